From an optimization exercise on the open Yosys and OpenROAD flow, aimed at small area and a short achievable clock period; shortcuts taken in it are not production practice. The RTL was checked by simulation tests, not by an equivalence proof against the original design. Order is by start time. A run may have started before the one above it ended, and the first run may already hold edits. The series may have gaps, and a smaller design here may also do less where the tests do not look. Power is estimated from default activity; no workload was simulated.

<file path="flow/run.sh">
#!/bin/bash
# synth_recipe.tcl (not shown) runs the flow's synth.tcl, then flattens the netlist and writes it again
# the make line also repeats each setting of config.mk as NAME=value (left out here)
make -C /OpenROAD-flow-scripts/flow DESIGN_CONFIG=/design/flow/config.mk WORK_HOME=/design/flow/orfs CLKGATE_MAP_FILE= SYNTH_SCRIPT=/design/flow/synth_recipe.tcl finish
</file>
<file path="flow/config.mk">
export PLATFORM = sky130hd
export DESIGN_NAME = SCP
export DESIGN_NICKNAME = SCP
export VERILOG_FILES = /design/flow/design.v
export SDC_FILE = /design/flow/constraint.sdc
export NUM_CORES = 4
export LEC_CHECK = 0
export CAP_MARGIN = 20
export CORE_MARGIN = 2
export CORE_UTILIZATION = 30
export SLEW_MARGIN = 20
</file>
<file path="flow/constraint.sdc">
create_clock -name core_clock -period 22.0 [get_ports {Clock}]
set_input_delay 4.4000 -clock core_clock [delete_from_list [all_inputs] [get_ports {Clock}]]
set_output_delay 4.4000 -clock core_clock [all_outputs]
set_load 0.01 [all_outputs]
</file>
<file path="flow/design.v">
module Adder(A, B, Result);
	parameter W = 32;
	input  [W-1:0] A, B;
	output [W-1:0] Result;
	assign Result = A + B;
endmodule
module Mux2x1(In0, In1, Select, Out);
	parameter W = 32;
	output reg[W-1:0] Out;
	input [W-1:0] In0, In1;
	input Select;
	always @(In0 or In1 or Select)
		Out = (Select) ? In1 : In0;
endmodule
module PC(clock, reset, PC_in, PC_out);
	parameter Addr_W = 32;
	input clock, reset;
	input [Addr_W-1:0] PC_in;
	output reg [Addr_W-1:0] PC_out;
	always @ (posedge clock) begin
		if(reset==1'b1)
			PC_out<=0;
		else
			PC_out<=PC_in;
	end
endmodule
module RF(clock, reset, write_enable, write_data, read_addr1, 
		   read_addr2, pc, write_addr, read_data1, read_data2);
	parameter Addr_W = 16; 
	parameter Data_W = 32;
	input  clock, reset ,write_enable;
	input  [3:0]write_addr;
	input  [3:0]read_addr1;
	input  [3:0]read_addr2;
	input  [Data_W-1:0]write_data;
	input  [Data_W-1:0]pc;
	output reg [Data_W-1:0]read_data1;
	output reg [Data_W-1:0]read_data2;
	integer k;
	reg [Data_W-1:0] register_file [Addr_W-1:0];
	always@(*) begin 
		if (read_addr1 == 4'hf) begin 
			read_data1 = pc;
		end else begin 
			read_data1 = register_file[read_addr1];
		end 
		if (read_addr2 == 4'hf) begin 
			read_data2 = pc;
		end else begin 
			read_data2 = register_file[read_addr2];
		end 	
	end 
	always@(posedge clock) begin 
		if (reset==1'b1) begin 
			for (k=0; k<16; k=k+1) begin
				register_file[k] <= 32'b0;
			end
		end else if (write_enable==1'b1) begin
			register_file[write_addr] <= write_data;
		end
	end
endmodule
module SignExtender (In, Out, ExtType);
	input [11:0] In;
	input ExtType;
	output [31:0] Out;
	wire [31:0] Ext12;
	wire [31:0] Ext8;
	assign Ext12 = {{20{1'b0}},In[11:0]};
	assign Ext8 =  {{24{1'b0}},In[7:0]};
	assign Out = (ExtType==1'b1) ? Ext12 : Ext8;  
endmodule 
module Shifter(In, ShiftType, ShiftAmount, Out);
	input  [31:0] In;
	input  ShiftType;
	input  [4:0]ShiftAmount;
	output [31:0] Out;
	assign Out = (ShiftType == 1'b1) ? (In >> ShiftAmount) : (In << ShiftAmount);
endmodule   
module ALU(A, B, ALU_Control, ALU_Out, CO, OVF, N, Z);
    parameter W = 16;
    input [W-1:0] A,B;   
    input [2:0] ALU_Control; 
    output [W-1:0] ALU_Out;  
    output CO;   
    output OVF;  
    output N;    
    output Z;    
	reg [W-1:0] ALU_Result;
	assign ALU_Out = ALU_Result;  
	reg [W:0]Carry_Out;  
	reg Overflow;  
	assign CO = Carry_Out[W];  
	assign OVF = Overflow;
	assign N = ALU_Result[W-1];
	assign Z = ~(|ALU_Result);
    always @(*)
    begin
        case(ALU_Control)
        3'b000: begin 
			ALU_Result = A + B ; 
			Overflow  = ((~A[W-1])&(~B[W-1])&ALU_Result[W-1])|(A[W-1]&B[W-1]&(~ALU_Result[W-1]));
			Carry_Out = {1'b0, A} + {1'b0, B};
			end 
        3'b001: begin 
			ALU_Result = A - B ;
			Overflow  = ((~A[W-1])&B[W-1]&ALU_Result[W-1])|((A[W-1])&(~B[W-1])&(~ALU_Result[W-1]));
			Carry_Out = ~({1'b0, A} + {1'b0, (-B)});
			end
        3'b010: begin  
			ALU_Result = B - A;
			Overflow  = ((~A[W-1])&B[W-1]&(~ALU_Result[W-1]))|((A[W-1])&(~B[W-1])&ALU_Result[W-1]);
			Carry_Out = ~({1'b0, (-A)} + {1'b0, B});
			end 
        3'b011: begin  
			ALU_Result = A & (~B); 
			Overflow = 1'b0;
			Carry_Out = {W{1'b0}};
			end 
        3'b100: begin  
			ALU_Result = A & B;
			Overflow = 1'b0;
			Carry_Out = {W{1'b0}};
			end
        3'b101: begin  
			ALU_Result = A | B;
			Overflow = 1'b0;
			Carry_Out = {W{1'b0}};
			end
        3'b110: begin  
            ALU_Result = A ^ B;
			Overflow = 1'b0;
			Carry_Out = {W{1'b0}};
			end
        3'b111: begin  
            ALU_Result = ~(A ^ B);
			Overflow = 1'b0;
			Carry_Out = {W{1'b0}};
			end
        default: begin ALU_Result = A + B ; 
		   	Overflow = 1'b0;
			Carry_Out = {W{1'b0}};
			end
        endcase
    end
endmodule
module DM(clock, reset, write_enable, write_data, addr, read_data);
	parameter Addr_W = 64; 
	parameter Data_W = 32;
	input  clock;
	input  reset;
	input  write_enable;
	input  [31:0]addr;
	input  [Data_W-1:0]write_data;
	output [Data_W-1:0]read_data;
	integer k;
	reg [Data_W-1:0] memory [Addr_W-1:0];
	assign read_data=memory[addr[7:2]];
	always@(posedge clock) begin 
		if (reset== 1'b1) begin 
			for (k=0; k<64; k=k+1) begin
				memory[k] <= 32'b0;
			end
		end else if (write_enable==1'b1) begin
			memory[addr[7:2]] <= write_data;
		end
	end 
endmodule
module Datapath(Clock, Reset, PCSrc, MemtoReg, MemWrite, ALUSrc,
				ALUControl, ImmSrc, RegWrite, Shift, RegSrc,
				Cond, Op, Funct, Rd, Flags, Result_Out,
				Inst, InstAddr);
	parameter Data_W = 32;
	parameter Addr_W = 6;
	input  Clock,Reset,MemtoReg,PCSrc, ALUSrc;  
	input  MemWrite, ImmSrc, RegWrite, Shift,RegSrc;
	input  [2:0] ALUControl;
	output [3:0] Cond;
	output [1:0] Op;
	output [5:0] Funct;
	output [3:0] Rd;
	output [3:0] Flags;
	output [31:0] Result_Out;
	input  [31:0] Inst;
	output [31:0] InstAddr;
	wire [31:0] PC_in;
	wire [31:0] PCPlus4;
	wire [31:0] PCPlus8;
	wire [31:0] Result;
	wire [31:0] PC;
	wire [3:0] RA2;
	wire [31:0] RD1;
	wire [31:0] RD2;
	wire [31:0] SRD2;
	wire [31:0] ExtImm;
	wire [31:0] ALUResult;
	wire [31:0] ALUResultS;
	wire [31:0] ReadData;
	wire [31:0] SrcB;
	assign Cond  = Inst[31:28];
	assign Op	 = Inst[27:26];
	assign Funct = Inst[25:20];
	assign Rd 	 = Inst[15:12];
	assign Result_Out = Result;
	assign InstAddr = PC;
	Mux2x1 #(.W(Data_W)) PCMux (.In0(PCPlus4), .In1(Result), .Select(PCSrc), .Out(PC_in));
	PC #(.Addr_W(32)) ProgramCounter (.clock(Clock), .reset(Reset), .PC_in(PC_in), .PC_out(PC));
	Adder #(.W(Data_W)) PC4 (.A(PC), .B(32'h4), .Result(PCPlus4));
	Adder #(.W(Data_W)) PC8 (.A(PCPlus4), .B(32'h4), .Result(PCPlus8));
	Mux2x1 #(.W(4)) RA2Mux (.In0(Inst[3:0]), .In1(Inst[15:12]), .Select(RegSrc), .Out(RA2));
	RF #(.Addr_W(16), .Data_W(Data_W)) RegisterFile ( .clock(Clock), .reset(Reset), 
								  .write_enable(RegWrite), .write_data(Result), 
								  .read_addr1(Inst[19:16]), .read_addr2(RA2), .pc(PCPlus8), 
								  .write_addr(Inst[15:12]), .read_data1(RD1), .read_data2(RD2));
	SignExtender SE1 (.In(Inst[11:0]), .Out(ExtImm), .ExtType(ImmSrc));
	Shifter SH1 (.In(RD2),.ShiftType(Inst[5]),.ShiftAmount(Inst[11:7]),.Out(SRD2));
	Mux2x1 #(.W(Data_W)) SrcBMux (.In0(SRD2), .In1(ExtImm), .Select(ALUSrc), .Out(SrcB));
	ALU #(.W(Data_W)) ALU1 (.A(RD1), .B(SrcB), .ALU_Control(ALUControl), 
							.ALU_Out(ALUResult), .CO(Flags[1]), .OVF(Flags[0]), 
							.N(Flags[3]), .Z(Flags[2]));
	Mux2x1 #(.W(Data_W)) SHMux (.In0(ALUResult), .In1(SrcB), .Select(Shift), .Out(ALUResultS));
	DM #(.Addr_W(64), .Data_W(Data_W)) DataMemory (.clock(Clock), .reset(Reset), .write_enable(MemWrite), 
													.write_data(RD2), .addr(ALUResultS), .read_data(ReadData));
	Mux2x1 #(.W(Data_W)) ResultMux (.In0(ALUResultS), .In1(ReadData), .Select(MemtoReg), .Out(Result));												
endmodule 
module Controller(Clock, Reset, Cond, Op, Funct, Rd, Flags,
				  PCSrc, MemtoReg, MemWrite, ALUSrc,
				  ImmSrc, RegWrite, Shift, RegSrc,
				  ALUControl, FlagReg);
	input  Clock;
	input  Reset;
	input [3:0] Cond;
	input [1:0] Op;
	input [5:0] Funct;
	input [3:0] Rd;
	input [3:0] Flags;
	output reg PCSrc, MemtoReg,ALUSrc;  
	output reg MemWrite, ImmSrc, RegWrite, Shift,RegSrc;
	output reg [2:0] ALUControl;
	output reg[3:0] FlagReg;
	reg ALUOp;
	reg [1:0]FlagW;
	reg NoWrite;
	always@(Op, Funct, NoWrite,Rd) begin 
		PCSrc	 = (Rd == 4'hF); 
		MemtoReg = 0; 
		ALUSrc   = 0;  
		MemWrite = 0; 
		ImmSrc 	 = 0;
		RegWrite = 0;
		RegSrc	 = 0;
		ALUOp 	 = 0;
		if (Op == 2'b00) begin 
			MemtoReg = 0;
			MemWrite = 0;
			RegWrite = ~NoWrite;
			ALUOp 	 = 1;
			if (Funct[5] == 1) begin 
				ALUSrc = 1;
				ImmSrc = 0;
			end else begin 
				RegSrc = 0;
				ALUSrc = 0;
			end 
		end else if (Op == 2'b01) begin 
			MemtoReg = 1;
			RegSrc   = 1;
			ALUOp 	 = 0;
			ALUSrc   = 1;  
			ImmSrc 	 = 1;
			if (Funct[0]==1) begin 
				MemWrite = 0;
				RegWrite = 1;
			end else begin 
				MemWrite = 1;
				RegWrite = 0;
			end
		end 
	end 
	always@(Funct, ALUOp) begin 
		ALUControl = 3'b000;
		FlagW = 2'b00;
		if (ALUOp == 0) begin 
			ALUControl = 3'b000;
			FlagW = 2'b00;
			NoWrite = 0;
			Shift = 0;
		end else begin 
			case(Funct[4:1])
				4'h0: begin  
					ALUControl = 3'b100;
					FlagW = Funct[0] ? 2'b10 : 2'b00;
					NoWrite = 0;
					Shift = 0;
				end 
				4'h2: begin  
					ALUControl = 3'b001;
					FlagW = Funct[0] ? 2'b11 : 2'b00;
					NoWrite = 0;
					Shift = 0;
				end 
				4'h4: begin  
					ALUControl = 3'b000;
					FlagW = Funct[0] ? 2'b11 : 2'b00;
					NoWrite = 0;
					Shift = 0;
				end 
				4'hA: begin  
					ALUControl = 3'b001;
					FlagW = 2'b11;
					NoWrite = 1;
					Shift = 0;
				end 
				4'hC: begin  
					ALUControl = 3'b101;
					FlagW = Funct[0] ? 2'b10 : 2'b00;
					NoWrite = 0;
					Shift = 0;
				end
				4'hD: begin 
					Shift = 1;
					NoWrite = 0;
				end
				default: begin
					ALUControl = 3'b000;
					FlagW = 2'b00;
					Shift = 0;
					NoWrite = 0;
				end 
			endcase 
		end 
	end 
	always@(posedge Clock) begin 
		if (Reset == 1'b1) begin 
			FlagReg <= 4'b0000;
		end else begin 
			if (FlagW[0] == 1'b1) begin 
				FlagReg[1:0] <= Flags[1:0];
			end 
			if (FlagW[1] == 1'b1) begin 
				FlagReg[3:2] <= Flags[3:2];
			end 
		end 
	end 
endmodule 
module SCP(Clock,Reset,Inst,InstAddr,FlagReg,Result_Out);
	input Clock,Reset;
	input [31:0] Inst;
	output [31:0] InstAddr;
	output [3:0] FlagReg;
	output [31:0] Result_Out;
	wire  Clock;
	wire  [3:0] Cond;
	wire  [1:0] Op;
	wire  [5:0] Funct;
	wire  [3:0] Rd;
	wire  [3:0] Flags;
	wire  MemtoReg,PCSrc, ALUSrc, MemWrite;  
	wire  ImmSrc, RegWrite, Shift,RegSrc;
	wire [2:0] ALUControl;
	Datapath m_Datapath(.Clock(Clock), .Reset(Reset), .PCSrc(PCSrc), .MemtoReg(MemtoReg), .MemWrite(MemWrite), 
				.ALUSrc(ALUSrc), .ALUControl(ALUControl), .ImmSrc(ImmSrc), .RegWrite(RegWrite), .Shift(Shift), 
				.RegSrc(RegSrc), .Cond(Cond), .Op(Op), .Funct(Funct), .Rd(Rd), .Flags(Flags), .Result_Out(Result_Out),
				.Inst(Inst), .InstAddr(InstAddr));
	Controller m_Controller (.Clock(Clock), .Reset(Reset), .Cond(Cond), .Op(Op), .Funct(Funct), .Rd(Rd), .Flags(Flags),
				  .PCSrc(PCSrc), .MemtoReg(MemtoReg), .MemWrite(MemWrite), .ALUSrc(ALUSrc), .Shift(Shift), 
				  .RegSrc(RegSrc), .ImmSrc(ImmSrc), .RegWrite(RegWrite),.ALUControl(ALUControl), .FlagReg(FlagReg));
endmodule	  
</file>
==> results.cfg, run 1 <==
[outcome]
outcome = timing/DRC/antenna clean

[power_and_ir_drop]
pwr-share-comb_pct = 34.6
seqPwrFrac_pct = 35.8
power.internal_mw = 9.52
p_leak_nw = 53.8
pwr-share-clk_pct = 29.6
p_per_area_nw_per_um2 = 105
switching_share_pct = 39.4
vdd_drop_max_mv = 0.0955
p_sw_mw = 6.20

[floorplan]
core_um2 = 434000
initial_core_util_pct = 30.1
die_h_um = 664
die_area_um2 = 441000
io-pin-count = 102
die_w_um = 664
num_rows = 242

[sta]
rsz0062_at_grt = false
fin_worst_skew_ns = 0.104
worst_pin_slew_ns = 1.34
hold_slack_ns = 0.521
fin_crit_ns = 21.90
setup_violations = 0
slew_violations = 0
max_freq_mhz = 45.7
maxSlewHeadroom_pct = 10.1
fin_crit_sh_pct = 99.5
fin_tns_setup_ns = 0
hold_violations = 0

[cts]
holdBufCountCts = 0
cts_tree = built
cts_made_buffers = 289
cts_repair_resize_count = 0
post-cts-setup-buffer-count = 0
clock-root-buffer = clkbuf_16
cts.reportedPaths.clkPinSlew_ns = 0.06
cts.sinks = 2574
clk_latency_ns = 0.97
clk_path_buf_depth = 4
htree_levels = 5

[yosys]
ys_top_cells_by_count = nor2_1 (2695), edfxtp_1 (2538), nand2_1 (1197), clkbuf_1 (760), a21oi_1 (372)
synth-edff-count = 2538
synth_cells = 11800
synth.distinct_cells = 124
synthTopCellsByArea = edfxtp_1 (58%), nor2_1 (7.7%), mux4_2 (3.7%)
yosysTopAreaCellShare_pct = 58.3
seq_area_frac_synth_pct = 58.8
async_flop_share_pct = 0
synth_warnings = 7
syn_area_per_cell_um2 = 11.1
syn-num-nets = 12000
ys.flop_type = edfxtp_1
netlist_area_um2 = 131000
yosysTopAreaCell = edfxtp_1
yosys.cell_count.top_type = nor2_1
synth-seq-cells = 2574

[critical_path]
worstPathMaxFanout = 25
startpoint = Inst[27]
cp-end-kind = primary output
crit_slowest_cell = nor4bb_1
arrival_ns = 17.50
required_ns = 17.60
critical-path-max-stage-delay_ns = 1.08
crit_type = in -> out
critPathLaunchType = input port
timing.rr.start = m_Datapath.ProgramCounter.PC_out[2]$_SDFF_PP0_

[hold_path]
hold_path.class = reg -> reg
worstHoldStart = m_Controller.FlagReg[0]$_SDFFE_PP0P_

[route]
antenna_left = 0
wl_met3_mm = 90.2
drc = 0
drt-met1-wl_mm = 215
first_pass_iters = 9
wl_mm = 600
highest_layer = met5
drtIter0Drc = 19000
route.met2.wl_mm = 245
vias = 108000
wl_per_cell_um = 33.9
viasPerCell = 6.09

[cells_and_area]
fillers = 43000
utilization_pct = 34.5
area_delta_synth_final_pct = 14.4
final_net_count = 11900
drive_gt1_share_pct = 14.6

[placement]
place_hpwl_mm = 385
gp_congestion = 1.04
portBuffers = 97

[grt]
grt_max_degree = 86
grtUsageTotal_pct = 26.2
grt_pass1_wl_mm = 819
grt_pass1_vias = 98400
antenna_found_initial = 44
grt-ovfl-total = 0

[job]
cap_violations = 0
## worst paths after layout
kind,endpoint,slack [ns],cells past startpoint
setup / recovery,Result_Out[0],0.10,31
setup reg to reg,m_Datapath.DataMemory.memory[52][0]$_SDFFCE_PN0P_,8.70,27
hold reg to reg,m_Controller.FlagReg[0]$_SDFFE_PP0P_,0.52,2
hold / removal,m_Controller.FlagReg[0]$_SDFFE_PP0P_,0.52,2
## logic make-up (layout without fill, tap and decap cells)
| group | count (synthesis) | in the layout | synth area share, % |
|---|---|---|---|
| XOR/XNOR | 88 | 88 | 0.595 |
| multiplexers | 697 | 697 | 7.62 |
| AO/OA/AOI/OAI | 2104 | 2104 | 11.8 |
| buffers and inverters | 1273 | 1414 | 4.06 |
| other | 0 | 22 | 0 |
| adder cells (fa/ha/maj) | 133 | 133 | 1.28 |
| flip-flops | 2574 | 2574 | 58.8 |
| AND/OR/NAND/NOR | 4918 | 4918 | 15.8 |
## power by group through the flow
stage | clock [mW] | sequential (mW) | combinational (mW)
floorplan | 0 | 5.71 | 2.40
finish | 4.66 | 5.63 | 5.43
CTS | 4.64 | 5.63 | 5.11
detailed placement | 0 | 5.73 | 5.09
global placement | 0 | 5.72 | 5.09
global route | 4.82 | 5.64 | 5.38
## flip-flops by register name, indices dropped and copies added, names as in the netlist
| register | flops |
|---|---|
| m_Datapath.DataMemory.memory | 2048 |
| m_Datapath.ProgramCounter.PC_out | 32 |
| m_Controller.FlagReg | 4 |
| m_Datapath.RegisterFile.register_file | 490 |
## cell usage in the layout (no fill, tap or decap), types with 216 or more instances in the layout
master,instances
a21oi_1,367
edfxtp_1,2538
clkbuf_16,293
mux2i_1,269
o21ai_0,245
nor2_1,2682
mux4_2,216
nand2_1,1116
nand3_1,336
buf_4,610
## through the flow
stage                     instances  instance area (µm²)  setup WS, ns  total power [mW]
after floorplan               11800               131000          4.70              8.11
after global placement        17100               141000          1.05              10.8
after detailed placement      17100               141000          1.02              10.8
after CTS                     17700               149000         0.983              15.4
after global routing          17700               150000         0.147              15.8
final                         17700               150000         0.105              15.7
## worst max-delay path, delay by kind of cell
family	cells	cell delay (ns)
adder cells (fa/ha/maj)	2	0.84
multiplexers	5	1.96
buffers and inverters	6	2.58
AND/OR/NAND/NOR	9	5.11
AO/OA/AOI/OAI	9	2.40
## routing by layer
| layer | global-route usage (%) | vias to the layer above |
|---|---|---|
| li1 | - | 43300 |
| met1 | 33.5 | 53700 |
| met2 | 36.9 | 8840 |
| met3 | 9.30 | 1833 |
| met4 | 17.4 | 40 |
| met5 | 0.499 | - |
## cell type report
type	instances	area, µm²	share of cell area (%)
Antenna cell	22	55.1	0.0368
Clock buffer	371	7640	5.11
Clock inverter	141	1090	0.726
Inverter	138	523	0.350
Multi-Input combinational cell	7940	49500	33.1
Sequential cell	2574	76900	51.4
Tap cell	5734	7170	4.80
Timing Repair Buffer	764	6660	4.45
==> inputs of run 2 (changes only) <==
==> flow/design.v (replaced) <==
module SCP(Clock,Reset,Inst,InstAddr,FlagReg,Result_Out);
	input Clock,Reset;
	input [31:0] Inst;
	output [31:0] InstAddr;
	output reg [3:0] FlagReg;
	output [31:0] Result_Out;
	wire [1:0] Op  = Inst[27:26];
	wire       I   = Inst[25];
	wire [3:0] cmd = Inst[24:21];
	wire       S   = Inst[20];
	wire [3:0] Rn  = Inst[19:16];
	wire [3:0] Rd  = Inst[15:12];
	wire [3:0] Rm  = Inst[3:0];
	reg  [31:0] PC;
	reg  [32*15-1:0] rf;    
	reg  [32*64-1:0] dm;    
	assign InstAddr = PC;
	wire [29:0] pc_hi4 = PC[31:2] + 30'd1;
	wire [29:0] pc_hi8 = PC[31:2] + 30'd2;
	wire [31:0] PCPlus4 = {pc_hi4, PC[1:0]};
	wire [31:0] PCPlus8 = {pc_hi8, PC[1:0]};
	wire        is_mem = (Op == 2'b01);
	wire [3:0]  ra2    = is_mem ? Rd : Rm;
	wire [15:0] oh1    = 16'd1 << Rn;
	wire [15:0] oh2    = 16'd1 << ra2;
	reg [31:0] RD1, RD2;
	integer k;
	always @(*) begin
		RD1 = PCPlus8 & {32{oh1[15]}};
		RD2 = PCPlus8 & {32{oh2[15]}};
		for (k = 0; k < 15; k = k + 1) begin
			RD1 = RD1 | (rf[32*k +: 32] & {32{oh1[k]}});
			RD2 = RD2 | (rf[32*k +: 32] & {32{oh2[k]}});
		end
	end
	wire [7:0]  addr8 = RD1[7:0] + Inst[7:0];
	wire [5:0]  widx  = addr8[7:2];
	wire [63:0] ohm   = 64'd1 << widx;
	reg  [31:0] ReadData;
	always @(*) begin
		ReadData = 32'd0;
		for (k = 0; k < 64; k = k + 1)
			ReadData = ReadData | (dm[32*k +: 32] & {32{ohm[k]}});
	end
	wire [31:0] SRD2 = Inst[5] ? (RD2 >> Inst[11:7]) : (RD2 << Inst[11:7]);
	wire        dp   = (Op == 2'b00);
	wire [31:0] B    = (dp & I) ? {24'd0, Inst[7:0]} : SRD2;
	wire        sub  = dp & ((cmd == 4'h2) | (cmd == 4'hA));
	wire [31:0] Bx   = B ^ {32{sub}};
	wire [32:0] sum  = {1'b0, RD1} + {1'b0, Bx} + {32'd0, sub};
	reg [31:0] alu;
	always @(*) begin
		if (dp && cmd == 4'h0)      alu = RD1 & B;
		else if (dp && cmd == 4'hC) alu = RD1 | B;
		else if (dp && cmd == 4'hD) alu = B;
		else                        alu = sum[31:0];
	end
	wire [31:0] Result = is_mem ? ReadData : alu;
	assign Result_Out = Result;
	wire logic_op = (cmd == 4'h0) | (cmd == 4'hC);
	wire arith_op = (cmd == 4'h2) | (cmd == 4'h4);
	wire we_nz = dp & ((S & (logic_op | arith_op)) | (cmd == 4'hA));
	wire we_cv = dp & ((S & arith_op) | (cmd == 4'hA));
	wire fN = alu[31];
	wire fZ = ~(|alu);
	wire fC = sub ? (~sum[32] | ~(|B)) : sum[32];
	wire fV = (RD1[31] == Bx[31]) & (sum[31] != RD1[31]);
	always @(posedge Clock) begin
		if (Reset) FlagReg <= 4'd0;
		else begin
			if (we_nz) FlagReg[3:2] <= {fN, fZ};
			if (we_cv) FlagReg[1:0] <= {fC, fV};
		end
	end
	wire pc_wr  = (Rd == 4'hF);
	always @(posedge Clock) begin
		if (Reset) PC <= 32'd0;
		else       PC <= pc_wr ? Result : PCPlus4;
	end
	wire reg_we = (dp & (cmd != 4'hA)) | (is_mem & S);
	wire mem_we = is_mem & ~S;
	wire [15:0] ohd = 16'd1 << Rd;
	wire [31:0] rf_wd = Reset ? 32'd0 : Result;
	wire [31:0] dm_wd = Reset ? 32'd0 : RD2;
	genvar g;
	generate
		for (g = 0; g < 15; g = g + 1) begin : regs
			always @(posedge Clock)
				if (Reset | (reg_we & ohd[g])) rf[32*g +: 32] <= rf_wd;
		end
		for (g = 0; g < 64; g = g + 1) begin : mem
			always @(posedge Clock)
				if (Reset | (mem_we & ohm[g])) dm[32*g +: 32] <= dm_wd;
		end
	endgenerate
endmodule
==> run 2 against run 1 <==
  * Still clean
  * Clock-buffer cell count down 69
  * Non-clock buffer count is 297 lower
  * Die area fell by 18%
  * Critical path depth increased by 1
  * Cell count fell by 31%
  * Largest cell class unchanged
  * Highest routed layer unchanged
==> results.cfg, run 2 <==
[grt]
antenna_found_initial = 30
grt_pass1_vias = 73200
grt_pass1_wl_mm = 643
grtUsageTotal_pct = 25.6
grt-ovfl-total = 0
grt_max_degree = 66

[critical_path]
cp-end-kind = primary output
critical-path-max-stage-delay_ns = 1.01
startpoint = Inst[27]
arrival_ns = 15.99
crit_slowest_cell = clkdlybuf4s50_1
required_ns = 17.60
critPathLaunchType = input port
crit_type = in -> out
worstPathMaxFanout = 29
timing.rr.start = PC[4]$_SDFF_PP0_
ff2ff_setup_slack_ns = 10.44

[cts]
holdBufCountCts = 0
clk_latency_ns = 0.94
cts_repair_resize_count = 0
clock-root-buffer = clkbuf_16
cts_tree = built
cts.sinks = 2564
cts.reportedPaths.clkPinSlew_ns = 0.05
cts_made_buffers = 236
clk_path_buf_depth = 4
htree_levels = 4
post-cts-setup-buffer-count = 0

[yosys]
synth_cells = 7075
yosysTopAreaCell = edfxtp_1
synth-edff-count = 2528
synth-seq-cells = 2564
seq_area_frac_synth_pct = 71.8
netlist_area_um2 = 107000
yosys.cell_count.top_type = edfxtp_1
ys_top_cells_by_count = edfxtp_1 (2528), a22oi_1 (683), clkbuf_1 (354), nor2_1 (295), a221oi_1 (281)
syn-num-nets = 7149
synth.distinct_cells = 112
synth_warnings = 1
ys.flop_type = edfxtp_1
synthTopCellsByArea = edfxtp_1 (71%), a22oi_1 (4.8%), a221oi_1 (2.3%)
syn_area_per_cell_um2 = 15.1
yosysTopAreaCellShare_pct = 71.1
async_flop_share_pct = 0

[floorplan]
initial_core_util_pct = 30.1
num_rows = 219
die_w_um = 601
die_h_um = 601
core_um2 = 355000
die_area_um2 = 361000
io-pin-count = 102

[sta]
fin_worst_skew_ns = 0.104
fin_crit_ns = 20.39
fin_tns_setup_ns = 0
setup_violations = 0
max_freq_mhz = 49.0
slew_violations = 0
rsz0062_at_grt = false
hold_violations = 0
hold_slack_ns = 0.477
fin_crit_sh_pct = 92.7
worst_pin_slew_ns = 1.31
maxSlewHeadroom_pct = 12.1
finalWorstSetupSlack_ns = 1.61

[power_and_ir_drop]
p_leak_nw = 40.9
vdd_drop_max_mv = 0.0833
p_per_area_nw_per_um2 = 113

[outcome]
outcome = timing/DRC/antenna clean

[placement]
gp_congestion = 0.983
place_hpwl_mm = 293
portBuffers = 97
dp.cells = 11800
pre_cts_slack_ns = 2.24

[cells_and_area]
fin_cells = 12200
drive_gt1_share_pct = 14.1
final_common_cell = edfxtp_1
most-common-layout-cells = edfxtp_1 (2528), a22oi_1 (683), buf_4 (367)
area_delta_synth_final_pct = 15.5
top_register = dm
fillers = 33800
largest_reg_flops = 2048
utilization_pct = 34.7
reg.largest.list = dm: 2048 flops, rf: 480 flops, PC: 32 flops
final_net_count = 7368

[route]
drc = 0
viasPerCell = 6.47
wl_mm = 484
wl_per_cell_um = 39.6
first_pass_iters = 9
drtIter0Drc = 17300
antenna_left = 0
vias = 79200

[job]
cap_violations = 0

[hold_path]
worstHoldStart = FlagReg[1]$_SDFFE_PP0P_
hold_path.class = reg -> reg
run 2: changes by cell type in the layout (fill, tap and decap cells not counted), sizes merged, moves of 157 or more:
cell | previous run | this run
a21oi | 372 | 215
buf | 674 | 374
a22o | 45 | 262
nor2 | 2697 | 295
mux2 | 209 | 17
nand2 | 1198 | 271
a22oi | 176 | 683
mux2i | 272 | 69
mux4 | 216 | 24
run 2: stage by stage:
step | total power [mW] | area, µm²
3_5_place_dp | 9.81 | 116000
4_1_cts | 13.7 | 123000
6_report | 14.0 | 123000
5_1_grt | 14.2 | 123000
2_1_floorplan | 7.93 | 107000
3_3_place_gp | 9.75 | 116000
run 2: critical path, delay by kind of cell:
family	cells	cell delay, ns
compound gates	17	4.74
simple gates	7	2.95
buf+inv	4	2.35
mux	1	0.60
fa+ha+maj	1	0.47
xor+xnor	2	0.37
run 2: power by group:
group	switching [mW]	leakage [nW]	internal, mW
clock	1.83	3.53	2.21
combinational	2.54	11.2	0.787
sequential	0.258	26.2	6.33
run 2: logic make-up (layout without fill, tap and decap cells):
kind of cell | Yosys count | in the layout | share of synthesized area, %
flip-flops | 2564 | 2564 | 71.8
AO/OA/AOI/OAI | 2270 | 2270 | 16.4
AND/OR/NAND/NOR | 1446 | 1446 | 7.09
buffers and inverters | 543 | 939 | 2.09
multiplexers | 110 | 110 | 1.34
XOR/XNOR | 102 | 102 | 0.850
adder cells (fa/ha/maj) | 40 | 40 | 0.476
other | 0 | 10 | 0
run 2: worst paths after layout:
kind,to,cells after the start
setup / recovery,Result_Out[24],32
hold / removal,FlagReg[1]$_SDFFE_PP0P_,2
setup reg to reg,rf[370]$_DFFE_PP_,29
hold reg to reg,FlagReg[1]$_SDFFE_PP0P_,2
run 2: cell type report:
type | count | area (µm²) | area share [%]
Clock buffer | 302 | 6230 | 5.05
Clock inverter | 113 | 1040 | 0.847
Sequential cell | 2564 | 76600 | 62.1
Inverter | 57 | 214 | 0.173
Tap cell | 4751 | 5940 | 4.82
Timing Repair Buffer | 467 | 3750 | 3.04
Antenna cell | 10 | 25.0 | 0.0203
Multi-Input combinational cell | 3968 | 29500 | 23.9
run 2: metal layers:
layer	wire length, µm	part of all wire [%]	vias to the layer above	track usage, %
li1	-	-	30100	-
met1	169000	35	40300	32.9
met2	206000	43	7350	37.9
met3	74300	15	1489	8.21
met4	34300	7.1	12	14.9
met5	80	0.017	-	0
==> inputs of run 3 (changes only) <==
--- a/flow/config.mk
+++ b/flow/config.mk
@@ -6,6 +6,8 @@
 export NUM_CORES = 4
 export LEC_CHECK = 0
+export ABC_AREA = 1
 export CAP_MARGIN = 20
 export CORE_MARGIN = 2
-export CORE_UTILIZATION = 30
+export CORE_UTILIZATION = 55
+export SETUP_SLACK_MARGIN = 5
 export SLEW_MARGIN = 20
==> run 3 against run 2 <==
  * Combinational power is essentially flat
  * First-iteration DRC count grew 4.2%
  * Sequential cell count is the same
  * Sequential share of layout area fell by 1.8 points
  * Largest cell class unchanged
  * Cell area grew 3.0%
  * Maximum frequency is 18% higher
  * Register-to-register slack gained 2.8 ns
  * Still clean
  * Non-clock buffer count increased by 19
==> results.cfg, run 3 <==
[outcome]
outcome = timing/DRC/antenna clean

[grt]
grtUsageTotal_pct = 50.6
grt-ovfl-total = 0
antenna_found_initial = 42
grt_max_degree = 69
grt_pass1_vias = 81100
grt_pass1_wl_mm = 694

[critical_path]
ff2ff_setup_slack_ns = 13.23
cpMostUsedCell = nand2_1
cp-end-kind = primary output
worstPathMaxFanout = 27
critPathLaunchType = input port
crit_type = in -> out
crit_slowest_cell = clkdlybuf4s50_1
critical-path-max-stage-delay_ns = 0.73
arrival_ns = 12.82
required_ns = 17.60

[power_and_ir_drop]
switching_share_pct = 33.3
p_per_area_nw_per_um2 = 114
vdd_drop_max_mv = 0.0996
pwr-share-clk_pct = 31.3
p_leak_nw = 48.4
p_sw_mw = 4.81
pwr-share-comb_pct = 23.0
power.internal_mw = 9.64
seqPwrFrac_pct = 45.7

[cts]
clk_latency_ns = 0.96
cts_tree = built
clk_path_buf_depth = 4
cts_made_buffers = 283
cts.reportedPaths.clkPinSlew_ns = 0.06
htree_levels = 5
cts.sinks = 2564
clock-root-buffer = clkbuf_16

[cells_and_area]
fillers = 15700
ff_latch_area_um2 = 76600
largest_reg_flops = 2048
final_net_count = 10000
area_delta_synth_final_pct = 14.6
utilization_pct = 63.5
reg.largest.list = dm: 2048 flops, rf: 480 flops, PC: 32 flops
final_common_cell = edfxtp_1
multi_input_area_um2 = 30900
top_register = dm
fin_cells = 12800
drive_gt1_share_pct = 11.5
most-common-layout-cells = edfxtp_1 (2528), nand2_1 (2371), nor2_1 (729)

[floorplan]
num_rows = 164
io-pin-count = 102
die_area_um2 = 205000
initial_core_util_pct = 55.4
die_h_um = 453
core_um2 = 200000
die_w_um = 453

[sta]
fin_crit_ns = 17.22
fin_worst_skew_ns = 0.0747
finalWorstSetupSlack_ns = 4.78
fin_crit_sh_pct = 78.3
slew_violations = 0
max_freq_mhz = 58.1
hold_violations = 0
rsz0062_at_grt = true
worst_pin_slew_ns = 1.27
fin_tns_setup_ns = 0
maxSlewHeadroom_pct = 15.1
setup_violations = 0

[yosys]
syn-num-nets = 9675
ys.flop_type = edfxtp_1
synth_cells = 9601
yosys.cell_count.top_type = edfxtp_1
netlist_area_um2 = 111000
ys_top_cells_by_count = edfxtp_1 (2528), nand2_1 (2391), nor2_1 (780), inv_1 (690), nand3_1 (499)
synth-edff-count = 2528
synth.distinct_cells = 74
synth_warnings = 1
yosysTopAreaCell = edfxtp_1
async_flop_share_pct = 0
seq_area_frac_synth_pct = 69.1
yosysTopAreaCellShare_pct = 68.5
syn_area_per_cell_um2 = 11.5
synthTopCellsByArea = edfxtp_1 (68%), nand2_1 (8.1%), nand4_1 (2.8%)
synth-seq-cells = 2564

[route]
drtIter0Drc = 18000
antenna_left = 0
wl_mm = 527
viasPerCell = 6.97
vias = 89300
drc = 0
wl_per_cell_um = 41.1
first_pass_iters = 9

[placement]
place_hpwl_mm = 322
portBuffers = 97
pre_cts_slack_ns = 3.05
gp_congestion = 1.06
dp.cells = 12300

[job]
cap_violations = 0

[hold_path]
hold_path.class = reg -> reg
run 3: cell count changes after synthesis, moves of 83 or more:
cell and delta:
clkbuf_1 -229, o21ai_0 +245, nand4_1 +296, buf_2 +93
a21o_1 -100, nor2_1 +485, inv_1 +635, a221oi_1 -192
nor3_1 -83, a22o_1 -210, a22oi_1 -403, nand2_1 +2122
nand3_1 +284, a222oi_1 -142
run 3: what timing repair did:
action | in CTS | in global routing
resized for setup | 175 | 102
hold buffers | 0 | 0
buffers inserted | 14 | 35
cloned | 5 | 4
pin swaps | 6 | 19
setup endpoints to repair | 32 | 31
run 3: critical path, delay by kind of cell:
family | cells | cell delay [ns]
and+or+nand+nor | 18 | 3.80
xor gates and xnor gates | 1 | 0.46
adders and majority gates | 1 | 0.57
AOI/OAI and AO/OA | 1 | 0.34
buffers and inverters | 9 | 3.15
run 3: area by class of cell:
type                    count  area share, %
diodes                     18         0.0354
clock buffers             341           5.87
clock inverters           127          0.801
inverters                 784           2.53
multi-input cells        5838           24.3
flip-flops and latches   2564           60.3
well taps                2656           2.61
repair buffers            486           3.57
run 3: power groups by stage:
| stage | clock (mW) | sequential [mW] | combinational, mW |
|---|---|---|---|
| floorplan | 0 | 6.64 | 1.40 |
| global placement | 0 | 6.66 | 2.99 |
| detailed placement | 0 | 6.69 | 3.01 |
| CTS | 4.48 | 6.59 | 3.08 |
| global route | 4.66 | 6.66 | 3.33 |
| finish | 4.52 | 6.60 | 3.33 |
run 3: metrics by stage:
stage | power [mW] | instance area, µm² | hold slack, ns
final | 14.4 | 127000 | 0.471
after global routing | 14.6 | 127000 | 0.507
after CTS | 14.1 | 126000 | 0.476
after detailed placement | 9.70 | 117000 | 0.467
after global placement | 9.65 | 117000 | 0.472
after floorplan | 8.04 | 111000 | 0.488
run 3: metal layers:
metal | track usage (%) | share of wire [%] | vias to the layer above
li1 | - | - | 35200
met1 | 60.7 | 31 | 43000
met2 | 73.3 | 42 | 8566
met3 | 16.6 | 15 | 2457
met4 | 44.3 | 11 | 32
met5 | 0 | 0.046 | -
run 3: kinds of logic after synthesis:
kind of cell | share of synthesized area [%]
fa+ha+maj | 0.458
compound gates | 7.77
flops | 69.1
mux | 0.0372
xor+xnor | 0.674
buf+inv | 4.65
simple gates | 17.3
run 3: path summary, 6_finish.rpt:
path,start,end,depth (start not counted)
max,Inst[18],Result_Out[2],30
min,FlagReg[1]$_SDFFE_PP0P_,FlagReg[1]$_SDFFE_PP0P_,2
max reg2reg,PC[4]$_SDFF_PP0_,FlagReg[2]$_SDFFE_PP0P_,49
min reg2reg,FlagReg[1]$_SDFFE_PP0P_,FlagReg[1]$_SDFFE_PP0P_,2
==> inputs of run 4 (changes only) <==
--- a/flow/design.v
+++ b/flow/design.v
@@ -24,23 +24,30 @@
 	wire [15:0] oh1    = 16'd1 << Rn;
 	wire [15:0] oh2    = 16'd1 << ra2;
-	reg [31:0] RD1, RD2;
-	integer k;
-	always @(*) begin
-		RD1 = PCPlus8 & {32{oh1[15]}};
-		RD2 = PCPlus8 & {32{oh2[15]}};
-		for (k = 0; k < 15; k = k + 1) begin
-			RD1 = RD1 | (rf[32*k +: 32] & {32{oh1[k]}});
-			RD2 = RD2 | (rf[32*k +: 32] & {32{oh2[k]}});
+	wire [31:0] RD1, RD2;
+	genvar b, w;
+	generate
+		for (b = 0; b < 32; b = b + 1) begin : rdp
+			wire [15:0] col;
+			for (w = 0; w < 15; w = w + 1) begin : c
+				assign col[w] = rf[32*w + b];
+			end
+			assign col[15] = PCPlus8[b];
+			assign RD1[b] = |(col & oh1);
+			assign RD2[b] = |(col & oh2);
 		end
-	end
+	endgenerate
 	wire [7:0]  addr8 = RD1[7:0] + Inst[7:0];
 	wire [5:0]  widx  = addr8[7:2];
 	wire [63:0] ohm   = 64'd1 << widx;
-	reg  [31:0] ReadData;
-	always @(*) begin
-		ReadData = 32'd0;
-		for (k = 0; k < 64; k = k + 1)
-			ReadData = ReadData | (dm[32*k +: 32] & {32{ohm[k]}});
-	end
+	wire [31:0] ReadData;
+	generate
+		for (b = 0; b < 32; b = b + 1) begin : rdm
+			wire [63:0] col;
+			for (w = 0; w < 64; w = w + 1) begin : c
+				assign col[w] = dm[32*w + b];
+			end
+			assign ReadData[b] = |(col & ohm);
+		end
+	endgenerate
 	wire [31:0] SRD2 = Inst[5] ? (RD2 >> Inst[11:7]) : (RD2 << Inst[11:7]);
 	wire        dp   = (Op == 2'b00);
==> flow/flow/run.sh (new file) <==
#!/bin/bash
# Standard ORFS layout, with timing repair aimed well below the clock period.
set -euo pipefail
bash standard.sh SETUP_SLACK_MARGIN=7 finish > standard_flow.log 2>&1
==> flow/standard.sh (new file) <==
#!/bin/bash
# synth_recipe.tcl (not shown) runs the flow's synth.tcl, then flattens the netlist and writes it again
# the make line also repeats each setting of config.mk as NAME=value (left out here)
make -C /OpenROAD-flow-scripts/flow DESIGN_CONFIG=/design/flow/config.mk WORK_HOME=/design/flow/orfs CLKGATE_MAP_FILE= SYNTH_SCRIPT=/design/flow/synth_recipe.tcl "${@:-finish}"
--- a/flow/config.mk
+++ b/flow/config.mk
@@ -9,5 +9,5 @@
 export CAP_MARGIN = 20
 export CORE_MARGIN = 2
-export CORE_UTILIZATION = 55
-export SETUP_SLACK_MARGIN = 5
+export CORE_UTILIZATION = 45
+export CTS_BUF_LIST = sky130_fd_sc_hd__clkbuf_4 sky130_fd_sc_hd__clkbuf_8
 export SLEW_MARGIN = 20
removed: flow/run.sh
==> run 4 against run 3 <==
  * Still clean on timing, DRC and antenna
  * Maximum frequency rose by 14%
  * Die area grew 20%
  * Cell area increased by 2.9%
  * Via count shrank 3.2%
  * Critical path type unchanged
  * Highest routed layer unchanged
==> results.cfg, run 4 <==
[cells_and_area]
fillers = 20100
multi_input_area_um2 = 32400
top_register = dm
largest_reg_flops = 2048
final_net_count = 9976
drive_gt1_share_pct = 20.3
reg.largest.list = dm: 2048 flops, rf: 480 flops, PC: 32 flops
ff_latch_area_um2 = 76600
final_common_cell = edfxtp_1
area_delta_synth_final_pct = 20.3
fin_cells = 13400
most-common-layout-cells = edfxtp_1 (2528), nand2_1 (2234), buf_4 (489)

[yosys]
yosysTopAreaCellShare_pct = 69.8
syn_area_per_cell_um2 = 11.9
seq_area_frac_synth_pct = 70.5
synthTopCellsByArea = edfxtp_1 (70%), nand2_1 (8.3%), a22oi_1 (3.1%)
synth.distinct_cells = 71
ys_top_cells_by_count = edfxtp_1 (2528), nand2_1 (2397), nor2_1 (677), nand3_1 (497), inv_1 (486)
ys.flop_type = edfxtp_1
yosys.cell_count.top_type = edfxtp_1
synth_cells = 9159
netlist_area_um2 = 109000
async_flop_share_pct = 0
synth_warnings = 1
synth-seq-cells = 2564
synth-edff-count = 2528
syn-num-nets = 9233
yosysTopAreaCell = edfxtp_1

[route]
vias = 86400
viasPerCell = 6.45
drtIter0Drc = 14800
first_pass_iters = 12
wl_per_cell_um = 37.1
drc = 0
antenna_left = 0
wl_mm = 496

[sta]
hold_violations = 0
fin_tns_setup_ns = 0
slew_violations = 0
fin_crit_ns = 15.06
setup_violations = 0
worst_pin_slew_ns = 1.23
fin_crit_sh_pct = 68.5
rsz0062_at_grt = true
max_freq_mhz = 66.4
maxSlewHeadroom_pct = 17.5
fin_worst_skew_ns = 0.129

[hold_path]
worstHoldStart = FlagReg[0]$_SDFFE_PP0P_
hold_path.class = reg -> reg

[floorplan]
die_w_um = 495
io-pin-count = 102
die_area_um2 = 245000
die_h_um = 495
initial_core_util_pct = 45.2
num_rows = 180
core_um2 = 240000

[critical_path]
worstPathMaxFanout = 21
critPathLaunchType = input port
crit_type = in -> out
arrival_ns = 10.66
timing.rr.start = PC[3]$_SDFF_PP0_
startpoint = Inst[16]
required_ns = 17.60
cp-end-kind = primary output

[power_and_ir_drop]
finalPower_mw = 14.7
p_per_area_nw_per_um2 = 112
vdd_drop_max_mv = 0.0751
p_leak_nw = 49.1

[cts]
holdBufCountCts = 0
clock-root-buffer = clkbuf_8
htree_levels = 5
cts_made_buffers = 422
clk_latency_ns = 1.17
cts_tree = built
cts.reportedPaths.clkPinSlew_ns = 0.09
clk_path_buf_depth = 4
cts.sinks = 2564

[outcome]
outcome = timing/DRC/antenna clean

[grt]
grt-ovfl-total = 0
antenna_found_initial = 27
grtUsageTotal_pct = 39.6
grt_max_degree = 71
grt_pass1_wl_mm = 660
grt_pass1_vias = 79300

[placement]
gp_congestion = 0.986
dp.cells = 12300
place_hpwl_mm = 299
portBuffers = 97

[job]
cap_violations = 0
-- run 4: timing repair --
action | in CTS | in global routing
buffers inserted | 230 | 84
pin swaps | 164 | 124
setup endpoints to repair | 32 | 32
gates cloned | 27 | 3
gates resized for setup | 776 | 285
-- run 4: logic make-up after synthesis --
logic type / count (synthesis) / share of synthesized area [%]
xor gates and xnor gates: 79 / 0.650
adders and majority gates: 40 / 0.467
AOI/OAI and AO/OA: 1321 / 8.16
DFF: 2564 / 70.5
buffers and inverters: 960 / 3.65
and+or+nand+nor: 4193 / 16.5
muxes: 2 / 0.0184
-- run 4: per-stage QoR --
stage,utilization (%),hold WS [ns],worst slack (ns),instance area [µm²]
3_3_place_gp,48.2,0.458,2.81,116000
5_1_grt,54.4,0.496,6.80,131000
2_1_floorplan,-,0.488,8.37,109000
4_1_cts,53.7,0.471,6.84,129000
3_5_place_dp,48.2,0.458,2.78,116000
6_report,54.4,0.472,6.94,131000
-- run 4: worst max-delay path, stage by stage --
cell             delay [ns]
buf_2                  0.17
inv_2                  0.09
nor2_2                 0.06
nand3_1                0.21
inv_1                  0.09
buf_4                  0.25
a221oi_1               0.45
nand4_1                0.17
nor2_2                 0.48
inv_1                  0.44
ha_1                   0.43
or2_1                  0.27
nand2_4                0.20
inv_4                  0.16
nand2_2                0.19
nor2_4                 0.06
buf_6                  0.23
nand2_1                0.10
nand2_1                0.05
a21oi_1                0.14
nand4_1                0.24
nor3_4                 0.70
nand3_4                0.32
nand2_8                0.18
inv_1                  0.05
clkdlybuf4s50_1        0.47
-- run 4: layout make-up --
type | instances | share of cell area (%)
Antenna cell | 28 | 0.0536
Clock buffer | 586 | 5.42
Clock inverter | 118 | 0.480
Inverter | 508 | 1.55
Multi-Input combinational cell | 5641 | 24.8
Sequential cell | 2564 | 58.6
Tap cell | 3185 | 3.05
Timing Repair Buffer | 762 | 6.03
Timing Repair inverter | 3 | 0.0277
-- run 4: layer usage --
metal	GRT usage, %	share of wire, %	vias up
li1	-	-	34900
met1	50.1	34	42100
met2	57.5	42	7492
met3	12.1	14	1833
met4	29.1	9.1	16
met5	0	0.040	-
-- run 4: final timing paths --
kind                             endpoint  slack (ns)  depth (start not counted)
setup reg to reg        rf[382]$_DFFE_PP_       13.55                         42
setup / recovery           Result_Out[10]        6.94                         26
hold / removal    FlagReg[0]$_SDFFE_PP0P_        0.47                          2
hold reg to reg   FlagReg[0]$_SDFFE_PP0P_        0.47                          2
-- run 4: where the power goes --
group	total [mW]	switching, mW	leakage (nW)	internal, mW
sequential	6.66	0.244	26.2	6.42
clock	4.02	1.92	4.10	2.10
combinational	4.01	3.00	18.8	1.01
total	14.7	5.16	49.1	9.53
==> inputs of run 5 (changes only) <==
==> flow/flow/run.sh (replaced) <==
#!/bin/bash
# Standard ORFS layout, with timing repair aimed well below the clock period.
set -euo pipefail
bash standard.sh SETUP_SLACK_MARGIN=9 finish > standard_flow.log 2>&1
==> run 5 against run 4 <==
  * Clock skew grew 0.0072 ns
  * Largest power group unchanged
  * Highest routed layer unchanged
  * Combinational power grew about 10%
  * Sequential share of layout area shrank 1.8 points
  * Sequential power is essentially flat
  * Cell area grew 3.2%
  * Worst setup slack gained 0.18 ns
  * Power grew 2.8%
  * Largest cell class unchanged
  * Die area is the same
==> results.cfg, run 5 <==
[hold_path]
worstHoldStart = FlagReg[0]$_SDFFE_PP0P_
hold_path.class = reg -> reg
hold_depth = 2
hold_end = FlagReg[0]$_SDFFE_PP0P_

[power_and_ir_drop]
pwr-share-comb_pct = 29.2
p_leak_nw = 50.9
pwr-share-clk_pct = 26.6
seqPwrFrac_pct = 44.1
p_sw_mw = 5.35
power.internal_mw = 9.76
switching_share_pct = 35.4
vdd_drop_max_mv = 0.0710
p_per_area_nw_per_um2 = 112

[yosys]
synth-seq-cells = 2564
yosysTopAreaCellShare_pct = 69.8
synth-edff-count = 2528
async_flop_share_pct = 0
syn_area_per_cell_um2 = 11.9
ys.flop_type = edfxtp_1
seq_area_frac_synth_pct = 70.5
yosysTopAreaCell = edfxtp_1
syn-num-nets = 9233
synth_warnings = 1
synthTopCellsByArea = edfxtp_1 (70%), nand2_1 (8.3%), a22oi_1 (3.1%)
synth_cells = 9159
netlist_area_um2 = 109000
synth.distinct_cells = 71
yosys.cell_count.top_type = edfxtp_1
ys_top_cells_by_count = edfxtp_1 (2528), nand2_1 (2397), nor2_1 (677), nand3_1 (497), inv_1 (486)

[cells_and_area]
final_net_count = 10200
reg.largest.list = dm: 2048 flops, rf: 480 flops, PC: 32 flops
most-common-layout-cells = edfxtp_1 (2528), nand2_1 (2161), buf_4 (603)
largest_reg_flops = 2048
top_register = dm
drive_gt1_share_pct = 24.2
area_delta_synth_final_pct = 24.1
final_common_cell = edfxtp_1
fillers = 19800
utilization_pct = 56.1

[grt]
grt_pass1_wl_mm = 661
grt_pass1_vias = 81000
grt-ovfl-total = 0
grtUsageTotal_pct = 39.4
antenna_found_initial = 20
grt_max_degree = 65

[floorplan]
num_rows = 180
die_area_um2 = 245000
io-pin-count = 102
core_um2 = 240000
initial_core_util_pct = 45.2
die_h_um = 495
die_w_um = 495

[route]
highest_layer = met5
first_pass_iters = 9
route.met2.wl_mm = 211
drc = 0
drtIter0Drc = 15200
wl_met3_mm = 69.3
drt-met1-wl_mm = 169
wl_mm = 494
vias = 87600
wl_per_cell_um = 36.3
viasPerCell = 6.43
antenna_left = 0

[critical_path]
critical-path-max-stage-delay_ns = 0.35
crit_slowest_cell = ha_4
critPathLaunchType = input port
timing.rr.start = PC[3]$_SDFF_PP0_
required_ns = 17.60
worstPathMaxFanout = 23
r2r_cells = 46
crit_type = in -> out
cp-end-kind = primary output
r2r-end = rf[404]$_DFFE_PP_
ff2ff_setup_slack_ns = 13.62
crit_family = simple AND/OR/NAND/NOR gates
arrival_ns = 10.49
crit_buf_inv = 11
cpMostUsedCell = nand2_1

[sta]
slew_violations = 0
rsz0062_at_grt = true
setup_violations = 0
maxSlewHeadroom_pct = 15.5
fin_tns_setup_ns = 0
hold_violations = 0
fin_worst_skew_ns = 0.136
fin_crit_sh_pct = 67.7
max_freq_mhz = 67.2
fin_crit_ns = 14.89
worst_pin_slew_ns = 1.26

[cts]
clk_path_buf_depth = 4
holdBufCountCts = 0
cts.reportedPaths.clkPinSlew_ns = 0.05
clock-root-buffer = clkbuf_8
htree_levels = 5
cts.sinks = 2564
cts_made_buffers = 425
cts_tree = built
clk_latency_ns = 1.16

[placement]
place_hpwl_mm = 290
gp_congestion = 0.986
portBuffers = 97

[job]
cap_violations = 0

[outcome]
outcome = timing/DRC/antenna clean
==> run 5: cell counts after synthesis <==
Identical to the previous run, type by type.
==> run 5: worst max path at each step <==
stage / from / end / cells past startpoint
after global placement: Inst[19] / Result_Out[15] / 34
after CTS: Inst[27] / Result_Out[28] / 45
after floorplan: Inst[27] / Result_Out[24] / 43
after global routing: Inst[27] / Result_Out[17] / 39
after detailed placement: Inst[19] / Result_Out[15] / 34
final: Inst[14] / Result_Out[28] / 45
==> run 5: cell families after synthesis <==
group,after synthesis,synth area share [%]
AOI/OAI and AO/OA,1321,8.16
xor gates and xnor gates,79,0.650
adders and majority gates,40,0.467
buffers and inverters,960,3.65
DFF,2564,70.5
muxes,2,0.0184
and+or+nand+nor,4193,16.5
==> run 5: per-stage QoR <==
stage          instances  setup slack [ns]  hold WS (ns)  cell area [µm²]  power [mW]
6_report           13600              7.11         0.466           135000        15.1
3_5_place_dp       12300              2.97         0.461           116000        9.93
5_1_grt            13600              6.91         0.488           135000        15.4
3_3_place_gp       12300              2.94         0.455           116000        9.87
2_1_floorplan       9159              8.74         0.488           109000        8.04
4_1_cts            13500              7.16         0.469           133000        14.7
==> run 5: tightest hold or removal path: cells and delay by family, from the launching register on <==
family / cells / cell delay (ns)
DFF: 1 / 0.31
and+or+nand+nor: 1 / 0.06
AOI/OAI and AO/OA: 1 / 0.05
==> run 5: metal layers <==
layer  vias to the layer above  global-route usage, %
met5                         -                      0
met4                        10                   28.6
met2                      7443                   58.0
met3                      1732                   11.1
met1                     43100                   50.0
li1                      35300                      -
==> run 5: layout make-up <==
class                           count  area (µm²)  area share [%]
Timing Repair inverter              3        28.8          0.0213
Inverter                          508        2050            1.52
Sequential cell                  2564       76600            56.8
Clock buffer                      565        6940            5.15
Antenna cell                       15        37.5          0.0278
Timing Repair Buffer              969       10400            7.70
Tap cell                         3185        3990            2.95
Clock inverter                    177         910           0.674
Multi-Input combinational cell   5642       33900            25.2
==> run 5: power groups by stage <==
stage | Combinational [mW] | Clock, mW | Sequential, mW
after floorplan | 1.34 | 0 | 6.70
after global placement | 3.16 | 0 | 6.71
after detailed placement | 3.18 | 0 | 6.74
after CTS | 4.00 | 4.02 | 6.65
after global routing | 4.44 | 4.23 | 6.73
final | 4.42 | 4.03 | 6.67
==> run 5: what timing repair did <==
| item | 4_1_cts | 5_1_grt |
|---|---|---|
| gates resized for setup | 1199 | 374 |
| endpoints found under the setup margin | 503 | 32 |
| pin swaps | 280 | 213 |
| buffers inserted | 404 | 101 |
| cloned | 40 | 4 |
==> inputs of run 6 (changes only) <==
--- a/flow/design.v
+++ b/flow/design.v
@@ -21,9 +21,9 @@
 	wire [31:0] PCPlus8 = {pc_hi8, PC[1:0]};
 	wire        is_mem = (Op == 2'b01);
-	wire [3:0]  ra2    = is_mem ? Rd : Rm;
 	wire [15:0] oh1    = 16'd1 << Rn;
-	wire [15:0] oh2    = 16'd1 << ra2;
-	wire [31:0] RD1, RD2;
-	genvar b, w;
+	wire [15:0] oh2    = 16'd1 << Rm;
+	wire [15:0] ohd    = 16'd1 << Rd;
+	wire [31:0] RD1, RD2, RD3;
+	genvar b, w, k2;
 	generate
 		for (b = 0; b < 32; b = b + 1) begin : rdp
@@ -35,4 +35,5 @@
 			assign RD1[b] = |(col & oh1);
 			assign RD2[b] = |(col & oh2);
+			assign RD3[b] = |(col & ohd);
 		end
 	endgenerate
@@ -40,12 +41,18 @@
 	wire [5:0]  widx  = addr8[7:2];
 	wire [63:0] ohm   = 64'd1 << widx;
+	wire [7:0]  ohl   = 8'd1 << widx[2:0];
+	wire [7:0]  ohh   = 8'd1 << widx[5:3];
 	wire [31:0] ReadData;
 	generate
 		for (b = 0; b < 32; b = b + 1) begin : rdm
-			wire [63:0] col;
-			for (w = 0; w < 64; w = w + 1) begin : c
-				assign col[w] = dm[32*w + b];
+			wire [7:0] grp;
+			for (w = 0; w < 8; w = w + 1) begin : g
+				wire [7:0] col;
+				for (k2 = 0; k2 < 8; k2 = k2 + 1) begin : c
+					assign col[k2] = dm[32*(8*w + k2) + b];
+				end
+				assign grp[w] = |(col & ohl);
 			end
-			assign ReadData[b] = |(col & ohm);
+			assign ReadData[b] = |(grp & ohh);
 		end
 	endgenerate
@@ -87,7 +94,6 @@
 	wire reg_we = (dp & (cmd != 4'hA)) | (is_mem & S);
 	wire mem_we = is_mem & ~S;
-	wire [15:0] ohd = 16'd1 << Rd;
 	wire [31:0] rf_wd = Reset ? 32'd0 : Result;
-	wire [31:0] dm_wd = Reset ? 32'd0 : RD2;
+	wire [31:0] dm_wd = Reset ? 32'd0 : RD3;
 	genvar g;
 	generate
==> flow/flow/run.sh (replaced) <==
#!/bin/bash
# Standard ORFS layout, with timing repair aimed well below the clock period.
set -euo pipefail
bash standard.sh SETUP_SLACK_MARGIN=8 finish > standard_flow.log 2>&1
==> run 6 against run 5 <==
  * Still clean
  * Synthesized cell count up 5.9%
  * Worst setup slack gained 0.52 ns
  * Core utilization fell by 0.72 points
  * Register-to-register slack gained 0.37 ns
  * Die area rose by 3.4%
  * Critical endpoint is now Result_Out[21]
  * Largest power group unchanged
  * Highest routed layer unchanged
==> results.cfg, run 6 <==
[outcome]
outcome = timing/DRC/antenna clean

[sta]
fin_crit_sh_pct = 65.3
max_freq_mhz = 69.6
finalWorstSetupSlack_ns = 7.63
worst_pin_slew_ns = 1.31
hold_slack_ns = 0.464
maxSlewHeadroom_pct = 12.7
fin_worst_skew_ns = 0.152
rsz0062_at_grt = true
fin_crit_ns = 14.37
fin_tns_setup_ns = 0
hold_violations = 0
slew_violations = 0
setup_violations = 0

[cts]
htree_levels = 5
cts.reportedPaths.clkPinSlew_ns = 0.05
holdBufCountCts = 0
clk_latency_ns = 1.16
clk_path_buf_depth = 4
cts_tree = built
cts.sinks = 2564
clock-root-buffer = clkbuf_8
cts_made_buffers = 426

[floorplan]
die_area_um2 = 254000
core_um2 = 248000
die_h_um = 504
num_rows = 183
io-pin-count = 102
initial_core_util_pct = 45.2
die_w_um = 504

[cells_and_area]
final_common_cell = edfxtp_1
fin_cells = 14100
final_net_count = 10500
stdcell_area_um2 = 138000
reg.largest.list = dm: 2048 flops, rf: 480 flops, PC: 32 flops
most-common-layout-cells = edfxtp_1 (2528), nand2_1 (2341), nand4_1 (548)
drive_gt1_share_pct = 21.9
utilization_pct = 55.4
area_delta_synth_final_pct = 22.5
largest_reg_flops = 2048
top_register = dm

[power_and_ir_drop]
p_per_area_nw_per_um2 = 116
power.internal_mw = 9.97
finalPower_mw = 16.0
seqPwrFrac_pct = 40.6
switching_share_pct = 37.5
p_leak_nw = 51.3
pwr-share-comb_pct = 34.1
p_sw_mw = 5.98
vdd_drop_max_mv = 0.0637
pwr-share-clk_pct = 25.3

[yosys]
syn_area_per_cell_um2 = 11.6
yosys.cell_count.top_type = nand2_1
synth-edff-count = 2528
ys.flop_type = edfxtp_1
yosysTopAreaCell = edfxtp_1
yosysTopAreaCellShare_pct = 67.5
synth-seq-cells = 2564
async_flop_share_pct = 0
netlist_area_um2 = 112000
ys_top_cells_by_count = nand2_1 (2577), edfxtp_1 (2528), nand4_1 (548), inv_1 (515), o21ai_0 (491)
seq_area_frac_synth_pct = 68.2
synth_cells = 9695
synth.distinct_cells = 77
syn-num-nets = 9769
synth_warnings = 1
synthTopCellsByArea = edfxtp_1 (68%), nand2_1 (8.6%), nand4_1 (3.0%)

[hold_path]
hold_path.class = reg -> reg

[grt]
grtUsageMet1_pct = 49.1
grtUsageTotal_pct = 38.3
grt-ovfl-total = 0
grt_pass1_vias = 84100
gr-max-usage-layer = met2
antenna_found_initial = 26
grtUsageMet2_pct = 55.4
grt_use_met3_pct = 11.8
grt_max_degree = 66
grt_pass1_wl_mm = 679

[route]
vias = 91300
first_pass_iters = 10
wl_mm = 502
drc = 0
viasPerCell = 6.47
antenna_left = 0
wl_per_cell_um = 35.6
drtIter0Drc = 15600

[critical_path]
critical-path-max-stage-delay_ns = 0.39
crit_slowest_cell = nor2_4
crit_type = in -> out
arrival_ns = 9.97
required_ns = 17.60
critPathLaunchType = input port
cp-end-kind = primary output
worstPathMaxFanout = 40

[placement]
dpl_cell_area_um2 = 119000
pre_cts_slack_ns = 3.83
gp_congestion = 1.02
place_hpwl_mm = 275
dp.cells = 12900
portBuffers = 97

[job]
cap_violations = 0
==> run 6: cell count changes after synthesis, sizes merged, moves of 65 or more <==
| cell | change |
|---|---|
| o22ai | +123 |
| buf | +116 |
| a22o | +185 |
| nand4 | +97 |
| o21ai | +209 |
| nand3 | -65 |
| a221oi | +202 |
| a22oi | -435 |
| a21oi | +121 |
| nand2 | +192 |
| nor2 | -211 |
==> run 6: final cells by class <==
cell class,count,area (µm²)
diodes,22,55.1
clock buffers,560,6910
clock inverters,177,958
fillers,20500,111000
inverters,555,2360
multi-input cells,6026,36600
flip-flops and latches,2564,76600
well taps,3330,4170
repair buffers,842,9860
repair inverters,19,176
==> run 6: per-layer routing <==
layer	vias up	part of all wire [%]
met5	-	0.026
met4	18	8.6
met3	1705	14
met2	7305	42
met1	44900	35
li1	37300	-
==> run 6: power groups by stage <==
stage / combinational [mW] / sequential, mW / clock (mW)
detailed placement: 3.84 / 6.56 / 0
finish: 5.44 / 6.48 / 4.04
CTS: 5.05 / 6.46 / 4.04
floorplan: 1.95 / 6.52 / 0
global placement: 3.82 / 6.53 / 0
global route: 5.53 / 6.53 / 4.26
==> run 6: final timing paths <==
check,from,to,slack [ns],cells after the start
setup / recovery,Inst[16],Result_Out[21],7.63,32
setup reg to reg,PC[3]$_SDFF_PP0_,FlagReg[2]$_SDFFE_PP0P_,13.99,39
hold reg to reg,FlagReg[1]$_SDFFE_PP0P_,FlagReg[1]$_SDFFE_PP0P_,0.46,2
hold / removal,FlagReg[1]$_SDFFE_PP0P_,FlagReg[1]$_SDFFE_PP0P_,0.46,2
==> run 6: logic make-up (layout without fill, tap and decap cells) <==
group	Yosys count	after routing	share of synthesized area, %
adders and majority gates	40	40	0.452
xor gates and xnor gates	65	65	0.530
and+or+nand+nor	4162	4165	16.1
buffers and inverters	1108	2153	4.37
muxes	2	2	0.0178
AOI/OAI and AO/OA	1754	1754	10.4
DFF	2564	2564	68.2
other	0	22	0
==> run 6: worst max-delay path, delay by kind of cell <==
kind,cells,cell delay (ns)
buffers and inverters,12,1.63
AO/OA/AOI/OAI,3,0.69
adder cells (fa/ha/maj),1,0.26
AND/OR/NAND/NOR,16,2.72
==> run 6: repair_timing <==
item / CTS / global route
gates cloned: 63 / 9
pin swaps: 258 / 132
resized for setup: 1342 / 264
buffers inserted: 295 / 76
endpoints found under the hold margin: 0 / 0
setup endpoints to repair: 32 / 32
==> inputs of run 7 (changes only) <==
==> flow/flow/run.sh (replaced) <==
#!/bin/bash
# Standard ORFS layout, with timing repair aimed well below the clock period
# and plain buffers (not delay cells) on the ports.
set -euo pipefail
bash standard.sh SETUP_SLACK_MARGIN=8 \
  "BUFFER_PORTS_ARGS=-inputs -outputs -buffer_cell sky130_fd_sc_hd__buf_4" \
  finish > standard_flow.log 2>&1
==> run 7 against run 6 <==
  * Non-clock buffer count down 68
  * Sequential share of layout area up 0.39 points
  * Clock-buffer cell count up 12
  * Still clean on timing, DRC and antenna
  * Die area unchanged
  * First-iteration DRC count up 1.7%
  * Cell count down 0.40%
  * Critical path type unchanged
  * Worst hold slack better by 0.0029 ns
  * Register-to-register slack better by 0.49 ns
==> results.cfg, run 7 <==
[cts]
holdBufCountCts = 0
cts_tree = built
cts.sinks = 2564
clk_path_buf_depth = 4
htree_levels = 5
clock-root-buffer = clkbuf_8
clk_latency_ns = 1.12
cts.reportedPaths.clkPinSlew_ns = 0.06
cts_made_buffers = 424

[hold_path]
worstHoldStart = FlagReg[1]$_SDFFE_PP0P_
hold_path.class = reg -> reg
hold_depth = 2
hold_end = FlagReg[1]$_SDFFE_PP0P_

[yosys]
synth-seq-cells = 2564
syn_area_per_cell_um2 = 11.6
synth_warnings = 1
yosysTopAreaCell = edfxtp_1
synth.distinct_cells = 77
seq_area_frac_synth_pct = 68.2
synth-edff-count = 2528
ys_top_cells_by_count = nand2_1 (2577), edfxtp_1 (2528), nand4_1 (548), inv_1 (515), o21ai_0 (491)
ys.flop_type = edfxtp_1
yosysTopAreaCellShare_pct = 67.5
netlist_area_um2 = 112000
yosys.cell_count.top_type = nand2_1
synthTopCellsByArea = edfxtp_1 (68%), nand2_1 (8.6%), nand4_1 (3.0%)
synth_cells = 9695
async_flop_share_pct = 0
syn-num-nets = 9769

[critical_path]
worstPathMaxFanout = 45
critical-path-max-stage-delay_ns = 0.46
timing.rr.start = PC[3]$_SDFF_PP0_
cp-end-kind = primary output
r2r_cells = 35
r2r-end = rf[306]$_DFFE_PP_
ff2ff_setup_slack_ns = 14.48
required_ns = 17.60
crit_type = in -> out
crit_slowest_cell = or4_4
critPathLaunchType = input port
arrival_ns = 9.81

[floorplan]
die_area_um2 = 254000
core_um2 = 248000
die_w_um = 504
initial_core_util_pct = 45.2
num_rows = 183
io-pin-count = 102
die_h_um = 504

[cells_and_area]
final_common_cell = edfxtp_1
area_delta_synth_final_pct = 21.6
largest_reg_flops = 2048
top_register = dm
drive_gt1_share_pct = 21.1
reg.largest.list = dm: 2048 flops, rf: 480 flops, PC: 32 flops
most-common-layout-cells = edfxtp_1 (2528), nand2_1 (2403), nand4_1 (548)
final_net_count = 10400

[power_and_ir_drop]
p_per_area_nw_per_um2 = 116
finalPower_mw = 15.8
vdd_drop_max_mv = 0.0827
p_leak_nw = 51.0

[grt]
grt_pass1_wl_mm = 676
grt_max_degree = 80
antenna_found_initial = 36
grt-ovfl-total = 0
grt_pass1_vias = 82900
grtUsageTotal_pct = 38.3

[sta]
hold_slack_ns = 0.467
rsz0062_at_grt = true
hold_violations = 0
slew_violations = 0
maxSlewHeadroom_pct = 8.66
setup_violations = 0
fin_crit_ns = 14.21
worst_pin_slew_ns = 1.37
max_freq_mhz = 70.4
fin_crit_sh_pct = 64.6
fin_worst_skew_ns = 0.152
fin_tns_setup_ns = 0

[placement]
place_hpwl_mm = 271
gp_congestion = 0.995
portBuffers = 97

[job]
cap_violations = 0

[route]
first_pass_iters = 10
wl_mm = 504
wl_per_cell_um = 35.9
antenna_left = 0
vias = 91200
viasPerCell = 6.49
drtIter0Drc = 15800
drc = 0

[outcome]
outcome = timing/DRC/antenna clean
## run 7: cell counts after synthesis
Identical to the previous run, type by type.
## run 7: worst max-delay path, delay by kind of cell
family | cells | cell delay [ns]
compound gates | 3 | 0.69
fa+ha+maj | 1 | 0.22
buf+inv | 8 | 1.18
simple gates | 16 | 3.20
## run 7: cell type report
| type | count | area (µm²) |
|---|---|---|
| multi-input combinational | 6027 | 36000 |
| fill | 20800 | 112000 |
| inverter | 555 | 2390 |
| tap | 3330 | 4170 |
| clock inverter | 173 | 1070 |
| clock buffer | 572 | 6970 |
| timing repair buffer | 774 | 9330 |
| sequential | 2564 | 76600 |
| timing repair inverter | 17 | 156 |
| antenna | 27 | 67.6 |
## run 7: logic make-up after synthesis
| logic type | share of synthesized area [%] |
|---|---|
| multiplexers | 0.0178 |
| AND/OR/NAND/NOR | 16.1 |
| AO/OA/AOI/OAI | 10.4 |
| XOR/XNOR | 0.530 |
| flip-flops | 68.2 |
| adder cells (fa/ha/maj) | 0.452 |
| buffers and inverters | 4.37 |
## run 7: worst max path at each step
stage	start	to	depth (start not counted)
detailed placement	Inst[2]	Result_Out[22]	34
global placement	Inst[17]	Result_Out[24]	32
CTS	Inst[0]	Result_Out[22]	40
finish	Inst[16]	Result_Out[21]	28
global route	Inst[1]	Result_Out[28]	41
floorplan	Inst[0]	Result_Out[22]	34
## run 7: stage by stage
step                      cell area [µm²]  std cells  utilization, %  worst slack, ns
after floorplan                    112000       9695               -             8.99
after global placement             119000      12900            47.7             4.75
after detailed placement           119000      12900            47.7             4.67
after CTS                          134000      13900            54.0             7.97
after global routing               137000      14000            55.0             7.84
final                              137000      14000            55.0             7.79
## run 7: report_power, final
group	total (mW)	leakage, nW	internal (mW)	switching, mW
combinational	5.23	20.6	1.51	3.73
clock	4.10	4.25	2.18	1.92
sequential	6.47	26.2	6.23	0.240
total	15.8	51.0	9.92	5.89
## run 7: metal layers
layer	wire, µm	share of wire (%)	global-route usage, %	vias to the layer above
met2	213000	42	55.7	7382
met3	69000	14	11.6	1795
met1	177000	35	48.7	44800
met5	126	0.025	0	-
met4	44500	8.8	27.7	20
li1	-	-	-	37200
## run 7: timing repair
item,4_1_cts,5_1_grt
setup buffers,244,72
cloned,76,8
setup endpoints to repair,32,32
resized for setup,853,403
pin swaps,158,180
==> inputs of run 8 (changes only) <==
--- a/flow/config.mk
+++ b/flow/config.mk
@@ -9,5 +9,5 @@
 export CAP_MARGIN = 20
 export CORE_MARGIN = 2
-export CORE_UTILIZATION = 45
+export CORE_UTILIZATION = 55
 export CTS_BUF_LIST = sky130_fd_sc_hd__clkbuf_4 sky130_fd_sc_hd__clkbuf_8
 export SLEW_MARGIN = 20
==> run 8 against run 7 <==
  * Sequential share of layout area grew 0.88 points
  * Combinational power down 4%
  * Power decreased by 2.0%
  * Highest routed layer unchanged
  * Wire length decreased by 2.7%
  * First-iteration DRC count rose by 9.9%
  * Clock power down 3%
==> results.cfg, run 8 <==
[yosys]
yosysTopAreaCellShare_pct = 67.5
netlist_area_um2 = 112000
syn-num-nets = 9769
syn_area_per_cell_um2 = 11.6
synth.distinct_cells = 77
synth-edff-count = 2528
yosysTopAreaCell = edfxtp_1
ys_top_cells_by_count = nand2_1 (2577), edfxtp_1 (2528), nand4_1 (548), inv_1 (515), o21ai_0 (491)
synthTopCellsByArea = edfxtp_1 (68%), nand2_1 (8.6%), nand4_1 (3.0%)
synth_warnings = 1
ys.flop_type = edfxtp_1
synth_cells = 9695
yosys.cell_count.top_type = nand2_1
seq_area_frac_synth_pct = 68.2
synth-seq-cells = 2564
async_flop_share_pct = 0

[power_and_ir_drop]
p_per_area_nw_per_um2 = 115
vdd_drop_max_mv = 0.0811
p_leak_nw = 50.7

[sta]
slew_violations = 0
hold_violations = 0
worst_pin_slew_ns = 1.39
fin_worst_skew_ns = 0.0922
rsz0062_at_grt = true
fin_tns_setup_ns = 0
fin_crit_ns = 14.26
maxSlewHeadroom_pct = 6.51
max_freq_mhz = 70.1
fin_crit_sh_pct = 64.8
setup_violations = 0

[route]
vias = 92000
antenna_left = 0
drtIter0Drc = 17400
drc = 0
viasPerCell = 6.90
wl_mm = 490
first_pass_iters = 13
wl_per_cell_um = 36.7

[floorplan]
initial_core_util_pct = 55.4
io-pin-count = 102
die_h_um = 456
die_w_um = 456
core_um2 = 203000
die_area_um2 = 208000
num_rows = 165

[job]
cap_violations = 0

[outcome]
outcome = timing/DRC/antenna clean

[cts]
cts_tree = built
clk_latency_ns = 1.14
htree_levels = 5
cts.sinks = 2564
clk_path_buf_depth = 4
cts.reportedPaths.clkPinSlew_ns = 0.06
cts_made_buffers = 418
clock-root-buffer = clkbuf_8

[placement]
place_hpwl_mm = 267
gp_congestion = 1.04
dp.cells = 12200
portBuffers = 97

[cells_and_area]
most-common-layout-cells = edfxtp_1 (2528), nand2_1 (2452), nand4_1 (548)
area_delta_synth_final_pct = 19.8
fin_cells = 13300
final_net_count = 10400
drive_gt1_share_pct = 20.1
top_register = dm
reg.largest.list = dm: 2048 flops, rf: 480 flops, PC: 32 flops
final_common_cell = edfxtp_1
largest_reg_flops = 2048

[grt]
grt-ovfl-total = 0
grtUsageTotal_pct = 45.6
grt_pass1_wl_mm = 658
grt_max_degree = 97
antenna_found_initial = 46
grt_pass1_vias = 83200

[critical_path]
r2r-end = rf[400]$_DFFE_PP_
critPathLaunchType = input port
required_ns = 17.60
r2r_cells = 35
crit_end = Result_Out[10]
startpoint = Inst[18]
crit_type = in -> out
arrival_ns = 9.86
ff2ff_setup_slack_ns = 14.46
timing.rr.start = PC[3]$_SDFF_PP0_
cp-end-kind = primary output
worstPathMaxFanout = 20

[hold_path]
hold_path.class = reg -> reg
run 8: changes by cell type in the layout (fill, tap and decap cells not counted), moves of 11 or more:
cell and delta:
nand2_1 +49, nand2_2 -29, o21ai_0 +17, nand2_4 -16
nand3_4 -16, buf_12 -14, clkinv_1 -13, o21ai_2 -11
run 8: metrics by stage:
step	utilization [%]	total power, mW	worst slack (ns)	cell area, µm²	hold slack, ns
detailed placement	58.1	10.3	4.61	118000	0.462
finish	66.4	15.5	7.74	135000	0.471
global route	66.4	15.8	7.81	135000	0.494
CTS	65.2	15.1	7.78	132000	0.471
global placement	58.0	10.3	4.78	118000	0.457
floorplan	-	8.47	8.99	112000	0.488
run 8: kinds of logic (layout without fill, tap and decap cells):
group / count (synthesis) / after routing / synth area share [%]
other: 0 / 28 / 0
adders and majority gates: 40 / 40 / 0.452
AOI/OAI and AO/OA: 1754 / 1754 / 10.4
xor gates and xnor gates: 65 / 65 / 0.530
DFF: 2564 / 2564 / 68.2
and+or+nand+nor: 4162 / 4166 / 16.1
buffers and inverters: 1108 / 2054 / 4.37
muxes: 2 / 2 / 0.0178
run 8: worst min path at each step:
stage                                        from                       to  slack [ns]  cells past startpoint
after floorplan           FlagReg[2]$_SDFFE_PP0P_  FlagReg[2]$_SDFFE_PP0P_        0.49                      2
final                     FlagReg[0]$_SDFFE_PP0P_  FlagReg[0]$_SDFFE_PP0P_        0.47                      2
after global routing      FlagReg[0]$_SDFFE_PP0P_  FlagReg[0]$_SDFFE_PP0P_        0.49                      2
after global placement    FlagReg[1]$_SDFFE_PP0P_  FlagReg[1]$_SDFFE_PP0P_        0.46                      2
after detailed placement  FlagReg[1]$_SDFFE_PP0P_  FlagReg[1]$_SDFFE_PP0P_        0.46                      2
after CTS                 FlagReg[1]$_SDFFE_PP0P_  FlagReg[1]$_SDFFE_PP0P_        0.47                      2
run 8: report_power, final:
group / internal [mW] / total, mW / switching [mW]
registers: 6.23 / 6.48 / 0.243
clock network: 2.09 / 3.99 / 1.89
logic: 1.42 / 5.04 / 3.62
total: 9.75 / 15.5 / 5.75
run 8: area by class of cell:
| cell class | instances | area (µm²) |
|---|---|---|
| Antenna cell | 28 | 70.1 |
| Fill cell | 15100 | 68100 |
| Timing Repair inverter | 13 | 116 |
| Tap cell | 2672 | 3340 |
| Multi-Input combinational cell | 6027 | 35200 |
| Sequential cell | 2564 | 76600 |
| Clock buffer | 577 | 6980 |
| Clock inverter | 148 | 783 |
| Timing Repair Buffer | 761 | 9120 |
| Inverter | 555 | 2370 |
run 8: metal layers:
metal  part of all wire [%]  track usage (%)  routed length [µm]  up-vias
met5                   0.10            0.276                 497        -
met4                    8.3             29.8               40800       36
met3                     15             17.0               75400     2124
met2                     41             64.6              203000     8030
met1                     35             58.9              171000    44700
li1                       -                -                   -    37100
run 8: timing repair:
| item | CTS | global route |
|---|---|---|
| cloned | 67 | 9 |
| hold endpoints to repair | 0 | 0 |
| hold buffers | 0 | 0 |
| gates resized for setup | 782 | 319 |
| setup endpoints to repair | 32 | 32 |
| pin swaps | 153 | 169 |
| setup buffers | 185 | 112 |
run 8: critical path, cell delays in order:
cell	delay, ns
buf_12	0.11
buf_4	0.15
nand3_2	0.16
buf_8	0.29
inv_1	0.13
buf_4	0.33
a221oi_1	0.37
inv_1	0.11
nor4_4	0.27
buf_4	0.27
inv_1	0.13
ha_2	0.43
nand2_4	0.07
nand2_4	0.08
xor2_4	0.22
buf_12	0.17
nor2_4	0.06
buf_12	0.16
buf_4	0.13
buf_6	0.12
nand2_4	0.07
nand2_4	0.08
nor2_4	0.32
nand3b_1	0.42
o21ai_4	0.54
inv_2	0.06
buf_6	0.13
==> inputs of run 9 (changes only) <==
--- a/flow/config.mk
+++ b/flow/config.mk
@@ -9,5 +9,6 @@
 export CAP_MARGIN = 20
 export CORE_MARGIN = 2
-export CORE_UTILIZATION = 55
-export CTS_BUF_LIST = sky130_fd_sc_hd__clkbuf_4 sky130_fd_sc_hd__clkbuf_8
+export CORE_UTILIZATION = 45
+export CTS_CLUSTER_DIAMETER = 60
+export CTS_CLUSTER_SIZE = 24
 export SLEW_MARGIN = 20
==> run 9 against run 8 <==
  * Still clean
  * Global-route usage shrank 7.9 points
  * Power shrank 1.7%
  * Sequential power is essentially flat
  * Synthesized cell count is the same
  * Core utilization shrank 12 points
  * Clock power shrank 11%
  * Cell area is essentially flat
  * Clock skew shrank 0.0062 ns
  * Wire length grew 2.1%
  * Clock-buffer cell count shrank 389
  * Die area grew 22%
  * Worst hold slack lost 0.0026 ns
  * Critical endpoint is now Result_Out[25]
  * Largest power group unchanged
==> results.cfg, run 9 <==
[route]
antenna_left = 0
wl_per_cell_um = 36.8
drc = 0
first_pass_iters = 7
vias = 89300
drtIter0Drc = 15700
wl_mm = 501
viasPerCell = 6.56

[power_and_ir_drop]
finalPower_mw = 15.2
p_per_area_nw_per_um2 = 113
p_leak_nw = 49.8
vdd_drop_max_mv = 0.105

[sta]
fin_crit_ns = 14.25
slew_violations = 0
worst_pin_slew_ns = 1.24
finalWorstSetupSlack_ns = 7.75
setup_violations = 0
max_freq_mhz = 70.2
fin_crit_sh_pct = 64.8
hold_violations = 0
rsz0062_at_grt = true
fin_tns_setup_ns = 0
maxSlewHeadroom_pct = 16.7
fin_worst_skew_ns = 0.0860

[floorplan]
io-pin-count = 102
core_um2 = 248000
die_w_um = 504
die_h_um = 504
initial_core_util_pct = 45.2
die_area_um2 = 254000
num_rows = 183

[cts]
cts_tree = built
cts.sinks = 2564
clk_latency_ns = 0.89
htree_levels = 4
clk_path_buf_depth = 3
cts_made_buffers = 176
clock-root-buffer = clkbuf_16
holdBufCountCts = 0
cts.reportedPaths.clkPinSlew_ns = 0.06

[yosys]
syn_area_per_cell_um2 = 11.6
syn-num-nets = 9769
seq_area_frac_synth_pct = 68.2
yosysTopAreaCellShare_pct = 67.5
ys_top_cells_by_count = nand2_1 (2577), edfxtp_1 (2528), nand4_1 (548), inv_1 (515), o21ai_0 (491)
yosys.cell_count.top_type = nand2_1
yosysTopAreaCell = edfxtp_1
synthTopCellsByArea = edfxtp_1 (68%), nand2_1 (8.6%), nand4_1 (3.0%)
netlist_area_um2 = 112000
ys.flop_type = edfxtp_1
synth_warnings = 1
synth-seq-cells = 2564
async_flop_share_pct = 0
synth.distinct_cells = 77
synth-edff-count = 2528
synth_cells = 9695

[cells_and_area]
top_register = dm
final_common_cell = edfxtp_1
ff_latch_area_um2 = 76600
reg.largest.list = dm: 2048 flops, rf: 480 flops, PC: 32 flops
largest_reg_flops = 2048
multi_input_area_um2 = 35800
area_delta_synth_final_pct = 19.8
fillers = 20800
final_net_count = 10200
stdcell_area_um2 = 135000
most-common-layout-cells = edfxtp_1 (2528), nand2_1 (2410), nand4_1 (548)
drive_gt1_share_pct = 18.5

[critical_path]
critPathLaunchType = input port
r2r-end = rf[444]$_DFFE_PP_
ff2ff_setup_slack_ns = 14.16
required_ns = 17.60
r2r_cells = 38
arrival_ns = 9.85
cp-end-kind = primary output
worstPathMaxFanout = 21
crit_type = in -> out
timing.rr.start = PC[3]$_SDFF_PP0_

[grt]
grt_pass1_vias = 80400
grtUsageTotal_pct = 37.7
grt-ovfl-total = 0
grt_pass1_wl_mm = 665
grt_max_degree = 89
antenna_found_initial = 38

[placement]
gp_congestion = 0.995
portBuffers = 97
pre_cts_slack_ns = 4.67
dpl_cell_area_um2 = 119000
place_hpwl_mm = 271

[job]
cap_violations = 0

[hold_path]
worstHoldStart = FlagReg[1]$_SDFFE_PP0P_
hold_depth = 2
hold_end = FlagReg[1]$_SDFFE_PP0P_
hold_path.class = reg -> reg

[outcome]
outcome = timing/DRC/antenna clean
run 9: cell type report:
cell class                      count  share of cell area (%)
Timing Repair Buffer              786                    7.03
Clock inverter                    125                    1.10
Sequential cell                  2564                    56.9
Tap cell                         3330                    3.09
Multi-Input combinational cell   6026                    26.6
Inverter                          555                    1.77
Timing Repair inverter             19                   0.138
Clock buffer                      188                    3.37
Antenna cell                       20                  0.0372
run 9: worst max-delay path, cell delays in order:
cell and delay (ns):
buf_4 0.14, inv_4 0.08, nor3_1 0.06, nand2_1 0.06, buf_4 0.38, inv_1 0.12, buf_4 0.36, a2111oi_0 0.70
nand4_1 0.87, ha_1 0.71, nand2_1 0.14, nor2_4 0.16, inv_1 0.09, nor4_1 0.30, nand2_1 0.15, nand3_1 0.09
nand3_1 0.12, a21oi_2 0.20, nand2_1 0.14, o21ai_1 0.16, buf_4 0.16, inv_1 0.04, buf_4 0.13
run 9: worst max path at each step:
stage              from              to  cells past startpoint
5_1_grt         Inst[1]  Result_Out[29]                     35
6_report       Inst[16]  Result_Out[25]                     23
3_3_place_gp   Inst[17]  Result_Out[24]                     32
4_1_cts         Inst[1]  Result_Out[28]                     39
2_1_floorplan   Inst[0]  Result_Out[22]                     34
3_5_place_dp    Inst[2]  Result_Out[22]                     34
run 9: kinds of logic (layout without fill, tap and decap cells):
logic type	after synthesis	after routing	share of synthesized area (%)
multiplexers	2	2	0.0178
buffers and inverters	1108	1673	4.37
XOR/XNOR	65	65	0.530
AND/OR/NAND/NOR	4162	4165	16.1
flip-flops	2564	2564	68.2
adder cells (fa/ha/maj)	40	40	0.452
other	0	20	0
AO/OA/AOI/OAI	1754	1754	10.4
run 9: timing repair:
item,4_1_cts,5_1_grt
gates resized for setup,816,377
setup endpoints to repair,32,32
setup buffers,214,113
gates cloned,64,21
pin swaps,140,158
run 9: through the flow:
step,hold slack (ns),std cells,utilization [%]
finish,0.468,13600,54.2
global route,0.485,13600,54.2
CTS,0.470,13500,53.0
detailed placement,0.462,12900,47.7
global placement,0.463,12900,47.7
floorplan,0.488,9695,-
run 9: layer usage:
metal | up-vias | track usage (%) | wire length [µm]
li1 | 36600 | - | -
met1 | 44100 | 48.3 | 176000
met2 | 7021 | 55.0 | 214000
met3 | 1585 | 11.4 | 68800
met4 | 30 | 25.4 | 41200
met5 | - | 0.0375 | 207
run 9: power by group:
part           switching, mW  internal (mW)
logic                   3.72           1.49
registers              0.240           6.22
clock network           1.87           1.68
total                   5.83           9.40
==> inputs of run 10 (changes only) <==
--- a/flow/config.mk
+++ b/flow/config.mk
@@ -10,5 +10,5 @@
 export CORE_MARGIN = 2
 export CORE_UTILIZATION = 45
-export CTS_CLUSTER_DIAMETER = 60
-export CTS_CLUSTER_SIZE = 24
+export CTS_CLUSTER_DIAMETER = 80
+export CTS_CLUSTER_SIZE = 30
 export SLEW_MARGIN = 20
==> run 10 against run 9 <==
  * Clock-buffer cell count down 47
  * Largest power group unchanged
  * Via count down 0.15%
  * Critical path type unchanged
  * Critical endpoint is now Result_Out[21]
  * Still clean
  * Worst hold slack worse by 0.0010 ns
==> results.cfg, run 10 <==
[placement]
place_hpwl_mm = 271
dp.cells = 12900
portBuffers = 97
gp_congestion = 0.995

[sta]
slew_violations = 0
setup_violations = 0
worst_pin_slew_ns = 1.32
max_freq_mhz = 70.3
fin_crit_ns = 14.23
fin_worst_skew_ns = 0.110
rsz0062_at_grt = true
hold_slack_ns = 0.467
fin_crit_sh_pct = 64.7
maxSlewHeadroom_pct = 12.2
hold_violations = 0
fin_tns_setup_ns = 0

[critical_path]
crit_slowest_cell = ha_1
worstPathMaxFanout = 7
ff2ff_setup_slack_ns = 14.12
crit_family = simple AND/OR/NAND/NOR gates
required_ns = 17.60
arrival_ns = 9.83
crit_type = in -> out
critPathLaunchType = input port
crit_buf_inv = 13
cpMostUsedCell = buf_4
cp-end-kind = primary output
critical-path-max-stage-delay_ns = 0.48

[floorplan]
die_area_um2 = 254000
num_rows = 183
die_h_um = 504
initial_core_util_pct = 45.2
core_um2 = 248000
io-pin-count = 102
die_w_um = 504

[cells_and_area]
final_net_count = 10200
drive_gt1_share_pct = 17.4
top_register = dm
final_common_cell = edfxtp_1
reg.largest.list = dm: 2048 flops, rf: 480 flops, PC: 32 flops
area_delta_synth_final_pct = 18.3
largest_reg_flops = 2048
fin_cells = 13500
most-common-layout-cells = edfxtp_1 (2528), nand2_1 (2418), nand4_1 (548)

[power_and_ir_drop]
pwr-share-comb_pct = 35.4
vdd_drop_max_mv = 0.106
pwr-share-clk_pct = 20.5
p_leak_nw = 49.0
switching_share_pct = 38.5
p_per_area_nw_per_um2 = 110
seqPwrFrac_pct = 44.1
power.internal_mw = 9.01
p_sw_mw = 5.65

[yosys]
synth-edff-count = 2528
netlist_area_um2 = 112000
async_flop_share_pct = 0
syn-num-nets = 9769
synth_compound_area_share_pct = 10.4
yosysTopAreaCellShare_pct = 67.5
synth_top_family_by_area = simple AND/OR/NAND/NOR gates
synthTopCellsByArea = edfxtp_1 (68%), nand2_1 (8.6%), nand4_1 (3.0%)
ys.flop_type = edfxtp_1
seq_area_frac_synth_pct = 68.2
yosysTopAreaCell = edfxtp_1
ys_top_cells_by_count = nand2_1 (2577), edfxtp_1 (2528), nand4_1 (548), inv_1 (515), o21ai_0 (491)
synthMuxAreaShare_pct = 0.0178
yosys.cell_count.top_type = nand2_1
synth_warnings = 1
synth_xor_area_share_pct = 0.530
syn_area_per_cell_um2 = 11.6
synthAdderAreaFrac_pct = 0.452
synth-simple-area-share_pct = 16.1
synth.distinct_cells = 77
synth_cells = 9695
synth-seq-cells = 2564

[route]
vias = 89200
viasPerCell = 6.60
drtIter0Drc = 16000
wl_per_cell_um = 36.9
antenna_left = 0
wl_mm = 498
drc = 0
first_pass_iters = 12

[grt]
grt_pass1_vias = 79800
antenna_found_initial = 38
grt-ovfl-total = 0
grt_max_degree = 89
grtUsageTotal_pct = 37.7
grt_pass1_wl_mm = 664

[cts]
cts_tree = built
htree_levels = 4
cts.sinks = 2564
holdBufCountCts = 0
cts.reportedPaths.clkPinSlew_ns = 0.04
clock-root-buffer = clkbuf_16
clk_path_buf_depth = 3
clk_latency_ns = 0.87
cts_made_buffers = 132

[job]
cap_violations = 0

[hold_path]
hold_path.class = reg -> reg

[outcome]
outcome = timing/DRC/antenna clean
run 10: worst register-to-register path: cells and delay by family (launching register included):
kind / cells / cell delay, ns
AND/OR/NAND/NOR: 19 / 2.99
AO/OA/AOI/OAI: 9 / 1.37
buffers and inverters: 7 / 1.12
XOR/XNOR: 2 / 1.00
flip-flops: 1 / 0.68
adder cells (fa/ha/maj): 1 / 0.38
run 10: kinds of logic (layout without fill, tap and decap cells):
| family | count (synthesis) | count (layout) |
|---|---|---|
| buf+inv | 1108 | 1568 |
| flops | 2564 | 2564 |
| compound gates | 1754 | 1754 |
| fa+ha+maj | 40 | 40 |
| simple gates | 4162 | 4166 |
| other cells | 0 | 34 |
| mux | 2 | 2 |
| xor+xnor | 65 | 65 |
run 10: metrics by stage:
step | power (mW) | cell area, µm² | worst slack (ns) | util, %
after global routing | 15.0 | 133000 | 7.69 | 53.5
after detailed placement | 10.4 | 119000 | 4.67 | 47.7
after floorplan | 8.47 | 112000 | 8.99 | -
after CTS | 14.2 | 130000 | 7.89 | 52.4
final | 14.7 | 133000 | 7.77 | 53.5
after global placement | 10.3 | 119000 | 4.75 | 47.7
run 10: power groups by stage:
stage               Combinational [mW]  Clock, mW  Sequential, mW
floorplan                         1.95          0            6.52
global placement                  3.78          0            6.53
detailed placement                3.80          0            6.56
CTS                               4.70       3.02            6.45
global route                      5.27       3.17            6.51
finish                            5.19       3.01            6.46
run 10: cell type report:
type / count / area, µm²
Timing Repair Buffer: 778 / 9440
Antenna cell: 34 / 85.1
Inverter: 555 / 2400
Timing Repair inverter: 18 / 180
Clock buffer: 141 / 3390
Fill cell: 20900 / 115000
Multi-Input combinational cell: 6027 / 35600
Sequential cell: 2564 / 76600
Clock inverter: 76 / 1150
Tap cell: 3330 / 4170
run 10: path summary, 6_finish.rpt:
path / startpoint / depth (start not counted) / to
worst max-delay path: Inst[16] / 28 / Result_Out[21]
worst min-delay path: FlagReg[1]$_SDFFE_PP0P_ / 2 / FlagReg[1]$_SDFFE_PP0P_
worst max register to register: PC[3]$_SDFF_PP0_ / 38 / rf[316]$_DFFE_PP_
worst min register to register: FlagReg[1]$_SDFFE_PP0P_ / 2 / FlagReg[1]$_SDFFE_PP0P_
run 10: per-layer routing:
layer	up-vias	GRT usage, %	routed length, µm
met3	1648	10.7	66000
met1	43900	48.5	177000
li1	36400	-	-
met5	-	0	94
met2	7164	55.1	212000
met4	16	26.2	43600
run 10: repair_timing:
action / CTS / global route
endpoints found under the hold margin: 0 / 0
cloned: 72 / 17
pin swaps: 132 / 165
resized for setup: 811 / 346
setup buffers: 211 / 105
endpoints found under the setup margin: 32 / 32
==> inputs of run 11 (changes only) <==
--- a/flow/config.mk
+++ b/flow/config.mk
@@ -9,6 +9,6 @@
 export CAP_MARGIN = 20
 export CORE_MARGIN = 2
-export CORE_UTILIZATION = 45
-export CTS_CLUSTER_DIAMETER = 80
-export CTS_CLUSTER_SIZE = 30
+export CORE_UTILIZATION = 50
+export CTS_CLUSTER_DIAMETER = 60
+export CTS_CLUSTER_SIZE = 24
 export SLEW_MARGIN = 20
==> run 11 against run 10 <==
  * Still clean
  * Synthesized cell count unchanged
  * Maximum frequency is 0.26% higher
  * Clock skew is 0.064 ns lower
  * Register-to-register slack better by 0.13 ns
  * Worst setup slack better by 0.037 ns
  * Synthesized area is the same
  * Cell area rose by 0.77%
  * Highest routed layer unchanged
==> results.cfg, run 11 <==
[route]
vias = 88800
antenna_left = 0
wl_per_cell_um = 37.1
viasPerCell = 6.69
drtIter0Drc = 15900
wl_mm = 492
first_pass_iters = 12
drc = 0

[sta]
fin_worst_skew_ns = 0.0462
worst_pin_slew_ns = 1.32
rsz0062_at_grt = true
max_freq_mhz = 70.5
maxSlewHeadroom_pct = 12.2
fin_crit_ns = 14.19
setup_violations = 0
slew_violations = 0
fin_tns_setup_ns = 0
fin_crit_sh_pct = 64.5
hold_violations = 0

[cts]
clk_path_buf_depth = 3
holdBufCountCts = 0
clock-root-buffer = clkbuf_16
clk_latency_ns = 0.91
htree_levels = 4
cts_tree = built
cts_made_buffers = 174
cts.reportedPaths.clkPinSlew_ns = 0.07
cts.sinks = 2564

[yosys]
synthTopCellsByArea = edfxtp_1 (68%), nand2_1 (8.6%), nand4_1 (3.0%)
synth-seq-cells = 2564
yosysTopAreaCell = edfxtp_1
seq_area_frac_synth_pct = 68.2
yosys.cell_count.top_type = nand2_1
netlist_area_um2 = 112000
syn-num-nets = 9769
synth-edff-count = 2528
yosysTopAreaCellShare_pct = 67.5
async_flop_share_pct = 0
syn_area_per_cell_um2 = 11.6
synth_warnings = 1
synth.distinct_cells = 77
synth_cells = 9695
ys_top_cells_by_count = nand2_1 (2577), edfxtp_1 (2528), nand4_1 (548), inv_1 (515), o21ai_0 (491)
ys.flop_type = edfxtp_1

[critical_path]
critPathLaunchType = input port
critical-path-max-stage-delay_ns = 0.51
arrival_ns = 9.79
crit_slowest_cell = nand4_1
cp-end-kind = primary output
worstPathMaxFanout = 37
crit_type = in -> out
required_ns = 17.60

[cells_and_area]
area_delta_synth_final_pct = 19.2
fillers = 18000
largest_reg_flops = 2048
top_register = dm
final_net_count = 10200
most-common-layout-cells = edfxtp_1 (2528), nand2_1 (2423), nand4_1 (548)
drive_gt1_share_pct = 18.6
final_common_cell = edfxtp_1
fin_cells = 13300
reg.largest.list = dm: 2048 flops, rf: 480 flops, PC: 32 flops

[grt]
grt-ovfl-total = 0
grt_pass1_vias = 80300
grt_max_degree = 74
antenna_found_initial = 21
grtUsageTotal_pct = 41.7
grt_pass1_wl_mm = 659

[floorplan]
io-pin-count = 102
num_rows = 174
core_um2 = 224000
initial_core_util_pct = 50.1
die_h_um = 478
die_area_um2 = 229000
die_w_um = 478

[outcome]
outcome = timing/DRC/antenna clean

[placement]
dp.cells = 12500
portBuffers = 97
place_hpwl_mm = 269
gp_congestion = 1.02

[job]
cap_violations = 0

[power_and_ir_drop]
p_per_area_nw_per_um2 = 112
vdd_drop_max_mv = 0.0921
finalPower_mw = 15.0
p_leak_nw = 49.6

[hold_path]
hold_path.class = reg -> reg
## run 11: cell counts after synthesis
Identical to the previous run, type by type.
## run 11: where the power goes
part	internal (mW)	leakage (nW)	switching (mW)
Combinational	1.45	20.5	3.56
Sequential	6.22	26.2	0.237
Clock	1.63	2.88	1.90
## run 11: metal layers
layer,vias to the layer above,GRT usage (%),routed length (µm)
li1,36600,-,-
met1,43900,54.9,176000
met2,6755,61.1,211000
met3,1573,10.2,62100
met4,6,29.1,43100
met5,-,0,43
## run 11: timing repair
action                                  in CTS  in global routing
endpoints found under the setup margin      32                 32
pin swaps                                  163                189
gates resized for setup                    848                349
hold endpoints to repair                     0                  0
buffers inserted                           231                 88
cloned                                      60                 14
## run 11: path summary, 6_finish.rpt
check	cells after the start	slack, ns	start	end
worst max-delay path	28	7.81	Inst[16]	Result_Out[14]
worst min-delay path	2	0.48	FlagReg[0]$_SDFFE_PP0P_	FlagReg[0]$_SDFFE_PP0P_
worst max register to register	37	14.25	PC[3]$_SDFF_PP0_	rf[374]$_DFFE_PP_
worst min register to register	2	0.48	FlagReg[0]$_SDFFE_PP0P_	FlagReg[0]$_SDFFE_PP0P_
## run 11: stage by stage
step	hold slack, ns	cell area (µm²)	util (%)	setup WS, ns
after floorplan	0.488	112000	-	8.99
after global placement	0.462	118000	52.7	4.52
after detailed placement	0.467	118000	52.7	4.65
after CTS	0.481	131000	58.6	7.99
after global routing	0.498	134000	59.8	7.82
final	0.478	134000	59.8	7.81
## run 11: cells by family after synthesis
family	count (synthesis)	synth area share (%)
simple gates	4162	16.1
flops	2564	68.2
compound gates	1754	10.4
buf+inv	1108	4.37
xor+xnor	65	0.530
fa+ha+maj	40	0.452
mux	2	0.0178
## run 11: layout make-up
class	instances	area, µm²	area share [%]
repair buffers	785	9270	6.91
diodes	14	35.0	0.0261
clock inverters	136	1640	1.22
repair inverters	15	168	0.125
flip-flops and latches	2564	76600	57.2
multi-input cells	6024	35800	26.7
well taps	2992	3740	2.79
inverters	555	2370	1.77
clock buffers	178	4370	3.26
## run 11: critical path: cells and delay by family
family | cells | cell delay, ns
and+or+nand+nor | 13 | 2.29
buffers and inverters | 8 | 1.31
adders and majority gates | 1 | 0.22
AOI/OAI and AO/OA | 6 | 1.31
==> inputs of run 12 (changes only) <==
--- a/flow/config.mk
+++ b/flow/config.mk
@@ -10,5 +10,5 @@
 export CORE_MARGIN = 2
 export CORE_UTILIZATION = 50
-export CTS_CLUSTER_DIAMETER = 60
-export CTS_CLUSTER_SIZE = 24
+export CTS_CLUSTER_DIAMETER = 80
+export CTS_CLUSTER_SIZE = 30
 export SLEW_MARGIN = 20
==> run 12 against run 11 <==
  * Sequential power about the same
  * Critical endpoint unchanged
  * Sequential share of layout area increased by 1.0 points
  * Global-route usage decreased by 0.20 points
  * Synthesized area unchanged
  * Critical path type unchanged
  * Clock-buffer cell count decreased by 40
==> results.cfg, run 12 <==
[yosys]
synth_cells = 9695
netlist_area_um2 = 112000
seq_area_frac_synth_pct = 68.2
synth-edff-count = 2528
synth.distinct_cells = 77
synth_warnings = 1
ys.flop_type = edfxtp_1
syn-num-nets = 9769
async_flop_share_pct = 0
syn_area_per_cell_um2 = 11.6
synthTopCellsByArea = edfxtp_1 (68%), nand2_1 (8.6%), nand4_1 (3.0%)
yosys.cell_count.top_type = nand2_1
yosysTopAreaCell = edfxtp_1
synth-seq-cells = 2564
yosysTopAreaCellShare_pct = 67.5
ys_top_cells_by_count = nand2_1 (2577), edfxtp_1 (2528), nand4_1 (548), inv_1 (515), o21ai_0 (491)

[power_and_ir_drop]
vdd_drop_max_mv = 0.0910
switching_share_pct = 38.0
pwr-share-comb_pct = 34.6
seqPwrFrac_pct = 45.2
pwr-share-clk_pct = 20.2
p_sw_mw = 5.43
power.internal_mw = 8.85
p_per_area_nw_per_um2 = 108
p_leak_nw = 48.5

[cts]
cts.sinks = 2564
clk_latency_ns = 0.88
clock-root-buffer = clkbuf_16
holdBufCountCts = 0
clk_path_buf_depth = 3
cts_made_buffers = 131
cts_tree = built
cts.reportedPaths.clkPinSlew_ns = 0.05
htree_levels = 4

[placement]
gp_congestion = 1.02
place_hpwl_mm = 269
portBuffers = 97
dp.cells = 12500

[sta]
slew_violations = 0
fin_crit_ns = 14.14
fin_crit_sh_pct = 64.3
worst_pin_slew_ns = 1.21
fin_worst_skew_ns = 0.0617
rsz0062_at_grt = true
maxSlewHeadroom_pct = 18.8
max_freq_mhz = 70.7
setup_violations = 0
fin_tns_setup_ns = 0
hold_violations = 0

[cells_and_area]
area_delta_synth_final_pct = 17.1
final_net_count = 10100
final_common_cell = edfxtp_1
top_register = dm
most-common-layout-cells = edfxtp_1 (2528), nand2_1 (2419), nand4_1 (548)
drive_gt1_share_pct = 17.6
largest_reg_flops = 2048
fin_cells = 13100
fillers = 18300
reg.largest.list = dm: 2048 flops, rf: 480 flops, PC: 32 flops

[grt]
grt_pass1_vias = 79700
grt_max_degree = 74
grtUsageTotal_pct = 41.5
grt_pass1_wl_mm = 655
grt-ovfl-total = 0
antenna_found_initial = 26

[floorplan]
die_h_um = 478
io-pin-count = 102
num_rows = 174
die_area_um2 = 229000
die_w_um = 478
initial_core_util_pct = 50.1
core_um2 = 224000

[outcome]
outcome = timing/DRC/antenna clean

[critical_path]
cp-end-kind = primary output
r2r-end = FlagReg[2]$_SDFFE_PP0P_
ff2ff_setup_slack_ns = 14.21
critPathLaunchType = input port
timing.rr.start = PC[3]$_SDFF_PP0_
worstPathMaxFanout = 37
arrival_ns = 9.74
r2r_cells = 41
crit_type = in -> out
required_ns = 17.60

[hold_path]
hold_path.class = reg -> reg
hold_depth = 2
hold_end = FlagReg[0]$_SDFFE_PP0P_
worstHoldStart = FlagReg[0]$_SDFFE_PP0P_

[route]
wl_per_cell_um = 37.1
vias = 88400
wl_mm = 487
viasPerCell = 6.73
antenna_left = 0
drtIter0Drc = 15700
first_pass_iters = 8
drc = 0

[job]
cap_violations = 0
## run 12: cell counts after synthesis
Identical to the previous run, type by type.
## run 12: cells by family (layout without fill, tap and decap cells)
family | count (synthesis) | after routing | share of synthesized area [%]
DFF | 2564 | 2564 | 68.2
muxes | 2 | 2 | 0.0178
other | 0 | 18 | 0
buffers and inverters | 1108 | 1533 | 4.37
xor gates and xnor gates | 65 | 65 | 0.530
and+or+nand+nor | 4162 | 4163 | 16.1
adders and majority gates | 40 | 40 | 0.452
AOI/OAI and AO/OA | 1754 | 1754 | 10.4
## run 12: worst max-delay path: stages
cell,delay [ns]
buf_6,0.16
inv_4,0.09
nand3_2,0.11
buf_12,0.15
clkinvlp_4,0.25
a221oi_1,0.41
nand2_1,0.15
nor4_2,0.20
buf_4,0.24
inv_1,0.13
ha_4,0.33
nand2_8,0.08
nand2_4,0.08
nand2_4,0.07
nand2_8,0.13
inv_6,0.08
nand2_8,0.16
inv_16,0.10
buf_16,0.29
nand2_1,0.07
nand4_1,0.14
o21ai_4,0.22
and3_4,0.27
nand4_1,0.51
o21ai_1,0.31
buf_4,0.23
inv_2,0.04
buf_4,0.13
## run 12: final cells by class
| class | instances | area [µm²] | area share [%] |
|---|---|---|---|
| flip-flops and latches | 2564 | 76600 | 58.2 |
| repair inverters | 17 | 183 | 0.139 |
| repair buffers | 750 | 8710 | 6.62 |
| diodes | 18 | 45.0 | 0.0342 |
| clock buffers | 138 | 3350 | 2.54 |
| well taps | 2992 | 3740 | 2.84 |
| inverters | 555 | 2370 | 1.80 |
| clock inverters | 73 | 870 | 0.661 |
| multi-input cells | 6024 | 35700 | 27.1 |
## run 12: how the worst max path moves through the flow
stage | startpoint | to | slack (ns) | depth (start not counted)
finish | Inst[19] | Result_Out[14] | 7.86 | 28
global route | Inst[1] | Result_Out[30] | 7.83 | 37
CTS | Inst[17] | Result_Out[21] | 8.00 | 36
detailed placement | Inst[3] | Result_Out[22] | 4.65 | 37
global placement | Inst[3] | Result_Out[22] | 4.52 | 35
floorplan | Inst[0] | Result_Out[22] | 8.99 | 34
## run 12: per-layer routing
layer  vias to the layer above  routed length, µm  track usage (%)
met2                      6613             209000             61.0
met1                     43900             175000             54.5
met3                      1540              59400             10.2
li1                      36300                  -                -
met5                         -                212                0
met4                        12              42500             28.6
## run 12: what timing repair did
action / CTS / global route
pin swaps: 147 / 207
setup endpoints to repair: 32 / 32
buffers inserted: 197 / 94
resized for setup: 795 / 414
gates cloned: 58 / 9
## run 12: power groups by stage
stage                     sequential (mW)  combinational [mW]  clock (mW)
after floorplan                      6.52                1.95           0
after global placement               6.53                3.76           0
after detailed placement             6.55                3.78           0
after CTS                            6.44                4.53        2.89
after global routing                 6.51                5.06        3.05
final                                6.45                4.94        2.88
## run 12: per-stage QoR
step                      util [%]  hold slack [ns]  total power [mW]  setup slack (ns)  instance area [µm²]
after floorplan                  -            0.488              8.47              8.99               112000
after global placement        52.7            0.462              10.3              4.52               118000
after detailed placement      52.7            0.467              10.3              4.65               118000
after CTS                     57.5            0.479              13.9              8.00               129000
after global routing          58.7            0.495              14.6              7.83               132000
final                         58.7            0.475              14.3              7.86               132000

[afterwards: timing with drivers on the ports]
How much do the figures lean on ideal ports? The routed layouts below were timed once more, with nothing changed but the port constraints.
Step 1, drivers: a clkbuf_16 drives Clock and a buf_2 each remaining input, both assumed.
Step 2, shift: input delay + t, output delay - t, t = (earliest + latest rising clock arrival at the registers) / 2. This alone moves slack from input paths to output paths.
a / b / c = no drivers / after step 1 / after step 2; a / b = the first two.
run | t, ns | slack for setup (ns) | worst setup path after step 2 | worst data-port slew with drivers (ns) | pins driven straight from the clock port
run 1 | 1.036 | 0.105 / 0.071 / 0.071 | input to output | 0.12 | 1
run 2 | 0.982 | 1.609 / 1.579 / 1.579 | input to output | 0.20 | 1
run 3 | 1.022 | 4.777 / 4.754 / 4.754 | input to output | 0.11 | 1
run 4 | 1.198 | 6.938 / 6.916 / 6.916 | input to output | 0.15 | 1
run 5 | 1.176 | 7.114 / 6.998 / 6.998 | input to output | 0.11 | 1
run 6 | 1.180 | 7.630 / 7.486 / 7.486 | input to output | 0.32 | 1
run 7 | 1.151 | 7.792 / 7.755 / 7.755 | input to output | 0.25 | 1
run 8 | 1.186 | 7.737 / 7.584 / 7.584 | input to output | 0.33 | 1
run 9 | 0.958 | 7.753 / 7.653 / 7.653 | input to output | 0.30 | 1
run 10 | 0.927 | 7.773 / 7.608 / 7.608 | input to output | 0.27 | 1
run 11 | 0.992 | 7.811 / 7.656 / 7.656 | input to output | 0.27 | 1
run 12 | 0.932 | 7.855 / 7.700 / 7.700 | input to output | 0.30 | 1
After both steps every run listed still meets setup and hold. For run 10, which loses most, drivers alone change the setup slack by -0.165 ns; drivers and shift together by -0.165 ns.
